Background: an optimization exercise with open tools, aiming at small area. Do not read the settings as production practice.
RTL that was checked went through simulation tests only; none was proved equivalent to the original.
Order is by start time. A run may have started before the one above it ended, and the first run may already hold edits.
Some runs may be left out. An edit can pass the tests and still lose a function that they never use.
For run 3, only the layout was checked, not whether the RTL still works.
Power and IR drop assume default switching activity.

[flow/config.mk]
export PLATFORM = sky130hd
export DESIGN_NAME = mips_exu
export DESIGN_NICKNAME = mips_exu
export VERILOG_FILES = /design/flow/design.v
export SDC_FILE = /design/flow/constraint.sdc
export NUM_CORES = 4
export LEC_CHECK = 0
export CAP_MARGIN = 20
export CELL_PAD_IN_SITES_DETAIL_PLACEMENT = 2
export CELL_PAD_IN_SITES_GLOBAL_PLACEMENT = 4
export CORE_MARGIN = 2
export CORE_UTILIZATION = 25
export PLACE_DENSITY = 0.3
export SLEW_MARGIN = 20
[flow/constraint.sdc]
create_clock -name core_clock -period 12.0 [get_ports {clk}]
set_input_delay 2.4000 -clock core_clock [delete_from_list [all_inputs] [get_ports {clk}]]
set_output_delay 2.4000 -clock core_clock [all_outputs]
set_load 0.01 [all_outputs]
[flow/design.v]
module register_file(
    Clk  ,
	rst_n,
    WEN  ,
    RW   ,
    busW ,
    RX   ,
    RY   ,
    busX ,
    busY
);
    input        Clk, rst_n, WEN;
    input  [4:0] RW, RX, RY;
    input  [31:0] busW;
    output reg[31:0] busX, busY;
    integer i;
    reg[31:0] register[0:31];
	always@(*)begin
		busX = register[RX];
		busY = register[RY];
	end	
	always@(posedge Clk or negedge rst_n) begin
		if(!rst_n)
			for(i=0;i<=31;i=i+1)
				register[i]<=0;		
		else if(WEN)
			register[RW]<=busW;
	end
endmodule
module control(
	op ,
	func ,
	RegDst ,
	Jump ,
	JR ,
	JAL,
	Branch ,
	MemRead ,
	MemtoReg ,
	ALUOp ,
	MemWrite ,
	ALUSrc ,
	RegWrite
);
	input  [5:0] op; 
	input  [5:0] func; 
	output RegDst,Jump,JR,JAL,Branch,MemRead,MemtoReg,MemWrite,ALUSrc,RegWrite;
	output [3:0] ALUOp;
	assign RegDst  = (op==6'd0)   ? 1:0;
	assign Jump    = (op==6'd2 || op==6'd3)   ? 1:0;
	assign JR	   = (op==6'd0 && func==6'd8) ? 1:0;
	assign JAL     = (op==6'd3)   ? 1:0;
	assign Branch  = (op==6'd4)   ? 1:0;
	assign MemRead = (op==6'd35)  ? 1:0;
	assign MemtoReg= (op==6'd35)  ? 1:0;
	assign ALUOp   = (op==6'd4)   ? 4'd1: 
					 (op==6'd0)   ? 4'd2: 
					 (op==6'd8)   ? 4'd3: 
					 (op==6'd10)  ? 4'd4: 
					 (op==6'd12)  ? 4'd5: 
					 (op==6'd13)  ? 4'd6: 
					 (op==6'd14)  ? 4'd7: 
					 (op==6'd35)  ? 4'd0: 
					 (op==6'd43)  ? 4'd0: 
									  0 ;
	assign MemWrite= (op==6'd43)  ? 1:0;
	assign ALUSrc  = (op==6'd35 || op==6'd43)  ? 1:0;
	assign RegWrite= (op==6'd4  || op==6'd43)  ? 0:1;  
endmodule
module alu_control(
	func ,
	ALUOp,
	out
);
	input  [5:0] func;
	input  [3:0] ALUOp; 
	output reg [3:0] out;
	always@(*)begin
		case(ALUOp)
			4'd0:	out = 4'd2; 
			4'd1:   out = 4'd6; 
			4'd2:	out = (func==6'd0 )? 4'd3: 
						  (func==6'd2 )? 4'd4: 
						  (func==6'd3 )? 4'd5: 
						  (func==6'd27)? 4'd12: 
						  (func==6'd32)? 4'd2: 
						  (func==6'd34)? 4'd6: 
						  (func==6'd36)? 4'd0: 
						  (func==6'd37)? 4'd1: 
						  (func==6'd40)? 4'd13: 
						  (func==6'd42)? 4'd7: 
							               0;
			4'd3:	out = 4'b0010; 
			4'd4:	out = 4'b0111; 
			4'd5:	out = 4'b0000; 
			4'd6:	out = 4'b0001; 
			4'd7:	out = 4'b1101; 
			default: out = 4'd0;
		endcase
	end
endmodule
module alu(
    ctrl,
    x,
    y,
	shamt, 
    zero,
    out  
);
    input  [3:0] ctrl;
    input  [31:0] x;
    input  [31:0] y;
	input  [4:0] shamt;
    output        zero;
    output [31:0] out;
    wire   [31:0] add,sub;
	wire   [31:0] negy;
	wire   [31:0] sll,sra,srl;
	assign add  	= x+y;
	assign negy 	= ~y+32'd1;
	assign sub  	= x+negy;
	assign zero 	= (x==y)?1:0;
	assign sll  	= y<<shamt;
	assign srl      = y>>shamt;
	assign sra      = y>>>shamt;
	assign out  	= (ctrl==4'd0) 		 ? x&y        :
					  (ctrl==4'd1) 		 ? x|y        :
				      (ctrl==4'd2) 		 ? add[31:0]  :
					  (ctrl==4'd3)       ? sll        :
					  (ctrl==4'd4)       ? srl        :
					  (ctrl==4'd5)       ? sra        :
				      (ctrl==4'd6)  	 ? sub[31:0]  :
				      (ctrl==4'd7 && x<y)? 1          :
				      (ctrl==4'd12)    	 ? ~(x|y)     :
				      (ctrl==4'd13)      ? x^y        :
						       			   0	      ;	
endmodule
module mips_exu (
	input         clk,
	input         rst_n,
	input         in_valid,
	input  [31:0] in_instr,
	output reg        res_valid,
	output reg [31:0] res_data,
	output reg        res_zero
);
	wire [5:0] op     = in_instr[31:26];
	wire [4:0] rs     = in_instr[25:21];
	wire [4:0] rt     = in_instr[20:16];
	wire [4:0] rd     = in_instr[15:11];
	wire [4:0] shamt  = in_instr[10:6];
	wire [5:0] func   = in_instr[5:0];
	wire [15:0] imm   = in_instr[15:0];
	wire RegDst, Jump, JR, JAL, Branch, MemRead, MemtoReg, MemWrite, ALUSrc, RegWrite;
	wire [3:0] ALUOp;
	wire [3:0] alu_ctrl;
	control u_ctrl(
		.op(op), .func(func),
		.RegDst(RegDst), .Jump(Jump), .JR(JR), .JAL(JAL), .Branch(Branch),
		.MemRead(MemRead), .MemtoReg(MemtoReg), .ALUOp(ALUOp),
		.MemWrite(MemWrite), .ALUSrc(ALUSrc), .RegWrite(RegWrite)
	);
	alu_control u_aluctrl(.func(func), .ALUOp(ALUOp), .out(alu_ctrl));
	wire imm_sext  = (op==6'd8) || (op==6'd10) || (op==6'd35) || (op==6'd43);
	wire imm_zext  = (op==6'd12) || (op==6'd13) || (op==6'd14);
	wire use_imm   = ALUSrc || imm_sext || imm_zext;
	wire [31:0] imm_ext = imm_zext ? {16'd0, imm} : {{16{imm[15]}}, imm};
	wire alu_write = (op==6'd0) || (op==6'd8) || (op==6'd10) || imm_zext;
	wire wen       = in_valid && RegWrite && alu_write;
	wire [4:0] wreg = RegDst ? rd : rt;
	wire [31:0] busX, busY;
	wire [31:0] alu_y = use_imm ? imm_ext : busY;
	wire [31:0] alu_out;
	wire        alu_zero;
	register_file u_rf(
		.Clk(clk), .rst_n(rst_n), .WEN(wen), .RW(wreg), .busW(alu_out),
		.RX(rs), .RY(rt), .busX(busX), .busY(busY)
	);
	alu u_alu(
		.ctrl(alu_ctrl), .x(busX), .y(alu_y), .shamt(shamt),
		.zero(alu_zero), .out(alu_out)
	);
	always @(posedge clk or negedge rst_n) begin
		if (!rst_n)
			res_valid <= 1'b0;
		else
			res_valid <= in_valid;
	end
	always @(posedge clk) begin
		if (in_valid) begin
			res_data <= alu_out;
			res_zero <= alu_zero;
		end
	end
endmodule
[flow/run.sh]
#!/bin/bash
# synth_recipe.tcl (not shown) runs the flow's synth.tcl, then flattens the netlist and writes it again
# the make line also repeats each setting of config.mk as NAME=value (left out here)
make -C /OpenROAD-flow-scripts/flow DESIGN_CONFIG=/design/flow/config.mk WORK_HOME=/design/flow/orfs CLKGATE_MAP_FILE= SYNTH_SCRIPT=/design/flow/synth_recipe.tcl finish
==> results_dict.tcl, run 1 <==
set metrics [dict create \
    status "finished clean" \
    path_clk_slew_ns 0.06 \
    synth_enable_flop_cells 33 \
    hpwlAfterDp_um 354000 \
    dp_cells 10300 \
    drtIter0Drc 8411 \
    ys.flop_type "dfrtp_1" \
    finalNetCount 7244 \
    ys_ff_latch 1058 \
    hold_class "reg -> reg" \
    die_w_um 508 \
    io_pins 69 \
    postCtsSetupRepairBufs 0 \
    p_per_area_mw_per_mm2 137 \
    syn_area_mm2 0.0635 \
    rows 185 \
    async_reset_ff_frac 0.969 \
    synth.distinct_cells 106 \
    relSlewSlack 0.168 \
    post_cts_resize_count 0 \
    arrival_ns 11.36 \
    timing.final.crit_share 0.890 \
    slowest_delay_ns 0.90 \
    clock_latency_ns 0.85 \
    viasPerCell 6.36 \
    ys.warnings.count 4 \
    io_buffers 68 \
    wl_um 505000 \
    core_area_mm2 0.253 \
    grt_overflow 0 \
    tightestPinTransition_ns 1.25 \
    layoutNonFillerInstCount 10600 \
    maxCapViolations 0 \
    crit_path_frequent_cell "o21ai_0" \
    start_util 0.251 \
    whs_ns 0.507 \
    num_vias 67600 \
    drt_first_pass_iters 6 \
    avgSynthCellArea_um2 8.92 \
    skew_ns 0.0657 \
    grt_setup_unrepaired "false" \
    synth.top_cell.area_share 0.404 \
    wl_per_cell_um 47.6 \
    hold_viol 0 \
    clockRootBuffer "clkbuf_16" \
    layout_common_cells "dfrtp_1 (1025), nand2_1 (844), o21ai_0 (633), a22oi_1 (445)" \
    synth_seq_area_share 0.419 \
    wl_met2_um 216000 \
    cts_tree "yes" \
    cts.sinks 1058 \
    synthCells 7122 \
    synth_xor_area_frac 0.00496 \
    grt_pass1_vias 67300 \
    routabilityCongestion 0.938 \
    fp.dieH_um 508 \
    top_layer_used "met5" \
    synth_top_family_by_area "compound AO/OA/AOI/OAI gates" \
    setup_viol 0 \
    critPathMaxFanout 33 \
    synth_fa_ha_area_frac 0.0191 \
    grt_max_degree 151 \
    track_usage 0.383 \
    synth_top_cell_by_area "dfrtp_1" \
    syn2layout_area_growth_pct 19.3 \
    dr_wl_met3_um 35700 \
    die_area_mm2 0.258 \
    htree_levels 4 \
    fin_tns_setup_ns 0 \
    irDropWorstVdd_mv 0.156 \
    end_kind "register" \
    cts_hold_buf 0 \
    timing.fmax_mhz 93.7 \
    fin_crit_ns 10.68 \
    critical_path_class "in -> reg" \
    p_leak_uw 0.0328 \
    drt-met1-wl_um 226000 \
    drive_gt1_frac 0.183 \
    cts.path.max_buffers 3 \
    layout_commonest_cell "dfrtp_1" \
    antenna_found_initial 73 \
    required_ns 12.68 \
    synth_area_leaders "dfrtp_1 (40%), mux2_2 (6.1%), a22oi_1 (5.3%), nand2_1 (5.1%), o21ai_0 (5.1%)" \
    start_kind "input pin" \
    synth_simple_gate_area_frac 0.181 \
    grt_pass1_wl_um 668000 \
    muxShareOfSynthArea 0.0810 \
    maxSlewViolCount 0 \
    synth_compound_area_frac 0.244 \
    drc 0 \
    crit_path_cell_trace "clkdlybuf4s50_1 -> nand2_1 -> nor2_4 -> buf_4 -> a22oi_1 -> nand3_1 -> or4_1 -> o21ai_0 -> inv_1 -> ha_1 -> inv_1 -> a21oi_1 -> o31ai_1 -> a21oi_1 -> o21bai_1 -> nor3_1 -> o21ai_0 -> a221oi_2 -> buf_4 -> xnor2_1 -> a2111oi_1 -> a311o_2 -> o21ai_0" \
    slowest_stage "a2111oi_1" \
    drtAntennaViolNets 0 \
    cts_buffers 142 \
]
worst max-delay path, delay by kind of cell:
kind                       cells  cell delay, ns
buffers and inverters          5            2.11
AOI/OAI and AO/OA             11            3.99
adders and majority gates      1            0.39
xor gates and xnor gates       1            0.11
and+or+nand+nor                5            2.21
cells in the mapped netlist, drive strengths merged (24+ instances only):
cell,count
dfrtp,1025
or2,27
nand4,117
clkbuf,528
inv,138
mux2,344
nand2b,24
or3,28
ha,94
nand3,259
a22oi,445
a22o,108
a21oi,363
o21bai,26
a31oi,24
a2111oi,86
and3,283
mux2i,62
nor3,81
a221oi,127
nand3b,39
and4,24
buf,128
mux4,29
or4,30
o31ai,48
o22ai,31
nor4,69
nand2,868
xnor2,32
o211ai,42
nor2,492
a211oi,61
edfxtp,33
a41oi,35
o21ai,669
logic make-up (layout without fill, tap and decap cells):
kind of cell / after synthesis / after routing
xor gates and xnor gates: 36 / 36
adders and majority gates: 96 / 96
AOI/OAI and AO/OA: 2294 / 2294
muxes: 435 / 435
buffers and inverters: 797 / 909
and+or+nand+nor: 2406 / 2406
DFF: 1058 / 1058
other: 0 / 20
stage by stage:
stage	power [µW]	setup WS, ns	cell area, µm²	util
6_report	10300	1.32	75800	0.299
5_1_grt	10600	1.05	75700	0.299
4_1_cts	10400	1.54	75700	0.299
3_5_place_dp	5630	0.669	70600	0.279
3_3_place_gp	5620	-0.135	70500	0.278
2_1_floorplan	4600	4.05	63500	-
metal layers:
layer,vias up,GRT usage
met1,36700,0.536
li1,26600,-
met3,939,0.0678
met5,-,0
met2,3332,0.569
met4,30,0.180
power by group:
group	leakage, µW	total [µW]	internal [µW]	switching [µW]
Clock	0.00248	4730	2760	1960
Sequential	0.0145	3880	3720	162
Combinational	0.0158	1730	432	1300
final timing paths:
check | start | endpoint | slack, ns | cells past startpoint
max | in_instr[22] | u_rf.register[13][24] | 1.32 | 23
min | u_rf.register[0][30] | u_rf.register[0][30] | 0.51 | 2
max reg2reg | u_rf.register[10][13] | u_rf.register[13][24] | 4.40 | 19
min reg2reg | u_rf.register[0][30] | u_rf.register[0][30] | 0.51 | 2
max in group asynchronous | rst_n | u_rf.register[8][14] | 8.03 | 3
min in group asynchronous | rst_n | u_rf.register[6][2] | 1.57 | 1
registers in the layout, summed over array words and instances (netlist names):
signal and cells:
res_data 32, res_zero 1, res_valid 1, u_rf.register 1024
final cells by class:
| type | instances | area (µm²) |
|---|---|---|
| antenna | 20 | 50.0 |
| clock buffer | 199 | 4060 |
| clock inverter | 66 | 1040 |
| fill | 28000 | 178000 |
| inverter | 141 | 531 |
| multi-input combinational | 5267 | 34800 |
| sequential | 1058 | 26600 |
| tap | 3366 | 4210 |
| timing repair buffer | 503 | 4450 |
==> run 2: changes to the inputs <==
==> flow/design.v (replaced) <==
module exu_alu(
	input  [5:0]  op,
	input  [5:0]  func,
	input  [4:0]  shamt,
	input  [31:0] x,
	input  [31:0] y,
	output reg [31:0] out,
	output        zero
);
	wire op_r = (op == 6'd0);
	wire f_sll = op_r && func == 6'd0;
	wire f_srl = op_r && (func == 6'd2 || func == 6'd3);
	wire f_nor = op_r && func == 6'd27;
	wire f_add = op_r ? func == 6'd32 :
	             !(op == 6'd4 || op == 6'd10 || op == 6'd12 || op == 6'd13 || op == 6'd14);
	wire f_sub = op_r ? func == 6'd34 : op == 6'd4;
	wire f_or  = op_r ? func == 6'd37 : op == 6'd13;
	wire f_xor = op_r ? func == 6'd40 : op == 6'd14;
	wire f_slt = op_r ? func == 6'd42 : op == 6'd10;
	wire        neg = f_sub || f_slt;
	wire [32:0] sum = {1'b0, x} + {1'b0, y ^ {32{neg}}} + {32'd0, neg};
	wire        ltu = !sum[32];
	assign zero = (x == y);
	always @(*) begin
		if (f_add || f_sub)
			out = sum[31:0];
		else if (f_slt)
			out = {31'd0, ltu};
		else if (f_sll)
			out = y << shamt;
		else if (f_srl)
			out = y >> shamt;
		else if (f_nor)
			out = ~(x | y);
		else if (f_or)
			out = x | y;
		else if (f_xor)
			out = x ^ y;
		else
			out = x & y;
	end
endmodule
module exu_aoi222(
	input  a1, b1, a2, b2, a3, b3,
	output y
);
	assign y = ~((a1 & b1) | (a2 & b2) | (a3 & b3));
endmodule
module exu_rdbit(
	input  [32:0] d,
	input  [32:0] sel,
	output        q
);
	wire [10:0] n;
	genvar g;
	generate
		for (g = 0; g < 11; g = g + 1) begin : g_aoi
			exu_aoi222 u_aoi(
				.a1(sel[3*g]), .b1(d[3*g]), .a2(sel[3*g+1]), .b2(d[3*g+1]),
				.a3(sel[3*g+2]), .b3(d[3*g+2]), .y(n[g])
			);
		end
	endgenerate
	assign q = ~&n;
endmodule
module mips_exu (
	input         clk,
	input         rst_n,
	input         in_valid,
	input  [31:0] in_instr,
	output reg        res_valid,
	output reg [31:0] res_data,
	output reg        res_zero
);
	wire [5:0]  op    = in_instr[31:26];
	wire [4:0]  rs    = in_instr[25:21];
	wire [4:0]  rt    = in_instr[20:16];
	wire [4:0]  rd    = in_instr[15:11];
	wire [4:0]  shamt = in_instr[10:6];
	wire [5:0]  func  = in_instr[5:0];
	wire [15:0] imm   = in_instr[15:0];
	wire op_r    = (op == 6'd0);
	wire imm_sext = (op == 6'd8) || (op == 6'd10) || (op == 6'd35) || (op == 6'd43);
	wire imm_zext = (op == 6'd12) || (op == 6'd13) || (op == 6'd14);
	wire use_imm  = imm_sext || imm_zext;
	wire writes   = op_r || (op == 6'd8) || (op == 6'd10) || imm_zext;
	wire wen      = in_valid && writes;
	wire [4:0] wreg = op_r ? rd : rt;
	wire [31:0] imm_ext = {{16{imm[15] & ~imm_zext}}, imm};
	reg  [31:0] regs [0:31];
	reg  [31:0] valid;
	wire [31:0] alu_out;
	wire [31:0] busX, busY;
	wire [31:0] selX = valid & (32'd1 << rs);
	wire [31:0] selY = valid & (32'd1 << rt) & {32{!use_imm}};
	genvar g;
	generate
		for (g = 0; g < 32; g = g + 1) begin : g_rd
			wire [32:0] col;
			genvar k;
			for (k = 0; k < 32; k = k + 1) begin : g_col
				assign col[k] = regs[k][g];
			end
			assign col[32] = 1'b0;
			exu_rdbit u_rx(.d(col), .sel({1'b0, selX}), .q(busX[g]));
			exu_rdbit u_ry(.d({imm_ext[g], col[31:0]}), .sel({use_imm, selY}), .q(busY[g]));
		end
	endgenerate
	generate
		for (g = 0; g < 32; g = g + 1) begin : g_reg
			wire we = wen && (wreg == g);
			always @(posedge clk)
				if (we) regs[g] <= alu_out;
			always @(posedge clk or negedge rst_n)
				if (!rst_n)
					valid[g] <= 1'b0;
				else if (we)
					valid[g] <= 1'b1;
		end
	endgenerate
	wire alu_zero;
	exu_alu u_alu(
		.op(op), .func(func), .shamt(shamt), .x(busX), .y(busY),
		.out(alu_out), .zero(alu_zero)
	);
	always @(posedge clk or negedge rst_n) begin
		if (!rst_n)
			res_valid <= 1'b0;
		else
			res_valid <= in_valid;
	end
	always @(posedge clk) begin
		res_data <= alu_out;
		res_zero <= alu_zero;
	end
endmodule
==> flow/config.mk (replaced) <==
export PLATFORM = sky130hd
export DESIGN_NAME = mips_exu
export DESIGN_NICKNAME = mips_exu
export VERILOG_FILES = /design/flow/design.v
export SDC_FILE = /design/flow/constraint.sdc
export NUM_CORES = 4
export LEC_CHECK = 0
export CAP_MARGIN = 20
export CORE_MARGIN = 2
export CORE_UTILIZATION = 50
export PLACE_DENSITY = 0.6
export SLEW_MARGIN = 20
export SYNTH_HIERARCHICAL = 1
export SYNTH_MINIMUM_KEEP_SIZE = 0
==> results_dict.tcl, run 2 <==
set metrics [dict create \
    fillers 8018 \
    maxSlewViolCount 0 \
    cts.path.max_buffers 3 \
    p_sw_uw 3170 \
    wl_um 233000 \
    p_clk_frac 0.340 \
    hold_viol 0 \
    antenna_found_initial 50 \
    largest_register_ffs 1024 \
    power_frac_seq 0.451 \
    combPwrFrac 0.208 \
    synth_commonest_cells "edfxtp_1 (1024), a222oi_1 (704), nand4_1 (145)" \
    layout_commonest_cell "edfxtp_1" \
    start_util 0.502 \
    synth_seq_area_share 0.633 \
    crit_path_cell_trace "clkdlybuf4s50_1 -> nand2b_1 -> a211o_1 -> a21oi_4 -> buf_4 -> nor4_2 -> buf_4 -> a222oi_1 -> nand4_1 -> or3_1 -> buf_4 -> inv_1 -> xnor2_1 -> ha_1 -> a21o_1 -> a2111oi_0 -> o221ai_1 -> a41oi_4 -> o31ai_1 -> xnor2_1 -> o22ai_2 -> buf_4" \
    grt_setup_unrepaired "false" \
    grt_use_met3 0.168 \
    fin_tns_setup_ns 0 \
    timing.fmax_mhz 96.1 \
    total_power_uw 10500 \
    clock_latency_ns 0.75 \
    cts.sinks 1090 \
    maxCapViolations 0 \
    die_w_um 323 \
    tightestPinTransition_ns 1.20 \
    grt_pass1_vias 39000 \
    grt_overflow 0 \
    ys.flop_type "edfxtp_1" \
    gr-usage-met2 0.634 \
    core_area_mm2 0.101 \
    syn_area_mm2 0.0509 \
    grt_pass1_wl_um 315000 \
    use_met1 0.547 \
    drt_first_pass_iters 14 \
    htree_levels 3 \
    critical_path_class "in -> reg" \
    critPathMaxFanout 32 \
    io_buffers 68 \
    layout_common_cells "edfxtp_1 (1024), a222oi_1 (704), buf_4 (173), nand4_1 (145), nand2_1 (113)" \
    p_int_uw 7320 \
    p_per_area_mw_per_mm2 178 \
    top_regs "regs: 1024 flops, res_data: 32 flops, valid: 32 flops" \
    arrival_ns 10.90 \
    fin_crit_ns 10.40 \
    post_cts_resize_count 0 \
    p_leak_uw 0.0195 \
    hpwlAfterDp_um 148000 \
    skew_ns 0.0360 \
    relSlewSlack 0.191 \
    ys_ff_latch 1090 \
    crit_path_frequent_cell "buf_4" \
    largest-register "regs" \
    synth.top_cell.area_share 0.604 \
    synth_top_cell_by_area "edfxtp_1" \
    synth_enable_flop_cells 1024 \
    synth_area_leaders "edfxtp_1 (60%), a222oi_1 (14%), mux4_2 (2.4%), ha_1 (2.3%), nand4_1 (1.8%)" \
    status "finished clean" \
    die_area_mm2 0.104 \
    finalNetCount 3873 \
    synthCells 3431 \
    drtIter0Drc 10600 \
    rows 117 \
    fp.dieH_um 323 \
    cts_buffers 109 \
    hold_class "reg -> reg" \
    postCtsSetupRepairBufs 0 \
    multi_input_area_mm2 0.0187 \
    path_clk_slew_ns 0.07 \
    start_kind "input pin" \
    end_kind "register" \
    async_reset_ff_frac 0.0303 \
    avgSynthCellArea_um2 14.8 \
    drc 0 \
    required_ns 12.50 \
    drive_gt1_frac 0.155 \
    num_vias 42100 \
    switching_share 0.302 \
    cp_top_family "compound AO/OA/AOI/OAI gates" \
    grt.busiest_layer "met2" \
    cts_tree "yes" \
    syn2layout_area_growth_pct 15.6 \
    grt_max_degree 60 \
    yosysMostFrequentCell "edfxtp_1" \
    crit_buf_inv 6 \
    synth.distinct_cells 92 \
    track_usage 0.439 \
    cts_hold_buf 0 \
    setup_viol 0 \
    routabilityCongestion 1.09 \
    regArea_mm2 0.0322 \
    ys.warnings.count 9 \
    wl_per_cell_um 44.5 \
    irDropWorstVdd_mv 0.139 \
    drtAntennaViolNets 0 \
    io_pins 69 \
    timing.final.crit_share 0.867 \
    viasPerCell 8.04 \
    slowest_stage "or3_1" \
    clockRootBuffer "clkbuf_16" \
    slowest_delay_ns 0.76 \
]
==> run 2: area by class of cell <==
class | instances | area share
multi-input combinational | 2195 | 0.318
clock inverter | 55 | 0.0118
inverter | 105 | 0.00669
clock buffer | 153 | 0.0522
antenna | 26 | 0.00111
sequential | 1090 | 0.548
tap | 1368 | 0.0291
timing repair buffer | 241 | 0.0337
==> run 2: worst reg2reg max path, cell delays in order (launching register included) <==
cell and delay, ns:
dfrtp_1 0.39, nand2_1 0.10, nor4_2 0.05, buf_4 0.36
a222oi_1 0.47, nand4_1 0.73, or3_1 0.77, buf_4 0.26
inv_1 0.11, xnor2_1 0.10, ha_1 0.23, a21o_1 0.25
a2111oi_0 0.64, o221ai_1 0.28, a41oi_4 0.35, o31ai_1 0.15
xnor2_1 0.20, o22ai_2 0.54, buf_4 0.45
==> run 2: power by group through the flow <==
stage	sequential (µW)	combinational, µW	clock [µW]
global route	4740	2230	3740
floorplan	4860	887	0
global placement	4810	2040	0
CTS	4730	2090	3580
detailed placement	4810	2080	0
finish	4730	2190	3570
==> run 2: worst paths after layout <==
path | from | to | slack [ns] | cells after the start
setup reg to reg | valid[27] | regs[6][17] | 5.30 | 18
hold / removal | valid[17] | valid[17] | 0.50 | 2
min in group asynchronous | rst_n | valid[5] | 1.87 | 1
hold reg to reg | valid[17] | valid[17] | 0.50 | 2
max in group asynchronous | rst_n | valid[28] | 9.46 | 1
setup / recovery | in_instr[27] | regs[6][17] | 1.60 | 22
==> run 2: metal layers <==
metal | up-vias | routed length (µm)
met5 | - | 256
met4 | 36 | 18900
met3 | 852 | 38400
met2 | 4067 | 98700
met1 | 20700 | 76400
li1 | 16400 | -
==> run 2: Yosys stat by module (local to each module, per instance) <==
module      flip-flops and latches  area [µm²]
mips_exu                      1090       34100
exu_alu                          0        8260
exu_aoi222                       0        10.0
exu_rdbit                        0        23.8
==> run 2: cell families (layout without fill, tap and decap cells) <==
| kind of cell | Yosys count | after routing | share of synthesized area |
|---|---|---|---|
| AOI/OAI and AO/OA | 1097 | 1097 | 0.194 |
| xor gates and xnor gates | 51 | 51 | 0.00877 |
| adders and majority gates | 96 | 96 | 0.0237 |
| buffers and inverters | 209 | 554 | 0.0172 |
| DFF | 1090 | 1090 | 0.633 |
| muxes | 159 | 159 | 0.0456 |
| other | 1 | 90 | 0.0000737 |
| and+or+nand+nor | 728 | 728 | 0.0779 |
==> run 2: per-stage QoR <==
step            util  hold WS [ns]  setup WS, ns  instances  area, µm²
6_report       0.580         0.495          1.60       5233      58900
3_5_place_dp   0.542         0.474          1.31       4998      55000
5_1_grt        0.580         0.508          1.55       5208      58800
3_3_place_gp   0.542         0.464          1.43       4998      55000
2_1_floorplan      -         0.441          1.43       3494      51200
4_1_cts        0.579         0.491          2.04       5206      58800
==> run 3: changes to the inputs <==
--- a/flow/design.v
+++ b/flow/design.v
@@ -1,2 +1,49 @@
+module exu_aoi222(input a1, b1, a2, b2, a3, b3, output y);
+	assign y = ~((a1 & b1) | (a2 & b2) | (a3 & b3));
+endmodule
+module exu_mux2i(input a0, a1, s, output y);
+	assign y = ~(s ? a1 : a0);
+endmodule
+module exu_xor2(input a, b, output y);
+	assign y = a ^ b;
+endmodule
+module exu_xnor2(input a, b, output y);
+	assign y = ~(a ^ b);
+endmodule
+module exu_nand2(input a, b, output y);
+	assign y = ~(a & b);
+endmodule
+module exu_nand3(input a, b, c, output y);
+	assign y = ~(a & b & c);
+endmodule
+module exu_nand4(input a, b, c, d, output y);
+	assign y = ~(a & b & c & d);
+endmodule
+module exu_nand2b(input a_n, b, output y);
+	assign y = a_n | ~b;
+endmodule
+module exu_inv(input a, output y);
+	assign y = ~a;
+endmodule
+module exu_nor2(input a, b, output y);
+	assign y = ~(a | b);
+endmodule
+module exu_rdbit(
+	input  [32:0] d,
+	input  [32:0] sel,
+	output        q
+);
+	wire [10:0] n;
+	genvar g;
+	generate
+		for (g = 0; g < 11; g = g + 1) begin : g_aoi
+			exu_aoi222 u_aoi(
+				.a1(sel[3*g]), .b1(d[3*g]), .a2(sel[3*g+1]), .b2(d[3*g+1]),
+				.a3(sel[3*g+2]), .b3(d[3*g+2]), .y(n[g])
+			);
+		end
+	endgenerate
+	assign q = ~&n;
+endmodule
 module exu_alu(
 	input  [5:0]  op,
@@ -5,8 +52,8 @@
 	input  [31:0] x,
 	input  [31:0] y,
-	output reg [31:0] out,
+	output [31:0] out,
 	output        zero
 );
-	wire op_r = (op == 6'd0);
+	wire op_r  = (op == 6'd0);
 	wire f_sll = op_r && func == 6'd0;
 	wire f_srl = op_r && (func == 6'd2 || func == 6'd3);
@@ -18,49 +65,263 @@
 	wire f_xor = op_r ? func == 6'd40 : op == 6'd14;
 	wire f_slt = op_r ? func == 6'd42 : op == 6'd10;
-	wire        neg = f_sub || f_slt;
-	wire [32:0] sum = {1'b0, x} + {1'b0, y ^ {32{neg}}} + {32'd0, neg};
-	wire        ltu = !sum[32];
-	assign zero = (x == y);
-	always @(*) begin
-		if (f_add || f_sub)
-			out = sum[31:0];
-		else if (f_slt)
-			out = {31'd0, ltu};
-		else if (f_sll)
-			out = y << shamt;
-		else if (f_srl)
-			out = y >> shamt;
-		else if (f_nor)
-			out = ~(x | y);
-		else if (f_or)
-			out = x | y;
-		else if (f_xor)
-			out = x ^ y;
-		else
-			out = x & y;
-	end
-endmodule
-module exu_aoi222(
-	input  a1, b1, a2, b2, a3, b3,
-	output y
+	wire f_and = !(f_sll || f_srl || f_nor || f_add || f_sub || f_or || f_xor || f_slt);
+	wire s_sum = f_add || f_sub;
+	wire t_and = f_and || f_or;       
+	wire t_xor = f_xor || f_or;       
+	wire neg   = f_sub || f_slt;
+	genvar i;
+	wire [31:0] q, p, a, nr;
+	generate
+		for (i = 0; i < 32; i = i + 1) begin : g_bit
+			exu_xor2  u_q(.a(x[i]), .b(y[i]), .y(q[i]));
+			exu_xor2  u_p(.a(q[i]), .b(neg), .y(p[i]));
+			exu_nor2  u_n(.a(x[i]), .b(y[i]), .y(nr[i]));
+			exu_nor2  u_a(.a(q[i]), .b(nr[i]), .y(a[i]));    
+		end
+	endgenerate
+	wire [31:0] sum;
+	wire        cout;
+	exu_adder u_add(.x(x), .p(p), .neg(neg), .sum(sum), .cout(cout));
+	wire ltu = !cout;
+	assign zero = ~|q;
+	wire [31:0] sh [0:5];
+	wire [4:0]  ns = ~shamt;
+	generate
+		for (i = 0; i < 32; i = i + 1) begin : g_rev
+			exu_mux2i u_r(.a0(y[i]), .a1(y[31-i]), .s(f_sll), .y(sh[0][i]));
+		end
+		genvar l;
+		for (l = 0; l < 5; l = l + 1) begin : g_lvl
+			for (i = 0; i < 32; i = i + 1) begin : g_b
+				if (i + (1 << l) < 32) begin : g_m
+					exu_mux2i u_m(.a0(sh[l][i]), .a1(sh[l][i + (1 << l)]), .s(shamt[l]), .y(sh[l+1][i]));
+				end else if (l % 2 == 0) begin : g_z0
+					exu_nor2 u_z(.a(sh[l][i]), .b(shamt[l]), .y(sh[l+1][i]));
+				end else begin : g_z1
+					exu_nand2 u_z(.a(sh[l][i]), .b(ns[l]), .y(sh[l+1][i]));
+				end
+			end
+		end
+	endgenerate
+	wire [31:0] r = sh[5];
+	wire [31:0] o1, o2;
+	generate
+		for (i = 0; i < 32; i = i + 1) begin : g_out
+			exu_aoi222 u_o1(.a1(s_sum), .b1(sum[i]), .a2(t_xor), .b2(q[i]), .a3(f_srl), .b3(r[i]), .y(o1[i]));
+			exu_aoi222 u_o2(.a1(t_and), .b1(a[i]), .a2(f_nor), .b2(nr[i]), .a3(f_sll), .b3(r[31-i]), .y(o2[i]));
+			if (i == 0) begin : g_slt
+				assign out[i] = ~(o1[i] & o2[i]) | (f_slt & ltu);
+			end else begin : g_n
+				exu_nand2 u_o(.a(o1[i]), .b(o2[i]), .y(out[i]));
+			end
+		end
+	endgenerate
+endmodule
+module exu_adder(
+	input  [31:0] x,
+	input  [31:0] p,
+	input         neg,
+	output [31:0] sum,
+	output        cout
 );
-	assign y = ~((a1 & b1) | (a2 & b2) | (a3 & b3));
-endmodule
-module exu_rdbit(
-	input  [32:0] d,
-	input  [32:0] sel,
-	output        q
-);
-	wire [10:0] n;
-	genvar g;
-	generate
-		for (g = 0; g < 11; g = g + 1) begin : g_aoi
-			exu_aoi222 u_aoi(
-				.a1(sel[3*g]), .b1(d[3*g]), .a2(sel[3*g+1]), .b2(d[3*g+1]),
-				.a3(sel[3*g+2]), .b3(d[3*g+2]), .y(n[g])
-			);
-		end
-	endgenerate
-	assign q = ~&n;
+	wire nc2;
+	wire nc5;
+	wire ni6;
+	wire nc10;
+	wire nc13;
+	wire ni14;
+	wire nc18;
+	wire nc21;
+	wire ni22;
+	wire nc26;
+	wire pn29;
+	wire g31;
+	wire nc33;
+	wire nc35;
+	wire nc37;
+	wire ni38;
+	wire nc41;
+	wire nc44;
+	wire ni45;
+	wire nc49;
+	wire nc52;
+	wire ni53;
+	wire pn57;
+	wire g59;
+	wire nc61;
+	wire nc63;
+	wire nc65;
+	wire nc67;
+	wire nc70;
+	wire nc73;
+	wire ni74;
+	wire nc78;
+	wire pn81;
+	wire g83;
+	wire nc85;
+	wire nc87;
+	wire nc89;
+	wire ni90;
+	wire nc93;
+	wire nc96;
+	wire ni97;
+	wire nc101;
+	wire nc104;
+	wire ni105;
+	wire pn109;
+	wire g111;
+	wire nc113;
+	wire nc115;
+	wire nc117;
+	wire nc119;
+	wire nc122;
+	wire nc125;
+	wire ni126;
+	wire nc130;
+	wire pn133;
+	wire g135;
+	wire nc137;
+	wire nc139;
+	wire nc141;
+	wire ni142;
+	wire nc145;
+	wire nc148;
+	wire ni149;
+	wire nc153;
+	wire nc156;
+	wire ni157;
+	wire pn161;
+	wire g163;
+	wire nc165;
+	wire nc167;
+	wire nc169;
+	wire nc171;
+	wire nc174;
+	wire nc177;
+	wire ni178;
+	wire nc182;
+	wire pn185;
+	wire g187;
+	wire nc189;
+	wire nc191;
+	wire nc193;
+	wire ni194;
+	wire nc197;
+	exu_xor2 u1(.a(p[0]), .b(neg), .y(sum[0]));
+	exu_mux2i u3(.a0(x[0]), .a1(neg), .s(p[0]), .y(nc2));
+	exu_xnor2 u4(.a(p[1]), .b(nc2), .y(sum[1]));
+	exu_inv u7(.a(x[1]), .y(ni6));
+	exu_mux2i u8(.a0(ni6), .a1(nc2), .s(p[1]), .y(nc5));
+	exu_xor2 u9(.a(p[2]), .b(nc5), .y(sum[2]));
+	exu_mux2i u11(.a0(x[2]), .a1(nc5), .s(p[2]), .y(nc10));
+	exu_xnor2 u12(.a(p[3]), .b(nc10), .y(sum[3]));
+	exu_inv u15(.a(x[3]), .y(ni14));
+	exu_mux2i u16(.a0(ni14), .a1(nc10), .s(p[3]), .y(nc13));
+	exu_xor2 u17(.a(p[4]), .b(nc13), .y(sum[4]));
+	exu_mux2i u19(.a0(x[4]), .a1(nc13), .s(p[4]), .y(nc18));
+	exu_xnor2 u20(.a(p[5]), .b(nc18), .y(sum[5]));
+	exu_inv u23(.a(x[5]), .y(ni22));
+	exu_mux2i u24(.a0(ni22), .a1(nc18), .s(p[5]), .y(nc21));
+	exu_xor2 u25(.a(p[6]), .b(nc21), .y(sum[6]));
+	exu_mux2i u27(.a0(x[6]), .a1(nc21), .s(p[6]), .y(nc26));
+	exu_xnor2 u28(.a(p[7]), .b(nc26), .y(sum[7]));
+	exu_nand4 u30(.a(p[4]), .b(p[5]), .c(p[6]), .d(p[7]), .y(pn29));
+	exu_nand2b u32(.a_n(p[4]), .b(x[4]), .y(g31));
+	exu_mux2i u34(.a0(ni22), .a1(g31), .s(p[5]), .y(nc33));
+	exu_mux2i u36(.a0(x[6]), .a1(nc33), .s(p[6]), .y(nc35));
+	exu_inv u39(.a(x[7]), .y(ni38));
+	exu_mux2i u40(.a0(ni38), .a1(nc35), .s(p[7]), .y(nc37));
+	exu_mux2i u42(.a0(nc13), .a1(nc37), .s(pn29), .y(nc41));
+	exu_xnor2 u43(.a(p[8]), .b(nc41), .y(sum[8]));
+	exu_inv u46(.a(x[8]), .y(ni45));
+	exu_mux2i u47(.a0(ni45), .a1(nc41), .s(p[8]), .y(nc44));
+	exu_xor2 u48(.a(p[9]), .b(nc44), .y(sum[9]));
+	exu_mux2i u50(.a0(x[9]), .a1(nc44), .s(p[9]), .y(nc49));
+	exu_xnor2 u51(.a(p[10]), .b(nc49), .y(sum[10]));
+	exu_inv u54(.a(x[10]), .y(ni53));
+	exu_mux2i u55(.a0(ni53), .a1(nc49), .s(p[10]), .y(nc52));
+	exu_xor2 u56(.a(p[11]), .b(nc52), .y(sum[11]));
+	exu_nand4 u58(.a(p[8]), .b(p[9]), .c(p[10]), .d(p[11]), .y(pn57));
+	exu_nor2 u60(.a(p[8]), .b(ni45), .y(g59));
+	exu_mux2i u62(.a0(x[9]), .a1(g59), .s(p[9]), .y(nc61));
+	exu_mux2i u64(.a0(ni53), .a1(nc61), .s(p[10]), .y(nc63));
+	exu_mux2i u66(.a0(x[11]), .a1(nc63), .s(p[11]), .y(nc65));
+	exu_mux2i u68(.a0(nc41), .a1(nc65), .s(pn57), .y(nc67));
+	exu_xor2 u69(.a(p[12]), .b(nc67), .y(sum[12]));
+	exu_mux2i u71(.a0(x[12]), .a1(nc67), .s(p[12]), .y(nc70));
+	exu_xnor2 u72(.a(p[13]), .b(nc70), .y(sum[13]));
+	exu_inv u75(.a(x[13]), .y(ni74));
+	exu_mux2i u76(.a0(ni74), .a1(nc70), .s(p[13]), .y(nc73));
+	exu_xor2 u77(.a(p[14]), .b(nc73), .y(sum[14]));
+	exu_mux2i u79(.a0(x[14]), .a1(nc73), .s(p[14]), .y(nc78));
+	exu_xnor2 u80(.a(p[15]), .b(nc78), .y(sum[15]));
+	exu_nand4 u82(.a(p[12]), .b(p[13]), .c(p[14]), .d(p[15]), .y(pn81));
+	exu_nand2b u84(.a_n(p[12]), .b(x[12]), .y(g83));
+	exu_mux2i u86(.a0(ni74), .a1(g83), .s(p[13]), .y(nc85));
+	exu_mux2i u88(.a0(x[14]), .a1(nc85), .s(p[14]), .y(nc87));
+	exu_inv u91(.a(x[15]), .y(ni90));
+	exu_mux2i u92(.a0(ni90), .a1(nc87), .s(p[15]), .y(nc89));
+	exu_mux2i u94(.a0(nc67), .a1(nc89), .s(pn81), .y(nc93));
+	exu_xnor2 u95(.a(p[16]), .b(nc93), .y(sum[16]));
+	exu_inv u98(.a(x[16]), .y(ni97));
+	exu_mux2i u99(.a0(ni97), .a1(nc93), .s(p[16]), .y(nc96));
+	exu_xor2 u100(.a(p[17]), .b(nc96), .y(sum[17]));
+	exu_mux2i u102(.a0(x[17]), .a1(nc96), .s(p[17]), .y(nc101));
+	exu_xnor2 u103(.a(p[18]), .b(nc101), .y(sum[18]));
+	exu_inv u106(.a(x[18]), .y(ni105));
+	exu_mux2i u107(.a0(ni105), .a1(nc101), .s(p[18]), .y(nc104));
+	exu_xor2 u108(.a(p[19]), .b(nc104), .y(sum[19]));
+	exu_nand4 u110(.a(p[16]), .b(p[17]), .c(p[18]), .d(p[19]), .y(pn109));
+	exu_nor2 u112(.a(p[16]), .b(ni97), .y(g111));
+	exu_mux2i u114(.a0(x[17]), .a1(g111), .s(p[17]), .y(nc113));
+	exu_mux2i u116(.a0(ni105), .a1(nc113), .s(p[18]), .y(nc115));
+	exu_mux2i u118(.a0(x[19]), .a1(nc115), .s(p[19]), .y(nc117));
+	exu_mux2i u120(.a0(nc93), .a1(nc117), .s(pn109), .y(nc119));
+	exu_xor2 u121(.a(p[20]), .b(nc119), .y(sum[20]));
+	exu_mux2i u123(.a0(x[20]), .a1(nc119), .s(p[20]), .y(nc122));
+	exu_xnor2 u124(.a(p[21]), .b(nc122), .y(sum[21]));
+	exu_inv u127(.a(x[21]), .y(ni126));
+	exu_mux2i u128(.a0(ni126), .a1(nc122), .s(p[21]), .y(nc125));
+	exu_xor2 u129(.a(p[22]), .b(nc125), .y(sum[22]));
+	exu_mux2i u131(.a0(x[22]), .a1(nc125), .s(p[22]), .y(nc130));
+	exu_xnor2 u132(.a(p[23]), .b(nc130), .y(sum[23]));
+	exu_nand4 u134(.a(p[20]), .b(p[21]), .c(p[22]), .d(p[23]), .y(pn133));
+	exu_nand2b u136(.a_n(p[20]), .b(x[20]), .y(g135));
+	exu_mux2i u138(.a0(ni126), .a1(g135), .s(p[21]), .y(nc137));
+	exu_mux2i u140(.a0(x[22]), .a1(nc137), .s(p[22]), .y(nc139));
+	exu_inv u143(.a(x[23]), .y(ni142));
+	exu_mux2i u144(.a0(ni142), .a1(nc139), .s(p[23]), .y(nc141));
+	exu_mux2i u146(.a0(nc119), .a1(nc141), .s(pn133), .y(nc145));
+	exu_xnor2 u147(.a(p[24]), .b(nc145), .y(sum[24]));
+	exu_inv u150(.a(x[24]), .y(ni149));
+	exu_mux2i u151(.a0(ni149), .a1(nc145), .s(p[24]), .y(nc148));
+	exu_xor2 u152(.a(p[25]), .b(nc148), .y(sum[25]));
+	exu_mux2i u154(.a0(x[25]), .a1(nc148), .s(p[25]), .y(nc153));
+	exu_xnor2 u155(.a(p[26]), .b(nc153), .y(sum[26]));
+	exu_inv u158(.a(x[26]), .y(ni157));
+	exu_mux2i u159(.a0(ni157), .a1(nc153), .s(p[26]), .y(nc156));
+	exu_xor2 u160(.a(p[27]), .b(nc156), .y(sum[27]));
+	exu_nand4 u162(.a(p[24]), .b(p[25]), .c(p[26]), .d(p[27]), .y(pn161));
+	exu_nor2 u164(.a(p[24]), .b(ni149), .y(g163));
+	exu_mux2i u166(.a0(x[25]), .a1(g163), .s(p[25]), .y(nc165));
+	exu_mux2i u168(.a0(ni157), .a1(nc165), .s(p[26]), .y(nc167));
+	exu_mux2i u170(.a0(x[27]), .a1(nc167), .s(p[27]), .y(nc169));
+	exu_mux2i u172(.a0(nc145), .a1(nc169), .s(pn161), .y(nc171));
+	exu_xor2 u173(.a(p[28]), .b(nc171), .y(sum[28]));
+	exu_mux2i u175(.a0(x[28]), .a1(nc171), .s(p[28]), .y(nc174));
+	exu_xnor2 u176(.a(p[29]), .b(nc174), .y(sum[29]));
+	exu_inv u179(.a(x[29]), .y(ni178));
+	exu_mux2i u180(.a0(ni178), .a1(nc174), .s(p[29]), .y(nc177));
+	exu_xor2 u181(.a(p[30]), .b(nc177), .y(sum[30]));
+	exu_mux2i u183(.a0(x[30]), .a1(nc177), .s(p[30]), .y(nc182));
+	exu_xnor2 u184(.a(p[31]), .b(nc182), .y(sum[31]));
+	exu_nand4 u186(.a(p[28]), .b(p[29]), .c(p[30]), .d(p[31]), .y(pn185));
+	exu_nand2b u188(.a_n(p[28]), .b(x[28]), .y(g187));
+	exu_mux2i u190(.a0(ni178), .a1(g187), .s(p[29]), .y(nc189));
+	exu_mux2i u192(.a0(x[30]), .a1(nc189), .s(p[30]), .y(nc191));
+	exu_inv u195(.a(x[31]), .y(ni194));
+	exu_mux2i u196(.a0(ni194), .a1(nc191), .s(p[31]), .y(nc193));
+	exu_mux2i u198(.a0(nc171), .a1(nc193), .s(pn185), .y(nc197));
+	exu_inv u_co(.a(nc197), .y(cout));
 endmodule
 module mips_exu (
@@ -97,12 +358,11 @@
 	generate
 		for (g = 0; g < 32; g = g + 1) begin : g_rd
-			wire [32:0] col;
+			wire [31:0] col;
 			genvar k;
 			for (k = 0; k < 32; k = k + 1) begin : g_col
 				assign col[k] = regs[k][g];
 			end
-			assign col[32] = 1'b0;
-			exu_rdbit u_rx(.d(col), .sel({1'b0, selX}), .q(busX[g]));
-			exu_rdbit u_ry(.d({imm_ext[g], col[31:0]}), .sel({use_imm, selY}), .q(busY[g]));
+			exu_rdbit u_rx(.d({col[31], col}), .sel({selX[31], selX}), .q(busX[g]));
+			exu_rdbit u_ry(.d({imm_ext[g], col}), .sel({use_imm, selY}), .q(busY[g]));
 		end
 	endgenerate
--- a/flow/config.mk
+++ b/flow/config.mk
@@ -8,6 +8,9 @@
 export CAP_MARGIN = 20
 export CORE_MARGIN = 2
-export CORE_UTILIZATION = 50
-export PLACE_DENSITY = 0.6
+export CORE_UTILIZATION = 55
+export CTS_BUF_LIST = sky130_fd_sc_hd__clkbuf_8
+export CTS_CLUSTER_DIAMETER = 80
+export CTS_CLUSTER_SIZE = 16
+export PLACE_DENSITY = 0.65
 export SLEW_MARGIN = 20
 export SYNTH_HIERARCHICAL = 1
==> results_dict.tcl, run 3 <==
set metrics [dict create \
    cts_buffers 80 \
    largest_register_ffs 1024 \
    required_ns 12.31 \
    synth.top_cell.area_share 0.651 \
    r2r_slack_ns 4.03 \
    rr_endpoint "regs[3][31]" \
    hold_class "reg -> reg" \
    utilization 0.615 \
    relSlewSlack 0.159 \
    rows 107 \
    drt_first_pass_iters 17 \
    yosysMostFrequentCell "edfxtp_1" \
    clockRootBuffer "clkbuf_8" \
    postCtsSetupRepairBufs 0 \
    largest-register "regs" \
    timing.fmax_mhz 91.1 \
    setup_ws_ns 1.02 \
    synth.distinct_cells 66 \
    maxSlewViolCount 0 \
    grt_max_degree 51 \
    ys.warnings.count 9 \
    grt_overflow 0 \
    grt_setup_unrepaired "false" \
    drive_gt1_frac 0.121 \
    fin_crit_ns 10.98 \
    ys.flop_type "edfxtp_1" \
    layout_commonest_cell "edfxtp_1" \
    critPathMaxFanout 33 \
    post_dp_cell_area_mm2 0.0509 \
    skew_ns 0.0652 \
    synthCells 2914 \
    start_util 0.555 \
    start_kind "input pin" \
    cts_hold_buf 0 \
    synth_area_leaders "edfxtp_1 (65%), a222oi_1 (16%), mux2i_1 (4.5%), nand4_1 (1.9%), dfrtp_1 (1.7%)" \
    setup_viol 0 \
    fin_tns_setup_ns 0 \
    drtAntennaViolNets 0 \
    hold_viol 0 \
    viasPerCell 8.37 \
    critical_path_class "in -> reg" \
    tightestPinTransition_ns 1.26 \
    grt_pass1_vias 34700 \
    drc 0 \
    syn_area_mm2 0.0472 \
    ff2ff_path_depth 23 \
    finalNetCount 3237 \
    p_per_area_mw_per_mm2 164 \
    grt_pass1_wl_um 260000 \
    end_kind "register" \
    syn2layout_area_growth_pct 10.8 \
    p_leak_uw 0.0173 \
    synth_seq_area_share 0.683 \
    synth_commonest_cells "edfxtp_1 (1024), a222oi_1 (768), mux2i_1 (214)" \
    io_pins 69 \
    design_area_mm2 0.0523 \
    async_reset_ff_frac 0.0303 \
    status "finished clean" \
    io_buffers 68 \
    wl_um 188000 \
    place_worst_setup_slack_ns 0.569 \
    r2r_start "valid[23]" \
    drtIter0Drc 10700 \
    avgSynthCellArea_um2 16.2 \
    clock_latency_ns 0.80 \
    synth_top_cell_by_area "edfxtp_1" \
    path_clk_slew_ns 0.11 \
    die_area_mm2 0.0882 \
    track_usage 0.413 \
    hpwlAfterDp_um 117000 \
    core_area_mm2 0.0851 \
    routabilityCongestion 1.03 \
    top_regs "regs: 1024 flops, res_data: 32 flops, valid: 32 flops" \
    maxCapViolations 0 \
    synth_enable_flop_cells 1024 \
    crit_end "regs[3][31]" \
    startpoint "in_instr[28]" \
    layout_common_cells "edfxtp_1 (1024), a222oi_1 (768), mux2i_1 (214), buf_4 (161), nand4_1 (141)" \
    cts_tree "yes" \
    whs_ns 0.509 \
    arrival_ns 11.28 \
    num_vias 37000 \
    irDropWorstVdd_mv 0.125 \
    cts.path.max_buffers 3 \
    cts.sinks 1090 \
    fp.dieH_um 297 \
    timing.final.crit_share 0.915 \
    antenna_found_initial 15 \
    die_w_um 297 \
    ys_ff_latch 1090 \
    post_cts_resize_count 0 \
    htree_levels 3 \
    wl_per_cell_um 42.6 \
]
[run 3: changes by cell type in the layout (fill, tap and decap cells not counted), sizes merged, moves of 38 or more]
| cell | previous run | this run |
|---|---|---|
| ha | 95 | 0 |
| mux2i | 72 | 214 |
| a222oi | 704 | 768 |
| clkinv | 39 | 1 |
| mux4 | 55 | 0 |
| xor2 | 6 | 81 |
| clkbuf | 153 | 82 |
| conb | 64 | 0 |
| o21ai | 68 | 6 |
| a21oi | 88 | 1 |
[run 3: critical path, stage by stage]
cell             delay (ns)
clkdlybuf4s50_1        0.72
nand2b_1               0.21
a211o_1                0.36
a21oi_4                0.57
buf_12                 0.30
nor4_2                 0.10
buf_4                  0.37
a222oi_1               0.43
nand4_1                0.44
or3_1                  0.58
xor2_1                 0.39
xor2_1                 0.37
nand2b_1               0.16
mux2i_1                0.08
mux2i_1                0.17
mux2i_1                0.10
mux2i_1                0.30
mux2i_1                0.22
mux2i_1                0.33
mux2i_1                0.23
mux2i_1                0.43
mux2i_1                0.26
mux2i_1                0.28
mux2i_1                0.17
mux2i_1                0.21
xnor2_1                0.09
a222oi_1               0.33
nand2_1                0.61
[run 3: layout make-up]
| cell class | instances | area (µm²) |
|---|---|---|
| fillers | 6344 | 32800 |
| diodes | 6 | 15.0 |
| clock buffers | 82 | 1130 |
| flip-flops and latches | 1090 | 32200 |
| multi-input cells | 1753 | 15100 |
| inverters | 45 | 169 |
| well taps | 1144 | 1430 |
| clock inverters | 65 | 323 |
| repair buffers | 232 | 1920 |
[run 3: where the power goes]
part	total [µW]	internal, µW	leakage (µW)	switching [µW]
Sequential	4850	4820	0.00986	27.3
Clock	1900	659	0.000928	1240
Combinational	1820	451	0.00650	1360
[run 3: worst min-delay path by stage]
stage	endpoint	depth (start not counted)	start	slack, ns
final	valid[5]	2	valid[5]	0.51
after global routing	valid[10]	2	valid[10]	0.53
after CTS	valid[10]	2	valid[10]	0.50
after detailed placement	valid[10]	2	valid[10]	0.48
after global placement	valid[10]	2	valid[10]	0.47
after floorplan	valid[10]	2	valid[10]	0.44
[run 3: stage by stage]
| stage | std cells | total power [µW] |
|---|---|---|
| after global routing | 4412 | 8760 |
| after CTS | 4410 | 8500 |
| final | 4417 | 8560 |
| after floorplan | 2914 | 5760 |
| after global placement | 4262 | 6610 |
| after detailed placement | 4263 | 6680 |
[run 3: per-layer routing]
| metal | routed length (µm) | GRT usage |
|---|---|---|
| met1 | 63000 | 0.551 |
| met2 | 78300 | 0.590 |
| met3 | 31700 | 0.119 |
| met4 | 15200 | 0.278 |
| met5 | 69 | 0 |
[run 3: modules after synthesis, one instance, submodules excluded, a selection]
module | cells | flip-flops and latches
mips_exu | 1372 | 1090
exu_nand4 | 1 | 0
exu_xor2 | 1 | 0
exu_nand2b | 1 | 0
exu_inv | 1 | 0
exu_nor2 | 1 | 0
exu_mux2i | 1 | 0
exu_alu | 51 | 0
exu_aoi222 | 1 | 0
exu_rdbit | 4 | 0
[run 3: cell families after synthesis]
group,count (synthesis),synth area share
AOI/OAI and AO/OA,837,0.176
xor gates and xnor gates,97,0.0180
muxes,214,0.0454
buffers and inverters,71,0.00710
DFF,1090,0.683
and+or+nand+nor,605,0.0705
==> run 4: changes to the inputs <==
--- a/flow/design.v
+++ b/flow/design.v
@@ -29,4 +29,10 @@
 	assign y = ~(a | b);
 endmodule
+module exu_and3(input a, b, c, output y);
+	assign y = a & b & c;
+endmodule
+module exu_or2(input a, b, output y);
+	assign y = a | b;
+endmodule
 module exu_rdbit(
 	input  [32:0] d,
@@ -350,31 +356,48 @@
 	wire [31:0] imm_ext = {{16{imm[15] & ~imm_zext}}, imm};
 	reg  [31:0] regs [0:31];
-	reg  [31:0] valid;
+	reg  [31:0] valid;            
 	wire [31:0] alu_out;
 	wire [31:0] busX, busY;
-	wire [31:0] selX = valid & (32'd1 << rs);
-	wire [31:0] selY = valid & (32'd1 << rt) & {32{!use_imm}};
+	wire [3:0] loX, loY, nloW;
+	wire [7:0] hiX, hiY, nhiW;
 	genvar g;
 	generate
-		for (g = 0; g < 32; g = g + 1) begin : g_rd
-			wire [31:0] col;
-			genvar k;
-			for (k = 0; k < 32; k = k + 1) begin : g_col
-				assign col[k] = regs[k][g];
-			end
-			exu_rdbit u_rx(.d({col[31], col}), .sel({selX[31], selX}), .q(busX[g]));
-			exu_rdbit u_ry(.d({imm_ext[g], col}), .sel({use_imm, selY}), .q(busY[g]));
+		for (g = 0; g < 4; g = g + 1) begin : g_lo
+			assign loX[g]  = (rs[1:0] == g);
+			assign loY[g]  = (rt[1:0] == g);
+			assign nloW[g] = ~(wreg[1:0] == g);
+		end
+		for (g = 0; g < 8; g = g + 1) begin : g_hi
+			assign hiX[g]  = (rs[4:2] == g);
+			assign hiY[g]  = (rt[4:2] == g && !use_imm);
+			assign nhiW[g] = ~(wreg[4:2] == g && wen);
 		end
 	endgenerate
+	wire [31:0] selX, selY, we;
 	generate
 		for (g = 0; g < 32; g = g + 1) begin : g_reg
-			wire we = wen && (wreg == g);
+			exu_and3 u_sx(.a(valid[g]), .b(hiX[g/4]), .c(loX[g%4]), .y(selX[g]));
+			exu_and3 u_sy(.a(valid[g]), .b(hiY[g/4]), .c(loY[g%4]), .y(selY[g]));
+			exu_nor2 u_we(.a(nhiW[g/4]), .b(nloW[g%4]), .y(we[g]));
+			wire valid_d;
+			exu_or2  u_vd(.a(we[g]), .b(valid[g]), .y(valid_d));
 			always @(posedge clk)
-				if (we) regs[g] <= alu_out;
+				if (we[g]) regs[g] <= alu_out;
 			always @(posedge clk or negedge rst_n)
 				if (!rst_n)
 					valid[g] <= 1'b0;
-				else if (we)
-					valid[g] <= 1'b1;
+				else
+					valid[g] <= valid_d;
+		end
+	endgenerate
+	generate
+		for (g = 0; g < 32; g = g + 1) begin : g_rd
+			wire [31:0] col;
+			genvar k;
+			for (k = 0; k < 32; k = k + 1) begin : g_col
+				assign col[k] = regs[k][g];
+			end
+			exu_rdbit u_rx(.d({col[31], col}), .sel({selX[31], selX}), .q(busX[g]));
+			exu_rdbit u_ry(.d({imm_ext[g], col}), .sel({use_imm, selY}), .q(busY[g]));
 		end
 	endgenerate
--- a/flow/config.mk
+++ b/flow/config.mk
@@ -6,12 +6,12 @@
 export NUM_CORES = 4
 export LEC_CHECK = 0
-export CAP_MARGIN = 20
+export CAP_MARGIN = 10
 export CORE_MARGIN = 2
-export CORE_UTILIZATION = 55
+export CORE_UTILIZATION = 50
 export CTS_BUF_LIST = sky130_fd_sc_hd__clkbuf_8
 export CTS_CLUSTER_DIAMETER = 80
 export CTS_CLUSTER_SIZE = 16
-export PLACE_DENSITY = 0.65
-export SLEW_MARGIN = 20
+export PLACE_DENSITY = 0.6
+export SLEW_MARGIN = 10
 export SYNTH_HIERARCHICAL = 1
 export SYNTH_MINIMUM_KEEP_SIZE = 0
==> results_dict.tcl, run 4 <==
set metrics [dict create \
    tightestPinTransition_ns 1.28 \
    synth_commonest_cells "edfxtp_1 (1024), a222oi_1 (768), mux2i_1 (214)" \
    p_per_area_mw_per_mm2 134 \
    layout_commonest_cell "edfxtp_1" \
    utilization 0.560 \
    post_cts_resize_count 0 \
    largest-register "regs" \
    grt_pass1_vias 33400 \
    ys.flop_type "edfxtp_1" \
    fin_tns_setup_ns 0 \
    drt_first_pass_iters 14 \
    cts_hold_buf 0 \
    setup_viol 0 \
    synth.distinct_cells 54 \
    fin_crit_ns 11.17 \
    cts.sinks 1090 \
    synth.top_cell.area_share 0.659 \
    p_leak_uw 0.0177 \
    hpwlAfterDp_um 126000 \
    wl_um 190000 \
    drtIter0Drc 9943 \
    top_regs "regs: 1024 flops, res_data: 32 flops, valid: 32 flops" \
    required_ns 12.48 \
    timing.final.crit_share 0.930 \
    end_kind "register" \
    maxCapViolations 0 \
    maxSlewViolCount 0 \
    routabilityCongestion 0.992 \
    drive_gt1_frac 0.108 \
    timing.fmax_mhz 89.6 \
    async_reset_ff_frac 0.0303 \
    path_clk_slew_ns 0.11 \
    die_area_mm2 0.0958 \
    rows 112 \
    synth_area_leaders "edfxtp_1 (66%), a222oi_1 (16%), mux2i_1 (4.6%), nand4_1 (1.8%), dfrtp_1 (1.8%)" \
    grt_max_degree 49 \
    fillers 7400 \
    cts_buffers 79 \
    num_vias 36000 \
    start_kind "input pin" \
    irDropWorstVdd_mv 0.0942 \
    skew_ns 0.0616 \
    grt_overflow 0 \
    grt_pass1_wl_um 260000 \
    cts_tree "yes" \
    postCtsSetupRepairBufs 0 \
    arrival_ns 11.65 \
    yosysMostFrequentCell "edfxtp_1" \
    crit_path_frequent_cell "mux2i_1" \
    core_area_mm2 0.0929 \
    die_w_um 309 \
    clockRootBuffer "clkbuf_8" \
    hold_viol 0 \
    synth_enable_flop_cells 1024 \
    start_util 0.502 \
    synth_top_cell_by_area "edfxtp_1" \
    antenna_found_initial 31 \
    syn_area_mm2 0.0467 \
    clock_latency_ns 0.79 \
    drtAntennaViolNets 0 \
    grt_setup_unrepaired "false" \
    io_buffers 68 \
    ys.warnings.count 9 \
    synthCells 2840 \
    layout_common_cells "edfxtp_1 (1024), a222oi_1 (768), mux2i_1 (214), buf_4 (187), nand4_1 (137)" \
    syn2layout_area_growth_pct 11.6 \
    cp_top_family "multiplexers" \
    synth_seq_area_share 0.691 \
    io_pins 69 \
    largest_register_ffs 1024 \
    cts.path.max_buffers 3 \
    finalNetCount 3210 \
    fp.dieH_um 309 \
    relSlewSlack 0.146 \
    drc 0 \
    viasPerCell 8.00 \
    critPathMaxFanout 33 \
    hold_class "reg -> reg" \
    avgSynthCellArea_um2 16.4 \
    htree_levels 3 \
    status "finished clean" \
    critical_path_class "in -> reg" \
    track_usage 0.389 \
    crit_buf_inv 2 \
    slowest_stage "and3_1" \
    slowest_delay_ns 1.04 \
    wl_per_cell_um 42.2 \
    ys_ff_latch 1090 \
]
run 4: cell count changes after synthesis, moves of 13 or more:
cell     before  now
a31o_2       13    0
and3_1       33   65
inv_1        45   23
nand2_1      78   52
nor2_1      108  133
nor3_1       31    3
nor4_1       29   15
o31ai_1      14    1
or2_1         1   34
run 4: logic make-up (layout without fill, tap and decap cells):
family,Yosys count,in the layout,share of synthesized area
AO/OA/AOI/OAI,799,799,0.170
XOR/XNOR,97,97,0.0182
buffers and inverters,27,425,0.00233
flip-flops,1090,1090,0.691
multiplexers,214,214,0.0459
other,0,11,0
AND/OR/NAND/NOR,613,613,0.0727
run 4: final timing paths:
| check | depth (start not counted) | end | slack (ns) | startpoint |
|---|---|---|---|---|
| max | 26 | regs[28][31] | 0.83 | in_instr[26] |
| min | 1 | valid[28] | 0.49 | valid[28] |
| max reg2reg | 23 | regs[28][31] | 4.17 | valid[15] |
| min reg2reg | 1 | valid[28] | 0.49 | valid[28] |
| max in group asynchronous | 1 | res_valid | 9.61 | rst_n |
| min in group asynchronous | 1 | valid[2] | 1.77 | rst_n |
run 4: area by class of cell:
type | count | area, µm² | share of cell area
Antenna cell | 11 | 27.5 | 0.000529
Clock buffer | 81 | 1110 | 0.0214
Clock inverter | 63 | 289 | 0.00555
Inverter | 23 | 86.3 | 0.00166
Multi-Input combinational cell | 1723 | 14600 | 0.281
Sequential cell | 1090 | 32200 | 0.619
Tap cell | 1254 | 1570 | 0.0301
Timing Repair Buffer | 258 | 2120 | 0.0408
run 4: per-module statistics from Yosys (local to each module, per instance), a selection:
module,flip-flops and latches,cell area (µm²),times used,cells
exu_alu,0,334,1,51
exu_and3,0,6.26,64,1
exu_aoi222,0,10.0,768,1
exu_inv,0,3.75,17,1
exu_mux2i,0,10.0,214,1
exu_nand2,0,3.75,41,1
exu_nand2b,0,6.26,4,1
exu_nand4,0,6.26,7,1
exu_nor2,0,3.75,120,1
exu_or2,0,6.26,32,1
exu_rdbit,0,23.8,64,4
exu_xnor2,0,8.76,16,1
exu_xor2,0,8.76,80,1
mips_exu,1090,32800,1,1170
run 4: layer usage:
layer  up-vias  routed length [µm]  track usage
met1     18000               67200        0.518
met3       558               27100        0.107
met5         -                 128            0
li1      14200                   -            -
met4        20               12300        0.212
met2      3257               83200        0.581
run 4: metrics by stage:
step | cells | worst slack, ns | power, µW | hold WS [ns] | area (µm²)
2_1_floorplan | 2840 | 1.14 | 4780 | 0.440 | 46700
3_3_place_gp | 4348 | 0.588 | 5180 | 0.456 | 50600
3_5_place_dp | 4348 | 0.535 | 5190 | 0.462 | 50600
4_1_cts | 4492 | 1.31 | 7000 | 0.488 | 52000
5_1_grt | 4494 | 0.605 | 7180 | 0.504 | 52100
6_report | 4503 | 0.834 | 7000 | 0.493 | 52100
run 4: power by group:
group          internal [µW]  total [µW]  switching (µW)
clock network            643        1870            1230
logic                    192         761             569
registers               4350        4370            15.5
==> run 5: changes to the inputs <==
==> flow/flow/run.sh (new file) <==
#!/bin/bash
# The standard layout (standard.sh, the standard flow's own ORFS run) with three changes
# to how cells are added after synthesis:
#  - ports are buffered with the smallest buffer rather than ORFS's default,
#  - clock tree synthesis runs without dummy loads (the clock is far from
#    critical, so the skew they balance does not matter),
#  - after global routing, cells on paths with positive slack are downsized
#    (ORFS's RECOVER_POWER step).
# make's full output goes to flow_make.log here; each ORFS step also keeps its
# own log under orfs/logs/.
set -euo pipefail
bash standard.sh \
	"BUFFER_PORTS_ARGS=-buffer_cell sky130_fd_sc_hd__buf_1" \
	"CTS_ARGS=-sink_clustering_enable -repair_clock_nets -dont_use_dummy_load -buf_list sky130_fd_sc_hd__clkbuf_8 -sink_clustering_size 16 -sink_clustering_max_diameter 80" \
	"RECOVER_POWER=100" \
	finish > flow_make.log 2>&1
==> flow/standard.sh (new file) <==
#!/bin/bash
# synth_recipe.tcl (not shown) runs the flow's synth.tcl, then flattens the netlist and writes it again
# the make line also repeats each setting of config.mk as NAME=value (left out here)
make -C /OpenROAD-flow-scripts/flow DESIGN_CONFIG=/design/flow/config.mk WORK_HOME=/design/flow/orfs CLKGATE_MAP_FILE= SYNTH_SCRIPT=/design/flow/synth_recipe.tcl "${@:-finish}"
removed: flow/run.sh
==> results_dict.tcl, run 5 <==
set metrics [dict create \
    status "failed layout checks" \
    violations "capacitance limit, slew limit" \
    p_leak_uw 0.0169 \
    grt_pass1_wl_um 262000 \
    grt_overflow 0 \
    post_dp_cell_area_mm2 0.0501 \
    drtAntennaViolNets 0 \
    timing.final.crit_share 0.935 \
    syn_area_mm2 0.0467 \
    track_usage 0.394 \
    largest-register "regs" \
    cts.sinks 1090 \
    ys.warnings.count 9 \
    cts_tree "yes" \
    synth_area_leaders "edfxtp_1 (66%), a222oi_1 (16%), mux2i_1 (4.6%), nand4_1 (1.8%), dfrtp_1 (1.8%)" \
    skew_ns 0.111 \
    synth_commonest_cells "edfxtp_1 (1024), a222oi_1 (768), mux2i_1 (214)" \
    finalNetCount 3193 \
    synth_top_cell_by_area "edfxtp_1" \
    maxCapViolations 49 \
    worstSetupPathDepth 24 \
    clock_latency_ns 0.80 \
    wl_um 192000 \
    num_vias 35900 \
    post_cts_resize_count 0 \
    synthCells 2840 \
    relSlewSlack -1.14 \
    crit_buf_inv 3 \
    hold_viol 0 \
    setup_viol 0 \
    tightestPinTransition_ns 3.21 \
    synth_enable_flop_cells 1024 \
    hold-path-cell-count 1 \
    hold_start "valid[27]" \
    fin_tns_setup_ns 0 \
    rows 112 \
    required_ns 12.29 \
    fin_crit_ns 11.22 \
    wl_per_cell_um 43.3 \
    crit_path_frequent_cell "mux2i_1" \
    hold_class "reg -> reg" \
    end_kind "register" \
    cp_top_family "simple AND/OR/NAND/NOR gates" \
    core_area_mm2 0.0929 \
    viasPerCell 8.12 \
    yosysMostFrequentCell "edfxtp_1" \
    htree_levels 3 \
    grt_pass1_vias 33200 \
    path_clk_slew_ns 0.10 \
    start_util 0.502 \
    drc 0 \
    synth_seq_area_share 0.691 \
    io_pins 69 \
    fp.dieH_um 309 \
    die_w_um 309 \
    crit_end "regs[24][30]" \
    design_area_mm2 0.0509 \
    start_kind "input pin" \
    slowest_stage "and3_1" \
    cts_hold_buf 0 \
    syn2layout_area_growth_pct 9.12 \
    routabilityCongestion 1.02 \
    layout_commonest_cell "edfxtp_1" \
    p_per_area_mw_per_mm2 134 \
    ff2ff_path_depth 20 \
    cts_buffers 80 \
    grt_max_degree 50 \
    largest_register_ffs 1024 \
    drtIter0Drc 9793 \
    avgSynthCellArea_um2 16.4 \
    grt_setup_unrepaired "false" \
    ys.flop_type "edfxtp_1" \
    die_area_mm2 0.0958 \
    top_regs "regs: 1024 flops, res_data: 32 flops, valid: 32 flops" \
    fillers 7490 \
    crit_path_cell_trace "buf_1 -> or2_1 -> a211oi_2 -> nor4b_1 -> and3_1 -> clkbuf_1 -> a222oi_1 -> nand4_1 -> or3_1 -> xor2_1 -> xor2_1 -> mux2i_1 -> mux2i_1 -> mux2i_1 -> mux2i_1 -> mux2i_1 -> mux2i_1 -> mux2i_1 -> mux2i_1 -> mux2i_1 -> xor2_1 -> a222oi_1 -> nand2_1 -> clkbuf_2" \
    critPathMaxFanout 33 \
    antenna_found_initial 38 \
    startpoint "in_instr[30]" \
    r2r_start "valid[29]" \
    layout_common_cells "edfxtp_1 (1024), a222oi_1 (768), mux2i_1 (214), nand4_1 (137), buf_4 (109)" \
    clockRootBuffer "clkbuf_8" \
    irDropWorstVdd_mv 0.103 \
    critical_path_class "in -> reg" \
    arrival_ns 11.51 \
    hpwlAfterDp_um 124000 \
    slowest_delay_ns 1.09 \
    rr_endpoint "regs[24][30]" \
    drive_gt1_frac 0.0811 \
    ys_ff_latch 1090 \
    synth.distinct_cells 54 \
    timing.fmax_mhz 89.1 \
    cts.path.max_buffers 3 \
    drt_first_pass_iters 12 \
    postCtsSetupRepairBufs 0 \
    r2r_slack_ns 3.76 \
    io_buffers 68 \
    synth.top_cell.area_share 0.659 \
    total_power_uw 6850 \
    maxSlewViolCount 1523 \
    async_reset_ff_frac 0.0303 \
]
## run 5: cell counts after synthesis
Identical to the previous run, type by type.
## run 5: worst min path at each step
stage / end / slack [ns]
floorplan: valid[0] / 0.44
global placement: valid[18] / 0.46
detailed placement: valid[7] / 0.46
CTS: valid[27] / 0.48
global route: valid[26] / 0.50
finish: valid[27] / 0.49
## run 5: cell families after synthesis
group,Yosys count,share of synthesized area
simple gates,613,0.0727
flops,1090,0.691
buf+inv,27,0.00233
mux,214,0.0459
compound gates,799,0.170
xor+xnor,97,0.0182
## run 5: layout make-up
| class | instances | area, µm² | area share |
|---|---|---|---|
| Antenna cell | 18 | 45.0 | 0.000885 |
| Clock buffer | 80 | 1100 | 0.0216 |
| Inverter | 23 | 86.3 | 0.00170 |
| Multi-Input combinational cell | 1723 | 14500 | 0.285 |
| Sequential cell | 1090 | 32200 | 0.633 |
| Tap cell | 1254 | 1570 | 0.0308 |
| Timing Repair Buffer | 240 | 1350 | 0.0264 |
## run 5: metal layers
| metal | global-route usage | share of wire | vias to the layer above |
|---|---|---|---|
| met4 | 0.217 | 0.067 | 10 |
| met3 | 0.105 | 0.15 | 525 |
| met2 | 0.583 | 0.43 | 3388 |
| met1 | 0.531 | 0.35 | 17900 |
| met5 | 0 | 0.00038 | - |
| li1 | - | - | 14100 |
## run 5: power by group
part	leakage (µW)	switching, µW	total [µW]	internal (µW)
clock network	0.000575	1150	1750	598
logic	0.00621	573	715	142
registers	0.0101	15.4	4380	4370
total	0.0169	1740	6850	5110
## run 5: through the flow
stage / hold slack, ns / util / instances / setup WS [ns]
final: 0.486 / 0.548 / 4428 / 0.783
after global routing: 0.505 / 0.548 / 4422 / 0.402
after detailed placement: 0.462 / 0.539 / 4330 / 0.734
after CTS: 0.484 / 0.551 / 4410 / 1.53
after floorplan: 0.440 / - / 2840 / 1.14
after global placement: 0.458 / 0.539 / 4330 / 0.933
## run 5: worst reg2reg max path: cells and delay by family, from the launching register on
| family | cells | cell delay [ns] |
|---|---|---|
| muxes | 9 | 2.84 |
| AOI/OAI and AO/OA | 2 | 0.56 |
| xor gates and xnor gates | 3 | 0.77 |
| and+or+nand+nor | 4 | 1.72 |
| buffers and inverters | 2 | 1.45 |
| DFF | 1 | 0.38 |
## run 5: modules after synthesis (local to each module, per instance), excerpt
| module | copies in the design | cells inside | flip-flops and latches |
|---|---|---|---|
| exu_aoi222 | 768 | 1 | 0 |
| exu_nand4 | 7 | 1 | 0 |
| exu_and3 | 64 | 1 | 0 |
| exu_nor2 | 120 | 1 | 0 |
| exu_xor2 | 80 | 1 | 0 |
| exu_xnor2 | 16 | 1 | 0 |
| exu_mux2i | 214 | 1 | 0 |
| mips_exu | 1 | 1170 | 1090 |
| exu_nand2 | 41 | 1 | 0 |
| exu_nand2b | 4 | 1 | 0 |
==> run 6: changes to the inputs <==
==> flow/flow/run.sh (replaced) <==
#!/bin/bash
# The standard layout (standard.sh, the standard flow's own ORFS run) with two changes
# to how cells are added after synthesis:
#  - ports are buffered with the smallest buffer rather than ORFS's default,
#  - clock tree synthesis runs without dummy loads (the clock is far from
#    critical, so the skew they balance does not matter).
# make's full output goes to flow_make.log here; each ORFS step also keeps its
# own log under orfs/logs/.
set -euo pipefail
bash standard.sh \
	"BUFFER_PORTS_ARGS=-buffer_cell sky130_fd_sc_hd__buf_1" \
	"CTS_ARGS=-sink_clustering_enable -repair_clock_nets -dont_use_dummy_load -buf_list sky130_fd_sc_hd__clkbuf_8 -sink_clustering_size 16 -sink_clustering_max_diameter 80" \
	finish > flow_make.log 2>&1
==> results_dict.tcl, run 6 <==
set metrics [dict create \
    p_per_area_mw_per_mm2 134 \
    synth.top_cell.area_share 0.659 \
    drtIter0Drc 9928 \
    synth.distinct_cells 54 \
    fin_tns_setup_ns 0 \
    grt_pass1_wl_um 262000 \
    grt_setup_unrepaired "false" \
    total_power_uw 6850 \
    syn2layout_area_growth_pct 9.77 \
    clock_latency_ns 0.81 \
    layout_common_cells "edfxtp_1 (1024), a222oi_1 (768), mux2i_1 (214), buf_4 (171), nand4_1 (137)" \
    fp.dieH_um 309 \
    drc 0 \
    cts.sinks 1090 \
    design_area_mm2 0.0512 \
    wl_met2_um 82900 \
    skew_ns 0.115 \
    maxSlewViolCount 0 \
    clockRootBuffer "clkbuf_8" \
    start_util 0.502 \
    irDropWorstVdd_mv 0.102 \
    die_area_mm2 0.0958 \
    synth_enable_flop_cells 1024 \
    relSlewSlack 0.212 \
    grt_pass1_vias 33200 \
    top_regs "regs: 1024 flops, res_data: 32 flops, valid: 32 flops" \
    cts.path.max_buffers 3 \
    synth_area_leaders "edfxtp_1 (66%), a222oi_1 (16%), mux2i_1 (4.6%), nand4_1 (1.8%), dfrtp_1 (1.8%)" \
    ys_ff_latch 1090 \
    io_buffers 68 \
    postCtsSetupRepairBufs 0 \
    drt_first_pass_iters 15 \
    largest-register "regs" \
    tightestPinTransition_ns 1.18 \
    cts_tree "yes" \
    end_kind "register" \
    drtAntennaViolNets 0 \
    critical_path_class "in -> reg" \
    hold_viol 0 \
    num_vias 35900 \
    die_w_um 309 \
    rows 112 \
    synth_seq_area_share 0.691 \
    grt_max_degree 50 \
    cts_hold_buf 0 \
    async_reset_ff_frac 0.0303 \
    hpwlAfterDp_um 124000 \
    syn_area_mm2 0.0467 \
    io_pins 69 \
    status "finished clean" \
    wl_um 192000 \
    core_area_mm2 0.0929 \
    maxCapViolations 0 \
    cts_buffers 80 \
    p_leak_uw 0.0171 \
    largest_register_ffs 1024 \
    htree_levels 3 \
    utilization 0.551 \
    dr_wl_met3_um 28900 \
    avgSynthCellArea_um2 16.4 \
    synth_commonest_cells "edfxtp_1 (1024), a222oi_1 (768), mux2i_1 (214)" \
    ys.warnings.count 9 \
    top_layer_used "met5" \
    start_kind "input pin" \
    drt-met1-wl_um 67000 \
    post_dp_cell_area_mm2 0.0501 \
    grt_overflow 0 \
    r2r_slack_ns 4.12 \
    fin_crit_ns 10.83 \
    arrival_ns 11.32 \
    whs_ns 0.480 \
    viasPerCell 8.11 \
    path_clk_slew_ns 0.09 \
    antenna_found_initial 39 \
    drive_gt1_frac 0.102 \
    synth_top_cell_by_area "edfxtp_1" \
    track_usage 0.394 \
    ys.flop_type "edfxtp_1" \
    finalNetCount 3193 \
    synthCells 2840 \
    timing.final.crit_share 0.903 \
    critPathMaxFanout 33 \
    required_ns 12.48 \
    post_cts_resize_count 0 \
    routabilityCongestion 1.02 \
    setup_viol 0 \
    wl_per_cell_um 43.3 \
    yosysMostFrequentCell "edfxtp_1" \
    timing.fmax_mhz 92.3 \
    hold_class "reg -> reg" \
    layout_commonest_cell "edfxtp_1" \
]
[run 6: cell families (layout without fill, tap and decap cells)]
family / count (synthesis) / count (layout) / share of synthesized area
xor gates and xnor gates: 97 / 97 / 0.0182
AOI/OAI and AO/OA: 799 / 799 / 0.170
muxes: 214 / 214 / 0.0459
buffers and inverters: 27 / 343 / 0.00233
and+or+nand+nor: 613 / 613 / 0.0727
DFF: 1090 / 1090 / 0.691
other: 0 / 20 / 0
[run 6: Yosys stat by module (local to each module, per instance), excerpt]
module      times used  cells  cell area [µm²]
exu_alu              1     51              334
exu_and3            64      1             6.26
exu_aoi222         768      1             10.0
exu_nand2           41      1             3.75
exu_nor2           120      1             3.75
exu_or2             32      1             6.26
exu_rdbit           64      4             23.8
exu_xnor2           16      1             8.76
mips_exu             1   1170            32800
[run 6: where the power goes]
part | total, µW | switching [µW] | internal, µW | leakage [µW]
clock network | 1750 | 1150 | 598 | 0.000575
logic | 734 | 576 | 157 | 0.00645
registers | 4370 | 15.4 | 4350 | 0.0101
total | 6850 | 1750 | 5110 | 0.0171
[run 6: layer usage]
metal,GRT usage,up-vias
li1,-,14100
met1,0.531,17800
met2,0.583,3443
met3,0.105,517
met4,0.217,12
met5,0,-
[run 6: path summary, 6_finish.rpt]
check                        startpoint          end  cells after the start
min                           valid[27]    valid[27]                      1
max in group asynchronous         rst_n     valid[9]                      2
max reg2reg                    valid[2]  regs[6][31]                     24
min reg2reg                   valid[27]    valid[27]                      1
min in group asynchronous         rst_n    valid[13]                      2
max                        in_instr[30]  regs[6][31]                     27
[run 6: critical path, stage by stage]
cell	delay [ns]
buf_1	0.14
or2_1	0.47
a211oi_2	0.94
nor4b_1	0.26
and3_1	0.60
a222oi_1	0.51
nand4_1	0.29
or3_1	0.52
xor2_1	0.37
xor2_1	0.29
mux2i_1	0.32
mux2i_1	0.16
mux2i_1	0.25
mux2i_1	0.21
mux2i_1	0.47
mux2i_1	0.27
mux2i_1	0.33
mux2i_1	0.20
mux2i_1	0.45
mux2i_1	0.29
mux2i_1	0.29
mux2i_1	0.17
mux2i_1	0.21
xnor2_1	0.10
a222oi_1	0.32
nand2_1	0.14
buf_4	0.27
[run 6: area by class of cell]
cell class                      count  area, µm²
Antenna cell                       20       50.0
Clock buffer                       80       1100
Fill cell                        7415      41700
Inverter                           23       86.3
Multi-Input combinational cell   1723      14600
Sequential cell                  1090      32200
Tap cell                         1254       1570
Timing Repair Buffer              240       1570
[run 6: through the flow]
step / worst slack [ns] / cells
6_report: 1.17 / 4430
5_1_grt: 0.725 / 4422
4_1_cts: 1.53 / 4410
3_5_place_dp: 0.734 / 4330
3_3_place_gp: 0.933 / 4330
2_1_floorplan: 1.14 / 2840
==> run 7: changes to the inputs <==
--- a/flow/design.v
+++ b/flow/design.v
@@ -32,4 +32,7 @@
 	assign y = a & b & c;
 endmodule
+module exu_ao22(input a1, b1, a2, b2, output y);
+	assign y = (a1 & b1) | (a2 & b2);
+endmodule
 module exu_or2(input a, b, output y);
 	assign y = a | b;
@@ -374,5 +377,5 @@
 		end
 	endgenerate
-	wire [31:0] selX, selY, we;
+	wire [31:0] selX, selY, we, nwe;
 	generate
 		for (g = 0; g < 32; g = g + 1) begin : g_reg
@@ -380,8 +383,14 @@
 			exu_and3 u_sy(.a(valid[g]), .b(hiY[g/4]), .c(loY[g%4]), .y(selY[g]));
 			exu_nor2 u_we(.a(nhiW[g/4]), .b(nloW[g%4]), .y(we[g]));
+			exu_or2  u_nwe(.a(nhiW[g/4]), .b(nloW[g%4]), .y(nwe[g]));
 			wire valid_d;
 			exu_or2  u_vd(.a(we[g]), .b(valid[g]), .y(valid_d));
+			wire [31:0] regs_d;
+			genvar k;
+			for (k = 0; k < 32; k = k + 1) begin : g_hold
+				exu_ao22 u_h(.a1(we[g]), .b1(alu_out[k]), .a2(nwe[g]), .b2(regs[g][k]), .y(regs_d[k]));
+			end
 			always @(posedge clk)
-				if (we[g]) regs[g] <= alu_out;
+				regs[g] <= regs_d;
 			always @(posedge clk or negedge rst_n)
 				if (!rst_n)
==> flow/run.sh (new file) <==
#!/bin/bash
# synth_recipe.tcl (not shown) runs the flow's synth.tcl, then flattens the netlist and writes it again
# the make line also repeats each setting of config.mk as NAME=value (left out here)
make -C /OpenROAD-flow-scripts/flow DESIGN_CONFIG=/design/flow/config.mk WORK_HOME=/design/flow/orfs CLKGATE_MAP_FILE= SYNTH_SCRIPT=/design/flow/synth_recipe.tcl finish
removed: flow/flow/run.sh
removed: flow/standard.sh
==> results_dict.tcl, run 7 <==
set metrics [dict create \
    die_w_um 306 \
    drtAntennaViolNets 0 \
    synth.top_cell.area_share 0.464 \
    start_kind "input pin" \
    routabilityCongestion 1.05 \
    synth_commonest_cells "dfxtp_1 (1057), a22o_1 (1024), a222oi_1 (768)" \
    core_area_mm2 0.0901 \
    drc 0 \
    top_regs "regs: 1024 flops, res_data: 32 flops, valid: 32 flops" \
    wl_um 233000 \
    postCtsSetupRepairBufs 0 \
    largest_register_ffs 1024 \
    clockRootBuffer "clkbuf_8" \
    drtIter0Drc 12900 \
    num_vias 47300 \
    die_area_mm2 0.0936 \
    cts_hold_buf 0 \
    drive_gt1_frac 0.0846 \
    track_usage 0.473 \
    end_kind "register" \
    slowest_stage "and3_1" \
    fin_tns_setup_ns 0 \
    ys_ff_latch 1090 \
    ys.warnings.count 10 \
    critical_path_class "in -> reg" \
    synth_enable_flop_cells 0 \
    io_buffers 68 \
    io_pins 69 \
    place_worst_setup_slack_ns 0.677 \
    timing.fmax_mhz 90.0 \
    cts.sinks 1090 \
    layout_commonest_cell "dfxtp_1" \
    htree_levels 3 \
    cts_tree "yes" \
    grt_pass1_wl_um 325000 \
    grt_max_degree 42 \
    hold_viol 0 \
    fin_crit_ns 11.11 \
    syn_area_mm2 0.0456 \
    timing.final.crit_share 0.926 \
    syn2layout_area_growth_pct 11.0 \
    hold_class "reg -> reg" \
    p_leak_uw 0.0190 \
    tightestPinTransition_ns 1.40 \
    p_per_area_mw_per_mm2 117 \
    grt_setup_unrepaired "false" \
    synth.distinct_cells 54 \
    antenna_found_initial 35 \
    synth_seq_area_share 0.482 \
    start_util 0.506 \
    yosysMostFrequentCell "dfxtp_1" \
    ys.flop_type "dfxtp_1" \
    layout_common_cells "dfxtp_1 (1057), a22o_1 (1024), a222oi_1 (768), mux2i_1 (214), buf_4 (168)" \
    path_clk_slew_ns 0.12 \
    avgSynthCellArea_um2 11.7 \
    crit_buf_inv 3 \
    cts_buffers 79 \
    hpwlAfterDp_um 145000 \
    async_reset_ff_frac 0.0303 \
    setup_ws_ns 0.893 \
    synth_area_leaders "dfxtp_1 (46%), a22o_1 (20%), a222oi_1 (17%), mux2i_1 (4.7%), nand4_1 (1.9%)" \
    wl_per_cell_um 43.0 \
    dp_cells 5305 \
    viasPerCell 8.74 \
    skew_ns 0.0560 \
    fp.dieH_um 306 \
    layoutNonFillerInstCount 5419 \
    irDropWorstVdd_mv 0.0877 \
    critPathMaxFanout 21 \
    largest-register "regs" \
    clock_latency_ns 0.83 \
    r2r_slack_ns 3.93 \
    relSlewSlack 0.0651 \
    drt_first_pass_iters 13 \
    cp_top_family "multiplexers" \
    status "finished clean" \
    rows 110 \
    grt_overflow 0 \
    setup_viol 0 \
    synth_top_cell_by_area "dfxtp_1" \
    cts.path.max_buffers 3 \
    required_ns 12.70 \
    arrival_ns 11.81 \
    slowest_delay_ns 1.12 \
    maxCapViolations 0 \
    grt_pass1_vias 43700 \
    synthCells 3896 \
    crit_path_frequent_cell "mux2i_1" \
    finalNetCount 4247 \
    post_cts_resize_count 0 \
    maxSlewViolCount 0 \
]
-- run 7: layer usage --
metal | up-vias | GRT usage | part of all wire
met1 | 23000 | 0.599 | 0.35
met2 | 4937 | 0.657 | 0.39
met3 | 1022 | 0.206 | 0.18
met5 | - | 0 | 0.00076
met4 | 26 | 0.297 | 0.080
li1 | 18400 | - | -
-- run 7: final timing paths --
check                                     to  cells past startpoint    startpoint
worst max-delay path            regs[29][31]                     28  in_instr[31]
worst min register to register      valid[7]                      1      valid[7]
max in group asynchronous          valid[17]                      1         rst_n
worst min-delay path                valid[7]                      1      valid[7]
worst max register to register  regs[29][31]                     23     valid[18]
min in group asynchronous          res_valid                      1         rst_n
-- run 7: Yosys stat by module (local to each module, per instance), excerpt --
| module | flip-flops and latches | cell area, µm² | cells | copies in the design |
|---|---|---|---|---|
| mips_exu | 1090 | 22500 | 1170 | 1 |
| exu_alu | 0 | 334 | 51 | 1 |
| exu_rdbit | 0 | 23.8 | 4 | 64 |
| exu_aoi222 | 0 | 10.0 | 1 | 768 |
| exu_mux2i | 0 | 10.0 | 1 | 214 |
| exu_ao22 | 0 | 8.76 | 1 | 1024 |
| exu_xnor2 | 0 | 8.76 | 1 | 16 |
| exu_xor2 | 0 | 8.76 | 1 | 80 |
| exu_and3 | 0 | 6.26 | 1 | 64 |
| exu_nand2b | 0 | 6.26 | 1 | 4 |
| exu_nand4 | 0 | 6.26 | 1 | 7 |
| exu_or2 | 0 | 6.26 | 1 | 64 |
| exu_inv | 0 | 3.75 | 1 | 17 |
| exu_nand2 | 0 | 3.75 | 1 | 41 |
| exu_nor2 | 0 | 3.75 | 1 | 120 |
-- run 7: kinds of logic (layout without fill, tap and decap cells) --
family                    after synthesis  in the layout  share of synthesized area
and+or+nand+nor                       645            645                     0.0788
xor gates and xnor gates               97             97                     0.0186
AOI/OAI and AO/OA                    1823           1823                      0.371
buffers and inverters                  27            362                    0.00239
other                                   0             12                          0
DFF                                  1090           1090                      0.482
muxes                                 214            214                     0.0470
-- run 7: report_power, final --
group / internal (µW) / switching [µW]
logic: 107 / 249
clock network: 640 / 1240
registers: 3670 / 40.2
-- run 7: area by class of cell --
class | instances | area (µm²)
fill | 7697 | 39500
sequential | 1090 | 22000
clock buffer | 80 | 1100
antenna | 12 | 30.0
inverter | 23 | 86.3
multi-input combinational | 2779 | 23800
tap | 1176 | 1470
clock inverter | 20 | 154
timing repair buffer | 239 | 1960
-- run 7: metrics by stage --
stage | hold slack, ns | utilization | instance area, µm² | power [µW]
after floorplan | 0.440 | - | 45600 | 3940
after global routing | 0.505 | 0.561 | 50600 | 6070
final | 0.492 | 0.561 | 50600 | 5950
after global placement | 0.454 | 0.547 | 49300 | 4110
after detailed placement | 0.461 | 0.547 | 49300 | 4120
after CTS | 0.489 | 0.561 | 50600 | 5910
==> run 8: changes to the inputs <==
==> flow/flow/run.sh (new file) <==
#!/bin/bash
# The standard layout (standard.sh, the standard flow's own ORFS run) with two changes
# to how cells are added after synthesis:
#  - ports are buffered with the smallest buffer rather than ORFS's default,
#  - clock tree synthesis runs without dummy loads (the clock is far from
#    critical, so the skew they balance does not matter).
# make's full output goes to flow_make.log here; each ORFS step also keeps its
# own log under orfs/logs/.
set -euo pipefail
bash standard.sh \
	"BUFFER_PORTS_ARGS=-buffer_cell sky130_fd_sc_hd__buf_1" \
	"CTS_ARGS=-sink_clustering_enable -repair_clock_nets -dont_use_dummy_load -buf_list sky130_fd_sc_hd__clkbuf_8 -sink_clustering_size 16 -sink_clustering_max_diameter 80" \
	finish > flow_make.log 2>&1
==> flow/standard.sh (new file) <==
#!/bin/bash
# synth_recipe.tcl (not shown) runs the flow's synth.tcl, then flattens the netlist and writes it again
# the make line also repeats each setting of config.mk as NAME=value (left out here)
make -C /OpenROAD-flow-scripts/flow DESIGN_CONFIG=/design/flow/config.mk WORK_HOME=/design/flow/orfs CLKGATE_MAP_FILE= SYNTH_SCRIPT=/design/flow/synth_recipe.tcl "${@:-finish}"
--- a/flow/config.mk
+++ b/flow/config.mk
@@ -12,5 +12,5 @@
 export CTS_CLUSTER_DIAMETER = 80
 export CTS_CLUSTER_SIZE = 16
-export PLACE_DENSITY = 0.6
+export PLACE_DENSITY = 0.65
 export SLEW_MARGIN = 10
 export SYNTH_HIERARCHICAL = 1
removed: flow/run.sh
==> results_dict.tcl, run 8 <==
set metrics [dict create \
    crit_buf_inv 2 \
    track_usage 0.432 \
    largest_register_ffs 1024 \
    combPwrFrac 0.057 \
    total_power_uw 5820 \
    p_sw_uw 1470 \
    slowest_delay_ns 0.90 \
    synth.distinct_cells 54 \
    status "finished clean" \
    synth_area_leaders "dfxtp_1 (46%), a22o_1 (20%), a222oi_1 (17%), mux2i_1 (4.7%), nand4_1 (1.9%)" \
    grt_setup_unrepaired "false" \
    critPathMaxFanout 33 \
    place_worst_setup_slack_ns 0.713 \
    yosysMostFrequentCell "dfxtp_1" \
    largest-register "regs" \
    viasPerCell 8.43 \
    syn_area_mm2 0.0456 \
    wl_per_cell_um 39.5 \
    io_pins 69 \
    drive_gt1_frac 0.0897 \
    timing.final.crit_share 0.942 \
    relSlewSlack 0.0632 \
    htree_levels 3 \
    required_ns 12.65 \
    drtIter0Drc 11600 \
    synth_seq_area_share 0.482 \
    path_clk_slew_ns 0.10 \
    p_clk_frac 0.307 \
    drt_first_pass_iters 17 \
    startpoint "in_instr[27]" \
    p_int_uw 4350 \
    ys.flop_type "dfxtp_1" \
    cts_hold_buf 0 \
    layoutNonFillerInstCount 5382 \
    r2r_start "valid[8]" \
    layout_commonest_cell "dfxtp_1" \
    maxSlewViolCount 0 \
    die_area_mm2 0.0936 \
    hpwlAfterDp_um 132000 \
    cp_top_family "multiplexers" \
    wl_um 213000 \
    switching_share 0.252 \
    arrival_ns 11.95 \
    clock_latency_ns 0.76 \
    synth_enable_flop_cells 0 \
    dp_cells 5299 \
    rows 110 \
    grt_overflow 0 \
    hold_viol 0 \
    grt_pass1_wl_um 299000 \
    cts.path.max_buffers 3 \
    avgSynthCellArea_um2 11.7 \
    io_buffers 68 \
    skew_ns 0.0983 \
    fillers 7797 \
    ff2ff_path_depth 24 \
    fp.dieH_um 306 \
    synth_simple_gate_area_frac 0.0788 \
    critical_path_class "in -> reg" \
    postCtsSetupRepairBufs 0 \
    start_util 0.506 \
    start_kind "input pin" \
    grt_use_met3 0.163 \
    post_cts_resize_count 0 \
    cts.sinks 1090 \
    drc 0 \
    r2r_slack_ns 3.70 \
    drtAntennaViolNets 0 \
    finalNetCount 4239 \
    layout_common_cells "dfxtp_1 (1057), a22o_1 (1024), a222oi_1 (768), mux2i_1 (214), buf_4 (163)" \
    grt_max_degree 53 \
    cts_tree "yes" \
    fin_tns_setup_ns 0 \
    rr_endpoint "regs[1][31]" \
    core_area_mm2 0.0901 \
    use_met1 0.600 \
    setup_viol 0 \
    synth_fa_ha_area_frac 0 \
    irDropWorstVdd_mv 0.0944 \
    synth_top_family_by_area "compound AO/OA/AOI/OAI gates" \
    fin_crit_ns 11.30 \
    antenna_found_initial 6 \
    grt.busiest_layer "met1" \
    async_reset_ff_frac 0.0303 \
    synth_commonest_cells "dfxtp_1 (1057), a22o_1 (1024), a222oi_1 (768)" \
    synthCells 3896 \
    routabilityCongestion 1.08 \
    top_regs "regs: 1024 flops, res_data: 32 flops, valid: 32 flops" \
    gr-usage-met2 0.555 \
    synth_top_cell_by_area "dfxtp_1" \
    die_w_um 306 \
    crit_path_frequent_cell "mux2i_1" \
    muxShareOfSynthArea 0.0470 \
    tightestPinTransition_ns 1.40 \
    syn2layout_area_growth_pct 9.65 \
    cts_buffers 79 \
    ys_ff_latch 1090 \
    synth_compound_area_frac 0.371 \
    timing.fmax_mhz 88.5 \
    p_per_area_mw_per_mm2 116 \
    clockRootBuffer "clkbuf_8" \
    end_kind "register" \
    p_leak_uw 0.0187 \
    ys.warnings.count 10 \
    crit_end "regs[1][31]" \
    slowest_stage "nor4b_2" \
    num_vias 45400 \
    maxCapViolations 0 \
    power_frac_seq 0.637 \
    grt_pass1_vias 41200 \
    setup_ws_ns 0.699 \
    worstSetupPathDepth 28 \
    synth_xor_area_frac 0.0186 \
    hold_class "reg -> reg" \
    synth.top_cell.area_share 0.464 \
]
run 8: cell count changes in the layout (fill, tap and decap cells not counted), moves of 3 or more:
cell             previous run  this run
buf_1                       0        62
clkdlybuf4s50_1            62         0
and3_1                     40        17
and3_2                     25        48
or2_1                      62        47
or2_2                       7        22
inv_1                      33        23
diode_2                    12         4
buf_2                       7         0
clkbuf_2                    0         6
buf_4                     168       163
clkinvlp_4                  3         0
inv_6                       3         0
run 8: final cells by class:
type	instances	area (µm²)	share of cell area
multi-input cells	2779	23800	0.477
flip-flops and latches	1090	22000	0.440
repair buffers	231	1490	0.0297
well taps	1176	1470	0.0294
clock buffers	79	1090	0.0218
inverters	23	86.3	0.00173
diodes	4	10.0	0.000200
run 8: Yosys stat by module, one instance, submodules excluded, a selection:
| module | area (µm²) | times used | flops+latches | cells inside |
|---|---|---|---|---|
| exu_inv | 3.75 | 17 | 0 | 1 |
| exu_nand2b | 6.26 | 4 | 0 | 1 |
| exu_nand4 | 6.26 | 7 | 0 | 1 |
| exu_xor2 | 8.76 | 80 | 0 | 1 |
| exu_nand2 | 3.75 | 41 | 0 | 1 |
| exu_ao22 | 8.76 | 1024 | 0 | 1 |
run 8: cells by family (layout without fill, tap and decap cells):
logic type      Yosys count  count (layout)
compound gates         1823            1823
mux                     214             214
simple gates            645             645
other cells               0               4
xor+xnor                 97              97
buf+inv                  27             333
flops                  1090            1090
run 8: stage by stage:
stage | hold WS (ns) | util | instance area (µm²)
detailed placement | 0.464 | 0.542 | 48900
floorplan | 0.440 | - | 45600
CTS | 0.488 | 0.554 | 50000
finish | 0.493 | 0.554 | 50000
global placement | 0.455 | 0.542 | 48900
global route | 0.508 | 0.554 | 50000
run 8: worst register-to-register path: stages, from the launching register on:
cell,delay (ns)
dfrtp_1,0.40
and3_2,0.52
a222oi_1,0.56
nand4_1,0.33
or3_1,0.55
xor2_1,0.42
xor2_1,0.29
mux2i_1,0.16
mux2i_1,0.35
mux2i_1,0.17
mux2i_1,0.55
mux2i_1,0.36
mux2i_1,0.37
mux2i_1,0.19
mux2i_1,0.33
mux2i_1,0.24
mux2i_1,0.62
mux2i_1,0.24
mux2i_1,0.26
mux2i_1,0.13
xnor2_1,0.15
a222oi_1,0.31
nand2_1,0.15
buf_4,0.29
a22o_1,0.27
run 8: per-layer routing:
layer  share of wire  up-vias
li1                -    18300
met1            0.38    22100
met2            0.38     4283
met3            0.17      698
met4           0.073        6
met5         0.00032        -
run 8: power groups by stage:
stage | Sequential, µW | Combinational, µW | Clock, µW
floorplan | 3780 | 161 | 0
detailed placement | 3780 | 312 | 0
finish | 3710 | 329 | 1790
CTS | 3700 | 312 | 1790
global placement | 3790 | 310 | 0
global route | 3710 | 338 | 1910
run 8: how the worst min path moves through the flow:
stage / startpoint / to / cells past startpoint
finish: valid[20] / valid[20] / 1
global route: valid[8] / valid[8] / 1
CTS: valid[15] / valid[15] / 1
detailed placement: valid[15] / valid[15] / 1
global placement: valid[20] / valid[20] / 1
floorplan: valid[0] / valid[0] / 1
==> run 9: changes to the inputs <==
--- a/flow/config.mk
+++ b/flow/config.mk
@@ -8,9 +8,9 @@
 export CAP_MARGIN = 10
 export CORE_MARGIN = 2
-export CORE_UTILIZATION = 50
+export CORE_UTILIZATION = 48
 export CTS_BUF_LIST = sky130_fd_sc_hd__clkbuf_8
 export CTS_CLUSTER_DIAMETER = 80
 export CTS_CLUSTER_SIZE = 16
-export PLACE_DENSITY = 0.65
+export PLACE_DENSITY = 0.6
 export SLEW_MARGIN = 10
 export SYNTH_HIERARCHICAL = 1
==> results_dict.tcl, run 9 <==
set metrics [dict create \
    fin_tns_setup_ns 0 \
    synth.top_cell.area_share 0.464 \
    relSlewSlack 0.114 \
    htree_levels 3 \
    p_sw_uw 1480 \
    cts.path.max_buffers 3 \
    synth_compound_area_frac 0.371 \
    p_leak_uw 0.0187 \
    drive_gt1_frac 0.0863 \
    muxShareOfSynthArea 0.0470 \
    path_clk_slew_ns 0.11 \
    setup_viol 0 \
    synth_top_cell_by_area "dfxtp_1" \
    synth_simple_gate_area_frac 0.0788 \
    io_pins 69 \
    async_reset_ff_frac 0.0303 \
    end_kind "register" \
    rows 113 \
    status "finished clean" \
    critPathMaxFanout 21 \
    hold_class "reg -> reg" \
    synth_area_leaders "dfxtp_1 (46%), a22o_1 (20%), a222oi_1 (17%), mux2i_1 (4.7%), nand4_1 (1.9%)" \
    track_usage 0.429 \
    antenna_found_initial 42 \
    critical_path_class "in -> reg" \
    viasPerCell 8.26 \
    power_frac_seq 0.636 \
    yosysMostFrequentCell "dfxtp_1" \
    start_kind "input pin" \
    cts_buffers 78 \
    p_clk_frac 0.306 \
    utilization 0.530 \
    timing.final.crit_share 0.920 \
    fin_crit_ns 11.04 \
    synth_top_family_by_area "compound AO/OA/AOI/OAI gates" \
    tightestPinTransition_ns 1.33 \
    p_per_area_mw_per_mm2 116 \
    syn_area_mm2 0.0456 \
    p_int_uw 4350 \
    synth.distinct_cells 54 \
    num_vias 45300 \
    io_buffers 68 \
    switching_share 0.254 \
    synthCells 3896 \
    drt_first_pass_iters 14 \
    required_ns 12.66 \
    grt_setup_unrepaired "false" \
    hpwlAfterDp_um 136000 \
    cts.sinks 1090 \
    grt_overflow 0 \
    largest-register "regs" \
    die_w_um 312 \
    synth_enable_flop_cells 0 \
    synth_commonest_cells "dfxtp_1 (1057), a22o_1 (1024), a222oi_1 (768)" \
    routabilityCongestion 1.02 \
    combPwrFrac 0.059 \
    grt_max_degree 37 \
    grt_pass1_wl_um 308000 \
    layout_commonest_cell "dfxtp_1" \
    finalNetCount 4242 \
    cts_tree "yes" \
    drtAntennaViolNets 0 \
    largest_register_ffs 1024 \
    start_util 0.482 \
    top_regs "regs: 1024 flops, res_data: 32 flops, valid: 32 flops" \
    wl_per_cell_um 40.3 \
    maxCapViolations 0 \
    synth_seq_area_share 0.482 \
    ys.warnings.count 10 \
    clock_latency_ns 0.80 \
    synth_xor_area_frac 0.0186 \
    grt_use_met3 0.145 \
    syn2layout_area_growth_pct 10.0 \
    fillers 8483 \
    wl_um 221000 \
    timing.fmax_mhz 90.6 \
    avgSynthCellArea_um2 11.7 \
    use_met1 0.570 \
    ys.flop_type "dfxtp_1" \
    drtIter0Drc 12100 \
    clockRootBuffer "clkbuf_8" \
    postCtsSetupRepairBufs 0 \
    drc 0 \
    grt.busiest_layer "met2" \
    ys_ff_latch 1090 \
    cts_hold_buf 0 \
    fp.dieH_um 312 \
    synth_fa_ha_area_frac 0 \
    irDropWorstVdd_mv 0.101 \
    gr-usage-met2 0.610 \
    skew_ns 0.0806 \
    grt_pass1_vias 41100 \
    post_cts_resize_count 0 \
    hold_viol 0 \
    core_area_mm2 0.0946 \
    die_area_mm2 0.0974 \
    arrival_ns 11.70 \
    maxSlewViolCount 0 \
    layout_common_cells "dfxtp_1 (1057), a22o_1 (1024), a222oi_1 (768), mux2i_1 (214), buf_4 (166)" \
]
==> run 9: cell counts after synthesis <==
No cell type changed its count.
==> run 9: worst max-delay path: stages <==
cell and delay (ns):
buf_1 0.18, or2_1 0.51, a211oi_2 0.11, buf_4 0.21, nor3_1 0.77, and3_1 0.99
a222oi_1 0.27, nand4_1 0.24, or3_1 0.22, xor2_1 0.37, xor2_1 0.28, mux2i_1 0.31
mux2i_1 0.16, mux2i_1 0.28, mux2i_1 0.22, mux2i_1 0.50, mux2i_1 0.27, mux2i_1 0.36
mux2i_1 0.20, mux2i_1 0.42, mux2i_1 0.25, mux2i_1 0.29, mux2i_1 0.16, xor2_1 0.19
a222oi_1 0.32, nand2_1 0.55, buf_12 0.39, a22o_1 0.22
==> run 9: power by group through the flow <==
stage | Sequential [µW] | Combinational (µW) | Clock, µW
global route | 3710 | 348 | 1910
floorplan | 3780 | 161 | 0
detailed placement | 3780 | 325 | 0
global placement | 3780 | 323 | 0
finish | 3700 | 343 | 1780
CTS | 3700 | 325 | 1790
==> run 9: area by class of cell <==
| class | instances | area (µm²) | area share |
|---|---|---|---|
| diodes | 16 | 40.0 | 0.000799 |
| well taps | 1265 | 1580 | 0.0316 |
| repair buffers | 235 | 1530 | 0.0305 |
| flip-flops and latches | 1090 | 22000 | 0.439 |
| multi-input cells | 2779 | 23800 | 0.476 |
| clock buffers | 78 | 1070 | 0.0214 |
| inverters | 23 | 86.3 | 0.00172 |
==> run 9: modules after synthesis (local to each module, per instance), excerpt <==
module | cells inside | cell area, µm²
exu_and3 | 1 | 6.26
exu_ao22 | 1 | 8.76
exu_aoi222 | 1 | 10.0
exu_mux2i | 1 | 10.0
exu_nand2 | 1 | 3.75
exu_nand2b | 1 | 6.26
exu_or2 | 1 | 6.26
exu_rdbit | 4 | 23.8
exu_xnor2 | 1 | 8.76
==> run 9: per-layer routing <==
layer,up-vias,part of all wire
met3,787,0.15
met4,38,0.070
met2,3983,0.40
li1,18300,-
met5,-,0.0011
met1,22200,0.38
==> run 9: path summary, 6_finish.rpt <==
kind | depth (start not counted) | slack (ns) | to | startpoint
hold / removal | 1 | 0.49 | valid[29] | valid[29]
min in group asynchronous | 2 | 1.69 | res_valid | rst_n
setup / recovery | 28 | 0.96 | regs[28][30] | in_instr[30]
hold reg to reg | 1 | 0.49 | valid[29] | valid[29]
max in group asynchronous | 2 | 9.84 | valid[16] | rst_n
setup reg to reg | 23 | 3.92 | regs[28][30] | valid[18]
==> run 9: kinds of logic after synthesis <==
| group | Yosys count |
|---|---|
| flip-flops | 1090 |
| buffers and inverters | 27 |
| AO/OA/AOI/OAI | 1823 |
| XOR/XNOR | 97 |
| AND/OR/NAND/NOR | 645 |
| multiplexers | 214 |
==> run 9: per-stage QoR <==
step | worst slack (ns) | cells | instance area [µm²] | hold slack [ns] | total power (µW)
4_1_cts | 1.54 | 5470 | 50100 | 0.486 | 5810
5_1_grt | 0.920 | 5474 | 50100 | 0.505 | 5960
6_report | 0.959 | 5486 | 50100 | 0.492 | 5830
2_1_floorplan | 0.988 | 3896 | 45600 | 0.440 | 3940
3_3_place_gp | 1.07 | 5392 | 49000 | 0.454 | 4110
3_5_place_dp | 0.732 | 5392 | 49000 | 0.459 | 4110
==> run 10: changes to the inputs <==
==> flow/flow/run.sh (replaced) <==
#!/bin/bash
# The standard layout (standard.sh, the standard flow's own ORFS run) with three changes
# to how cells are added after synthesis:
#  - ports are buffered with the smallest buffer rather than ORFS's default,
#  - clock tree synthesis runs without dummy loads (the clock is far from
#    critical, so the skew they balance does not matter),
#  - global placement keeps the timing-driven buffering and resizing only
#    from its later iterations (overflow below 0.2), when cells sit near
#    their final places.
# make's full output goes to flow_make.log here; each ORFS step also keeps its
# own log under orfs/logs/.
set -euo pipefail
bash standard.sh \
	"BUFFER_PORTS_ARGS=-buffer_cell sky130_fd_sc_hd__buf_1" \
	"CTS_ARGS=-sink_clustering_enable -repair_clock_nets -dont_use_dummy_load -buf_list sky130_fd_sc_hd__clkbuf_8 -sink_clustering_size 16 -sink_clustering_max_diameter 80" \
	"GPL_KEEP_OVERFLOW=0.2" \
	finish > flow_make.log 2>&1
--- a/flow/config.mk
+++ b/flow/config.mk
@@ -8,9 +8,9 @@
 export CAP_MARGIN = 10
 export CORE_MARGIN = 2
-export CORE_UTILIZATION = 48
+export CORE_UTILIZATION = 50
 export CTS_BUF_LIST = sky130_fd_sc_hd__clkbuf_8
 export CTS_CLUSTER_DIAMETER = 80
 export CTS_CLUSTER_SIZE = 16
-export PLACE_DENSITY = 0.6
+export PLACE_DENSITY = 0.65
 export SLEW_MARGIN = 10
 export SYNTH_HIERARCHICAL = 1
==> results_dict.tcl, run 10 <==
set metrics [dict create \
    status "finished clean" \
    grt_pass1_vias 41200 \
    grt_overflow 0 \
    die_w_um 306 \
    viasPerCell 8.43 \
    synth_top_cell_by_area "dfxtp_1" \
    synth.top_cell.area_share 0.464 \
    synth_compound_area_frac 0.371 \
    hold_class "reg -> reg" \
    arrival_ns 11.24 \
    clockRootBuffer "clkbuf_8" \
    synth_area_leaders "dfxtp_1 (46%), a22o_1 (20%), a222oi_1 (17%), mux2i_1 (4.7%), nand4_1 (1.9%)" \
    drtAntennaViolNets 0 \
    setup_viol 0 \
    htree_levels 3 \
    rows 110 \
    p_per_area_mw_per_mm2 117 \
    hpwlAfterDp_um 130000 \
    relSlewSlack 0.0611 \
    end_kind "register" \
    synthCells 3896 \
    start_kind "input pin" \
    synth_simple_gate_area_frac 0.0788 \
    timing.fmax_mhz 94.3 \
    largest-register "regs" \
    layout_common_cells "dfxtp_1 (1057), a22o_1 (1024), a222oi_1 (768), mux2i_1 (214), nand4_1 (137)" \
    avgSynthCellArea_um2 11.7 \
    post_cts_resize_count 0 \
    synth_top_family_by_area "compound AO/OA/AOI/OAI gates" \
    ys_ff_latch 1090 \
    io_pins 69 \
    largest_register_ffs 1024 \
    grt_max_degree 58 \
    antenna_found_initial 16 \
    maxCapViolations 0 \
    cts_hold_buf 0 \
    finalNetCount 4198 \
    yosysMostFrequentCell "dfxtp_1" \
    cts_buffers 79 \
    cts.sinks 1090 \
    muxShareOfSynthArea 0.0470 \
    routabilityCongestion 1.02 \
    core_area_mm2 0.0901 \
    cts.path.max_buffers 3 \
    drc 0 \
    syn2layout_area_growth_pct 9.30 \
    fillers 7798 \
    p_leak_uw 0.0185 \
    clock_latency_ns 0.78 \
    ys.flop_type "dfxtp_1" \
    synth_fa_ha_area_frac 0 \
    drt_first_pass_iters 15 \
    async_reset_ff_frac 0.0303 \
    fp.dieH_um 306 \
    total_power_uw 5830 \
    io_buffers 68 \
    hold_viol 0 \
    die_area_mm2 0.0936 \
    layout_commonest_cell "dfxtp_1" \
    synth_xor_area_frac 0.0186 \
    critical_path_class "in -> reg" \
    num_vias 45100 \
    whs_ns 0.494 \
    postCtsSetupRepairBufs 0 \
    synth_enable_flop_cells 0 \
    drive_gt1_frac 0.0937 \
    path_clk_slew_ns 0.10 \
    cts_tree "yes" \
    start_util 0.506 \
    irDropWorstVdd_mv 0.0802 \
    syn_area_mm2 0.0456 \
    synth.distinct_cells 54 \
    critPathMaxFanout 33 \
    wl_per_cell_um 39.7 \
    synth_seq_area_share 0.482 \
    top_regs "regs: 1024 flops, res_data: 32 flops, valid: 32 flops" \
    tightestPinTransition_ns 1.40 \
    grt_setup_unrepaired "false" \
    timing.final.crit_share 0.884 \
    ys.warnings.count 10 \
    track_usage 0.430 \
    wl_um 212000 \
    skew_ns 0.0857 \
    fin_crit_ns 10.61 \
    maxSlewViolCount 0 \
    required_ns 12.63 \
    fin_tns_setup_ns 0 \
    grt_pass1_wl_um 298000 \
    synth_commonest_cells "dfxtp_1 (1057), a22o_1 (1024), a222oi_1 (768)" \
    drtIter0Drc 11700 \
]
[run 10: changes by cell type in the layout (fill, tap and decap cells not counted), moves of 2 or more]
cell / delta
diode_2: -8
and3_1: -27
a21oi_2: -2
or2_1: -21
or2_2: +21
buf_4: -46
nor2_2: -3
nor2_4: +3
nand2_1: -22
nand2_2: +22
a21oi_4: +2
and3_2: +27
[run 10: path summary, 6_finish.rpt]
check / slack, ns / depth (start not counted) / startpoint / end
max: 1.39 / 24 / in_instr[30] / regs[25][26]
min: 0.49 / 1 / valid[25] / valid[25]
max reg2reg: 4.39 / 25 / valid[20] / regs[20][0]
min reg2reg: 0.49 / 1 / valid[25] / valid[25]
max in group asynchronous: 9.55 / 1 / rst_n / valid[26]
min in group asynchronous: 1.82 / 1 / rst_n / valid[29]
[run 10: through the flow]
| stage | util | setup slack (ns) | instance area, µm² | cells |
|---|---|---|---|---|
| floorplan | - | 0.988 | 45600 | 3896 |
| global placement | 0.540 | 1.31 | 48700 | 5256 |
| detailed placement | 0.540 | 1.06 | 48700 | 5256 |
| CTS | 0.552 | 1.81 | 49800 | 5335 |
| global route | 0.553 | 1.23 | 49800 | 5342 |
| finish | 0.553 | 1.39 | 49800 | 5345 |
[run 10: kinds of logic after synthesis]
kind of cell | Yosys count
DFF | 1090
and+or+nand+nor | 645
muxes | 214
buffers and inverters | 27
xor gates and xnor gates | 97
AOI/OAI and AO/OA | 1823
[run 10: area by class of cell]
class	instances	area, µm²	area share
multi-input combinational	2779	24000	0.481
sequential	1090	22000	0.441
tap	1176	1470	0.0295
timing repair buffer	190	1200	0.0241
clock buffer	79	1090	0.0218
inverter	23	86.3	0.00173
antenna	8	20.0	0.000402
[run 10: worst max-delay path, cell delays in order]
cell and delay [ns]:
buf_1 0.17, or2_1 0.53, a211oi_2 0.27, nor4_1 1.03, and3_2 0.85, buf_4 0.41, a222oi_1 0.16, nand4_1 0.23
or3_1 0.25, xor2_1 0.36, xor2_1 0.30, mux2i_1 0.29, mux2i_1 0.26, mux2i_1 0.46, mux2i_1 0.24, mux2i_1 0.32
mux2i_1 0.21, mux2i_1 0.39, mux2i_1 0.20, mux2i_1 0.25, xnor2_1 0.10, a222oi_1 0.36, nand2_2 0.67, a22o_1 0.44
[run 10: power breakdown]
part,leakage [µW],internal [µW],switching [µW],total (µW)
logic,0.00898,89.5,238,328
clock network,0.000568,593,1200,1790
registers,0.00897,3670,40.9,3710
[run 10: modules after synthesis (local to each module, per instance), a selection]
module,times used,cells inside
exu_alu,1,51
exu_nand2,41,1
exu_xnor2,16,1
exu_nand2b,4,1
exu_mux2i,214,1
exu_aoi222,768,1
[run 10: routing by layer]
| layer | global-route usage | vias to the layer above | wire (µm) |
|---|---|---|---|
| met2 | 0.561 | 4366 | 80400 |
| met5 | 0 | - | 57 |
| met1 | 0.589 | 21700 | 80000 |
| met4 | 0.257 | 8 | 14800 |
| met3 | 0.171 | 694 | 37300 |
| li1 | - | 18300 | - |

==> re-timing with driven ports <==
How much do the figures lean on ideal ports? The routed layouts below were timed once more, with nothing changed but the port constraints. Step 1 (the two cells are an assumption about what drives the block):
set clk [get_ports {clk}]
set_driving_cell -lib_cell sky130_fd_sc_hd__clkbuf_16 $clk
set_driving_cell -lib_cell sky130_fd_sc_hd__buf_2 [delete_from_list [all_inputs] $clk]
Step 2 moves the port delays by t, midway between the first and last clock arrival at a register: inputs arrive t later, outputs are due t later. That takes back most of the time a late clock gives input paths. a / b / c = no drivers / after step 1 / after step 2; a / b = the first two.
| run | t (ns) | slack for setup (ns) | worst setup path after step 2 | clock arrival spread, ns | worst slew at a driven data input, ns |
|---|---|---|---|---|---|
| run 1 | 0.920 | 1.323 / 1.400 / 0.479 | input to register | 0.066 / 0.065 | 0.05 |
| run 2 | 0.810 | 1.595 / 1.651 / 0.841 | input to register | 0.036 / 0.036 | 0.09 |
| run 3 | 0.833 | 1.023 / 1.062 / 0.229 | input to register | 0.065 / 0.065 | 0.04 |
| run 4 | 0.828 | 0.834 / 0.818 / -0.009 | input to register | 0.061 / 0.061 | 0.14 |
| run 5 | 0.814 | 0.783 / 0.710 / -0.104 | input to register | 0.110 / 0.111 | 0.14 |
| run 6 | 0.819 | 1.165 / 1.137 / 0.318 | input to register | 0.115 / 0.114 | 0.15 |
| run 7 | 0.871 | 0.893 / 0.932 / 0.061 | input to register | 0.056 / 0.056 | 0.05 |
| run 8 | 0.786 | 0.699 / 0.747 / -0.039 | input to register | 0.098 / 0.099 | 0.03 |
| run 9 | 0.834 | 0.959 / 1.005 / 0.171 | input to register | 0.081 / 0.081 | 0.10 |
| run 10 | 0.803 | 1.392 / 1.432 / 0.629 | input to register | 0.085 / 0.086 | 0.15 |
The setup slack of run 5, which loses most, moves by -0.073 ns with the drivers and by -0.887 ns with both steps.
